This is an optimization exercise on Yosys and OpenROAD, whose aim is small area, not a production implementation. The RTL was checked by simulation tests, not by an equivalence proof against the original design. Order is by start time. A run may have started before the one above it ended, and the first run may already hold edits. The series may have gaps, and a smaller design here may also do less where the tests do not look. In runs 8 to 11 the design's own scripts or RTL, not TritonCTS, make the clock network. The flow treats the clock pin as an ideal source. Dropping or thinning the clock tree relies on that and would not hold on a real chip. Power figures rest on the tool's default switching activity, not on a simulated workload.

==> flow/design.v <==
`timescale 1ns / 1ps
module ClockDivider_Digit(
    input i_clk,
    input i_reset,
    output o_clk,
    output o_en
    );
    reg r_clk;
    reg [2:0] r_counter;
    assign o_clk = r_clk;
    assign o_en = (r_counter == 5 -1) && !r_clk;
    always @(posedge i_clk or posedge i_reset) begin
        if(i_reset) begin
            r_clk <= 0;
            r_counter <= 0;
        end
        else begin
            if(r_counter == 5 -1) begin
                r_counter <= 0;
                r_clk <= ~r_clk;
            end
            else begin
                r_counter <= r_counter + 1;
            end
        end
    end
endmodule
`timescale 1ns / 1ps
module Counter_FND(
    input i_clk,
    input i_reset,
    input i_en,
    output [1:0] o_counter 
    );
    reg [1:0] r_counter;
    assign o_counter = r_counter;
    always @(posedge i_clk or posedge i_reset) begin
        if(i_reset) begin
            r_counter <= 0;
        end
        else if(i_en) begin
            r_counter <= r_counter + 1;
        end
    end
endmodule
`timescale 1ns / 1ps
module Decoder_2x4(
    input [1:0] i_digitPosition,
    output [3:0] o_Digit
    );
    reg [3:0] r_Digit;
    assign o_Digit = r_Digit;
    always @(*) begin
        case (i_digitPosition)
            2'b00 : r_Digit = 4'b1110;
            2'b01 : r_Digit = 4'b1101;
            2'b10 : r_Digit = 4'b1011;
            2'b11 : r_Digit = 4'b0111;
        endcase
    end
endmodule
`timescale 1ns / 1ps
module ClockDivider_Data(
    input i_clk,
    input i_reset,
    output o_clk,
    output o_en
    );
    reg r_clk;
    reg [5:0] r_counter;
    assign o_clk = r_clk;
    assign o_en = (r_counter == 50 -1) && !r_clk;
    always @(posedge i_clk or posedge i_reset) begin
        if(i_reset) begin
            r_clk <= 0;
            r_counter <= 0;
        end
        else begin
            if(r_counter == 50 -1) begin
                r_counter <= 0;
                r_clk <= ~r_clk;
            end
            else begin
                r_counter <= r_counter + 1;
            end
        end
    end
endmodule
`timescale 1ns / 1ps
module Counter_Data(
    input i_clk,
    input i_reset,
    input i_en,
    output [13:0] o_value
    );
    reg [13:0] r_value;
    assign o_value = r_value;
    always @(posedge i_clk or posedge i_reset) begin
        if(i_reset) begin
            r_value <= 0;
        end
        else if(i_en) begin
            r_value <= r_value + 1;
        end
    end
endmodule
`timescale 1ns / 1ps
module digit_Divider(
    input [13:0] i_value,
    output [3:0] o_1000, o_100, o_10, o_1
    );
    assign o_1 = i_value % 10;
    assign o_10 = i_value / 10 % 10;
    assign o_100 = i_value  / 100 % 10;
    assign o_1000 = i_value / 1000 % 10;
endmodule
`timescale 1ns / 1ps
module MUX_4x1(
    input [3:0] i_1000, i_100, i_10, i_1,
    input [1:0] i_digitPosition,
    output [3:0] o_value
    );
    reg [3:0] r_value;
    assign o_value = r_value;
    always @(*) begin
        r_value = 4'b1111;
        case (i_digitPosition)
            2'b00 : r_value = i_1;
            2'b01 : r_value = i_10;
            2'b10 : r_value = i_100;
            2'b11 : r_value = i_1000;
        endcase
    end
endmodule
`timescale 1ns / 1ps
module BCDToFND_Decoder(
    input [3:0] i_value,
    output [7:0] o_Font
    );
    reg [7:0] r_Font;
    assign o_Font = r_Font;
    always @(*) begin
        r_Font = 8'hff;
        case (i_value)
            4'h0 : r_Font = 8'hc0;
            4'h1 : r_Font = 8'hf9;
            4'h2 : r_Font = 8'ha4;
            4'h3 : r_Font = 8'hb0;
            4'h4 : r_Font = 8'h99;
            4'h5 : r_Font = 8'h92;
            4'h6 : r_Font = 8'h82;
            4'h7 : r_Font = 8'hf8;
            4'h8 : r_Font = 8'h80;
            4'h9 : r_Font = 8'h98;
        endcase
    end
endmodule
`timescale 1ns / 1ps
module UpCounter(
    input i_clk,
    input i_reset,
    output [3:0] o_FND_Digit,
    output [7:0] o_FND_Font
    );
    wire r_digit_clk;
    wire r_digit_en;
    wire [1:0] r_digitPosition;
    wire r_data_clk;
    wire r_data_en;
    wire [13:0] r_data;
    wire [3:0] r_1000, r_100, r_10, r_1;
    wire [3:0] r_value;
    ClockDivider_Digit CountDivDigit(
        .i_clk(i_clk),
        .i_reset(i_reset),
        .o_clk(r_digit_clk),
        .o_en(r_digit_en)
    );
    Counter_FND CountFND(
        .i_clk(i_clk),
        .i_reset(i_reset),
        .i_en(r_digit_en),
        .o_counter(r_digitPosition) 
    );
    Decoder_2x4 DigitSelect(
        .i_digitPosition(r_digitPosition),
        .o_Digit(o_FND_Digit)
    );
    ClockDivider_Data CountDivData(
        .i_clk(i_clk),
        .i_reset(i_reset),
        .o_clk(r_data_clk),
        .o_en(r_data_en)
    );
    Counter_Data CountData(
        .i_clk(i_clk),
        .i_reset(i_reset),
        .i_en(r_data_en),
        .o_value(r_data)
    );
    digit_Divider DigDiv(
        .i_value(r_data),
        .o_1000(r_1000), 
        .o_100(r_100), 
        .o_10(r_10), 
        .o_1(r_1)
    );
    MUX_4x1 SelVal(
        .i_1000(r_1000),
        .i_100(r_100),
        .i_10(r_10),
        .i_1(r_1),
        .i_digitPosition(r_digitPosition),
        .o_value(r_value)
    );
    BCDToFND_Decoder ToFNDFont(
        .i_value(r_value),
        .o_Font(o_FND_Font)
    );
endmodule
==> flow/run.sh <==
#!/bin/bash
# synth_recipe.tcl (not shown) runs the flow's synth.tcl, then flattens the netlist and writes it again
# the make line also repeats each setting of config.mk as NAME=value (left out here)
make -C /OpenROAD-flow-scripts/flow DESIGN_CONFIG=/design/flow/config.mk WORK_HOME=/design/flow/orfs CLKGATE_MAP_FILE= SYNTH_SCRIPT=/design/flow/synth_recipe.tcl finish
==> flow/config.mk <==
export PLATFORM = sky130hd
export DESIGN_NAME = UpCounter
export DESIGN_NICKNAME = UpCounter
export VERILOG_FILES = /design/flow/design.v
export SDC_FILE = /design/flow/constraint.sdc
export NUM_CORES = 4
export LEC_CHECK = 0
export CAP_MARGIN = 20
export CORE_MARGIN = 2
export CORE_UTILIZATION = 40
export SLEW_MARGIN = 20
==> flow/constraint.sdc <==
create_clock -name core_clock -period 120.0 [get_ports {i_clk}]
set_input_delay 24.0000 -clock core_clock [delete_from_list [all_inputs] [get_ports {i_clk}]]
set_output_delay 24.0000 -clock core_clock [all_outputs]
set_load 0.01 [all_outputs]
==> results.txt, run 1 <==
* Hold EP: CountDivDigit.r_counter[0]$_DFF_PP0_
* Slew Viols, Final at 0
* GPL Wtd Cong at 0.941
* DR vias at 27100
* Final Setup Violations at 0
* Share of cells above drive strength 1 at 9.53%
* Grt met2 use at 39.5%
* DR iter-0 viols at 2407
* CP dominant cell by count: ha_1
* Die Y at 254 um
* ANT nets after route at 0
* Rel. slew slack at 24.6%
* Row count at 91
* Data required, critical path at 96.00 ns
* Gr busiest metal: met2
* Mean Syn Cell Area at 6.95 um^2
* Largest net degree at the start of global routing at 42
* Area of the multi-input gates at 23300 um^2
* Post-synthesis instance total at 3611
* Post-CTS sizing at 0
* Worst Setup Slack, final at 17.33 ns
* Netlist cell types at 164
* Synth Cell Area at 25100 um^2
* Number of synthesized register bits at 27
* Depth of the CTS H-tree at 1
* Root Buffer: clkbuf_16
* Num ports at 14
* Antenna violations before repair at 0
* F_max at 9.74 MHz
* Clock sink total at 27
* Reg2Reg Depth at 9
* Clock Skews at 0.00630 ns
* Final wirelength at 80.4 mm
* WL/cell at 18.3 um
* Worst Hold Path Cells at 1
* Post-Place Worst Slack at 18.75 ns
* Delay-heaviest family, CP: simple AND/OR/NAND/NOR gates
* Layout Nets at 3797
* Synth warn at 7
* Tcrit/Tclk final at 85.6%
* Port bufs at 12
* Slew @ Worst Pin at 1.12 ns
* Num CTS Buffers at 3
* CTS tree: yes
* CP max stage cell: a22oi_2
* Worst Min Path Start: CountDivDigit.r_counter[0]$_DFF_PP0_
* Final Hold Vio Count at 0
* Crit path arrival time at 78.67 ns
* Hold Path Class: flop to flop
* First-pass DRT Iterations at 6
* Clk slew on worst S/H paths at 0.08 ns
* Vias per cell at 6.16
* GRT overflow at 0
* Chip width at 254 um
* Layout area overhead at 3.01%
* Number of global-route vias before repair at 24900
* Critical-path maximum fanout at 39
* Post-synth EDFFs at 0
* Grt met1 use at 34.6%
* Post-cts hold buffer count at 0
* Global-route wire length before repair at 131 mm
* Worst reg2reg startpoint: CountDivData.r_counter[1]$_DFF_PP0_
* CP peak stage delay at 0.93 ns
* Ys flop type: dfrtp_1
* GRT Util Overall at 24.2%
* Asr flop ratio synth at 100%
* Residual DRC count at 0
* Setup tns final at 0 ns
* R2r setup slk at 117.42 ns
* FF-to-FF End: CountData.r_value[8]$_DFFE_PP0P_
* Die area at 64800 um^2
* Met3 Use GR at 1.12%
* Clk buf depth at 2
* Inserted Diodes at 0
* Starting Density at 40.6%
* Postcts setup bufs at 0
* Max cap viols at 0
* FF/Latch Area at 676 um^2
* Worst path bufs/invs at 12
* Core Region at 61800 um^2
* RSZ-0062 raised after global routing: no
* Number of fill cells at 6505
* Kind of critical path: flop to output pin
* Post-synthesis sequential area ratio at 2.69%
* Crit path time final at 102.67 ns
* Startpoint types: flop
* Outcome: timing/DRC/antenna clean
* Worst setup EP type: output pin
* DPL Wire Length at 64.8 mm
* Worst-skew pair later-pin latency at 0.28 ns
## sequential cells by signal, indices dropped and copies added, names as in the netlist
| signal | cells |
|---|---|
| CountData.r_value | 14 |
| CountDivData.r_clk | 1 |
| CountDivData.r_counter | 6 |
| CountDivDigit.r_clk | 1 |
| CountDivDigit.r_counter | 3 |
| CountFND.r_counter | 2 |
## cell families after synthesis
logic type / share of synthesized area (%)
simple gates: 32.2
compound gates: 33.2
xor+xnor: 9.30
fa+ha+maj: 11.9
buf+inv: 4.67
mux: 6.04
flops: 2.69
other cells: 0.0299
## cell type report
| type | count | area share [%] |
|---|---|---|
| clock inverter | 1 | 0.0339 |
| sequential | 27 | 2.61 |
| inverter | 125 | 1.82 |
| timing repair buffer | 29 | 0.949 |
| clock buffer | 3 | 0.290 |
| multi-input combinational | 3372 | 90.2 |
| tap | 837 | 4.05 |
## cell usage after synthesis, drive strengths merged (76+ instances only)
master    n  area, um^2
mux2i    82         873
inv     124         465
xor2     80         708
ha      237        2970
a21o     76         591
o21a     76         572
o21ai   269        1410
a21oi   267        1380
nand3   135         713
nor3    150         845
nand2   343        1330
nor2    411        1590
xnor2   184        1630
## worst max-delay path by stage
stage,from,slack (ns),to,cells after the start
6_report,CountFND.r_counter[1]$_DFFE_PP0P_,17.33,o_FND_Font[6],288
4_1_cts,CountFND.r_counter[1]$_DFFE_PP0P_,18.15,o_FND_Font[6],286
3_3_place_gp,CountFND.r_counter[0]$_DFFE_PP0P_,20.33,o_FND_Font[6],288
2_1_floorplan,CountFND.r_counter[0]$_DFFE_PP0P_,32.73,o_FND_Font[6],324
3_5_place_dp,CountFND.r_counter[0]$_DFFE_PP0P_,18.75,o_FND_Font[6],285
5_1_grt,CountFND.r_counter[1]$_DFFE_PP0P_,10.00,o_FND_Font[6],289
## metal layers
metal / up-vias / share of wire [%] / routed length [um]
li1: 13500 / - / -
met1: 12600 / 49 / 39400
met2: 814 / 44 / 35300
met3: 107 / 4.8 / 3900
met4: 0 / 2.3 / 1830
met5: - / 0 / 0
## worst register-to-register path, cell delays in order, from the launching register on
cell	delay, ns
dfrtp_1	0.40
inv_1	0.06
ha_1	0.12
nor2b_1	0.16
nand3_1	0.12
nor3_1	0.58
nand2_1	0.18
nor2_1	0.49
nand3_1	0.19
xnor2_1	0.16
## cell usage in the layout, fill, tap and decap left out, types with 16 or more instances in the layout
master and count:
o21bai_1 22, o2111ai_1 17, xor2_1 79, a211oi_1 36
xnor2_1 182, o31ai_1 42, a21o_1 65, nor4_1 27
nand3_1 129, nand2b_1 54, or3_1 43, mux2i_1 75
nor2b_1 29, a21oi_1 259, dfrtp_1 27, conb_1 19
o211ai_1 45, and2_1 43, buf_4 16, nor3_1 135
nor2_1 403, nand4_1 40, mux2_2 46, o21ai_0 211
nand2_1 333, a31oi_1 50, inv_1 120, and3_1 37
ha_1 235, o21a_1 75, or2_2 36, o21ai_1 46
## metrics by stage
stage | util (%) | hold WS [ns] | cells | area (um^2)
floorplan | - | 0.427 | 3628 | 25200
global placement | 41.7 | 0.442 | 4389 | 25800
detailed placement | 41.7 | 0.454 | 4389 | 25800
CTS | 41.8 | 0.466 | 4393 | 25800
global route | 41.8 | 0.475 | 4394 | 25800
finish | 41.8 | 0.459 | 4394 | 25800
Power of run 1 is not shown: the default activity estimate is doubtful for this run.
==> run 2, diff against run 1 <==
==> flow/design.v (replaced) <==
`timescale 1ns / 1ps
module UpCounter(
    input i_clk,
    input i_reset,
    output [3:0] o_FND_Digit,
    output [7:0] o_FND_Font
    );
    reg [2:0] m;
    reg       g;
    reg [3:0] c1;
    reg [3:0] d0, d1, d2, d3;
    reg       f;
    wire m4   = (m == 3'd4);
    wire cy0  = g & m4;
    wire c19  = (c1 == 4'd9);
    wire cy1  = cy0 & c19;
    wire d09  = (d0 == 4'd9);
    wire d19  = (d1 == 4'd9);
    wire d29  = (d2 == 4'd9);
    wire d39  = (d3 == 4'd9);
    wire wrap = f & (d3 == 4'd6) & (d2 == 4'd3) & (d1 == 4'd8) & (d0 == 4'd3);
    always @(posedge i_clk or posedge i_reset) begin
        if (i_reset) begin
            m  <= 3'd0;
            g  <= 1'b0;
            c1 <= 4'd5;
            d0 <= 4'd0;
            d1 <= 4'd0;
            d2 <= 4'd0;
            d3 <= 4'd0;
            f  <= 1'b0;
        end else begin
            m <= m4 ? 3'd0 : m + 3'd1;
            if (m4)
                g <= ~g;
            if (cy0)
                c1 <= c19 ? 4'd0 : c1 + 4'd1;
            if (cy1) begin
                if (wrap) begin
                    d0 <= 4'd0;
                    d1 <= 4'd0;
                    d2 <= 4'd0;
                    d3 <= 4'd0;
                    f  <= 1'b0;
                end else begin
                    d0 <= d09 ? 4'd0 : d0 + 4'd1;
                    if (d09) begin
                        d1 <= d19 ? 4'd0 : d1 + 4'd1;
                        if (d19) begin
                            d2 <= d29 ? 4'd0 : d2 + 4'd1;
                            if (d29) begin
                                d3 <= d39 ? 4'd0 : d3 + 4'd1;
                                if (d39)
                                    f <= 1'b1;
                            end
                        end
                    end
                end
            end
        end
    end
    wire [1:0] p = c1[1:0] + {1'b0, g} + 2'd3 + {d0[0], 1'b0};
    assign o_FND_Digit = ~(4'b0001 << p);
    reg [3:0] dig;
    always @(*) begin
        case (p)
            2'd0: dig = d0;
            2'd1: dig = d1;
            2'd2: dig = d2;
            default: dig = d3;
        endcase
    end
    reg [7:0] font;
    always @(*) begin
        case (dig)
            4'd0: font = 8'hc0;
            4'd1: font = 8'hf9;
            4'd2: font = 8'ha4;
            4'd3: font = 8'hb0;
            4'd4: font = 8'h99;
            4'd5: font = 8'h92;
            4'd6: font = 8'h82;
            4'd7: font = 8'hf8;
            4'd8: font = 8'h80;
            4'd9: font = 8'h98;
            default: font = 8'hxx;
        endcase
    end
    assign o_FND_Font = font;
endmodule
==> results.txt, run 2 <==
* WL/cell at 15.0 um
* Clock Skews at 0.00406 ns
* Root Buffer: clkbuf_8
* Num CTS Buffers at 3
* Number of global-route vias before repair at 1392
* Post-CTS sizing at 0
* Synth cell count leaders: dfrtp_1, nand2_1, o21ai_0
* Post-cts hold buffer count at 0
* RSZ-0062 raised after global routing: no
* WL met2 at 1.71 mm
* Number of fill cells at 391
* Layout area overhead at 12.0%
* Post-synth EDFFs at 0
* Row count at 23
* Share of cells above drive strength 1 at 10.8%
* Dominant cells by area after synthesis: dfrtp_1, ha_1, o21ai_0, nand2_1, dfstp_2
* Global-route wire length before repair at 6.49 mm
* Crit path time final at 27.24 ns
* Most frequent cell after synthesis: dfrtp_1
* Synth warn at 1
* Die Y at 69.8 um
* Post-synthesis instance total at 183
* Top Layer Used: met4
* Max cap viols at 0
* Clk slew on worst S/H paths at 0.09 ns
* Antenna violations before repair at 0
* Depth of the CTS H-tree at 1
* Setup tns final at 0 ns
* Inserted Diodes at 0
* ANT nets after route at 0
* First-pass DRT Iterations at 4
* Outcome: timing/DRC/antenna clean
* Tcrit/Tclk final at 22.7%
* DR iter-0 viols at 45
* Met1 Routed Length at 1.71 mm
* Yosys top cell area share at 33.2%
* Postcts setup bufs at 0
* Final Setup Violations at 0
* GRT Util Overall at 16.5%
* Kind of critical path: flop to output pin
* Starting Density at 42.4%
* Mean Syn Cell Area at 9.47 um^2
* Final Util at 47.5%
* Number of synthesized register bits at 25
* Met3 WL at 210 um
* Clk buf depth at 2
* Port bufs at 12
* Data required, critical path at 96.00 ns
* Core Region at 4090 um^2
* GRT overflow at 0
* Most common cell after layout, fill and taps aside: dfrtp_1
* Vias per cell at 5.78
* Residual DRC count at 0
* Worst setup EP type: output pin
* Layout Nets at 207
* DR vias at 1415
* Worst-skew pair later-pin latency at 0.27 ns
* Synth Cell Area at 1730 um^2
* Asr flop ratio synth at 100%
* Ys flop type: dfrtp_1
* Chip width at 69.8 um
* DPL Wire Length at 2.82 mm
* Final wirelength at 3.68 mm
* Startpoint types: flop
* CTS tree: yes
* Num ports at 14
* Rel. slew slack at 65.0%
* Commonest non-fill, non-tap cells in the layout: dfrtp_1, nand2_1, o21ai_0, inv_1, clkdlybuf4s50_1
* Critical-path maximum fanout at 5
* GPL Wtd Cong at 0.927
* Clock sink total at 25
* Slew @ Worst Pin at 0.522 ns
* F_max at 36.7 MHz
* Hold Path Class: flop to flop
* Netlist cell types at 54
* Final Hold Vio Count at 0
* Area leader, netlist: dfrtp_1
* Crit path arrival time at 3.24 ns
* Slew Viols, Final at 0
* Post-synthesis sequential area ratio at 36.2%
* Largest net degree at the start of global routing at 26
* Die area at 4870 um^2
run 2: changes by cell type after synthesis, moves of 125 or more:
cell | previous run | this run
a21oi_1 | 259 | 7
ha_1 | 237 | 9
nand2_1 | 333 | 21
nand3_1 | 129 | 4
nor2_1 | 403 | 7
nor3_1 | 135 | 6
o21ai_0 | 212 | 16
xnor2_1 | 182 | 3
run 2: path summary, 6_finish.rpt:
check / startpoint / to / slack [ns] / depth (start not counted)
setup / recovery: c1[0]$_DFFE_PP1N_ / o_FND_Font[5] / 92.76 / 10
hold / removal: m[0]$_DFF_PP0_ / m[0]$_DFF_PP0_ / 0.48 / 1
setup reg to reg: m[0]$_DFF_PP0_ / d1[2]$_DFFE_PP0P_ / 117.54 / 7
hold reg to reg: m[0]$_DFF_PP0_ / m[0]$_DFF_PP0_ / 0.48 / 1
max in group asynchronous: i_reset / c1[0]$_DFFE_PP1N_ / 95.52 / 3
min in group asynchronous: i_reset / d0[2]$_DFFE_PP0P_ / 23.97 / 2
run 2: kinds of logic after synthesis:
group                    count (synthesis)  share of synthesized area (%)
buffers and inverters                   19                           5.34
multiplexers                             5                           5.34
AND/OR/NAND/NOR                         70                           24.2
XOR/XNOR                                 8                           4.91
flip-flops                              25                           36.2
adder cells (fa/ha/maj)                  9                           6.50
other                                    1                          0.216
AO/OA/AOI/OAI                           46                           17.3
run 2: final cells by class:
type	instances	area [um^2]	share of cell area [%]
inverters	13	48.8	2.51
repair buffers	14	143	7.35
clock inverters	1	5.00	0.258
flip-flops and latches	25	628	32.4
well taps	50	62.6	3.22
multi-input cells	139	1010	52.2
clock buffers	3	41.3	2.13
run 2: metal layers:
metal  up-vias  track usage (%)
met2        32             28.1
met1       690             21.5
li1        689                -
met3         4             2.18
met5         -                0
met4         0             5.77
run 2: critical path, stage by stage (launching register included):
cell             delay [ns]
dfstp_2                0.56
inv_1                  0.05
ha_1                   0.20
xor2_1                 0.32
a21oi_1                0.12
o21ai_0                0.31
nand2_1                0.19
ha_1                   0.25
or2_2                  0.29
a21oi_1                0.14
clkdlybuf4s50_1        0.54
run 2: per-stage QoR:
stage               worst slack [ns]  area, um^2  hold slack (ns)  instances
floorplan                      93.62        1730            0.427        183
global placement               93.15        1880            0.438        240
detailed placement             93.04        1880            0.480        240
CTS                            92.73        1930            0.490        244
global route                   92.50        1940            0.514        245
finish                         92.76        1940            0.483        245
Power of run 2 is not shown: the default activity estimate is doubtful for this run.
==> run 3, diff against run 2 <==
==> flow/design.v (replaced) <==
`timescale 1ns / 1ps
module UpCounter(
    input i_clk,
    input i_reset,
    output [3:0] o_FND_Digit,
    output [7:0] o_FND_Font
    );
    reg [2:0] m;
    reg       g;
    reg [3:0] c1;
    reg [3:0] d0, d1, d2, d3;
    reg       f;
    function [3:0] bcd_next(input [3:0] b, input e);
        bcd_next = {b[3] ^ (e & b[0] & (b[3] | (b[1] & b[2]))),
                    b[2] ^ (e & b[0] & b[1]),
                    b[1] ^ (e & b[0] & ~b[3]),
                    b[0] ^ e};
    endfunction
    wire cy0 = g & m[2];
    wire cy1 = cy0 & c1[0] & c1[3];
    wire e1  = cy1 & d0[0] & d0[3];
    wire e2  = e1 & d1[0] & d1[3];
    wire e3  = e2 & d2[0] & d2[3];
    wire clr = cy1 & f & d3[2] & d3[1] & d2[1] & d2[0] & d1[3] & d0[1] & d0[0];
    wire [3:0] n0 = bcd_next(d0, cy1);
    wire [3:0] n1 = bcd_next(d1, e1);
    wire [3:0] n2 = bcd_next(d2, e2);
    wire [3:0] n3 = bcd_next(d3, e3);
    always @(posedge i_clk or posedge i_reset) begin
        if (i_reset) begin
            m  <= 3'd0;
            g  <= 1'b0;
            c1 <= 4'd5;
            d0 <= 4'd0;
            d1 <= 4'd0;
            d2 <= 4'd0;
            d3 <= 4'd0;
            f  <= 1'b0;
        end else begin
            m  <= {m[1] & m[0], m[1] ^ m[0], ~(m[0] | m[2])};
            g  <= g ^ m[2];
            c1 <= bcd_next(c1, cy0);
            d0 <= {n0[3], n0[2] & ~clr, n0[1:0]};
            d1 <= {n1[3] & ~clr, n1[2:0]};
            d2 <= {n2[3:2], n2[1:0] & ~{2{clr}}};
            d3 <= {n3[3], n3[2:1] & ~{2{clr}}, n3[0]};
            f  <= ~clr & (f | (e3 & d3[0] & d3[3]));
        end
    end
    wire [1:0] p = {~(c1[1] ^ d0[0] ^ (c1[0] | g)), ~(c1[0] ^ g)};
    assign o_FND_Digit = ~(4'b0001 << p);
    reg [3:0] dig;
    always @(*) begin
        case (p)
            2'd0: dig = d0;
            2'd1: dig = d1;
            2'd2: dig = d2;
            default: dig = d3;
        endcase
    end
    reg [7:0] font;
    always @(*) begin
        case (dig)
            4'd0: font = 8'hc0;
            4'd1: font = 8'hf9;
            4'd2: font = 8'ha4;
            4'd3: font = 8'hb0;
            4'd4: font = 8'h99;
            4'd5: font = 8'h92;
            4'd6: font = 8'h82;
            4'd7: font = 8'hf8;
            4'd8: font = 8'h80;
            4'd9: font = 8'h98;
            default: font = 8'hxx;
        endcase
    end
    assign o_FND_Font = font;
endmodule
--- a/flow/config.mk
+++ b/flow/config.mk
@@ -8,4 +8,7 @@
 export CAP_MARGIN = 20
 export CORE_MARGIN = 2
-export CORE_UTILIZATION = 40
+export CORE_UTILIZATION = 70
+export CTS_BUF_LIST = sky130_fd_sc_hd__clkbuf_16
+export CTS_CLUSTER_DIAMETER = 100
+export CTS_CLUSTER_SIZE = 30
 export SLEW_MARGIN = 20
==> results.txt, run 3 <==
* Top Layer Used: met4
* Die area at 2590 um^2
* Yosys top cell area share at 37.4%
* Crit path time final at 27.54 ns
* Die Y at 50.9 um
* Synth cell count leaders: dfrtp_1, ha_1, nand2_1
* Global-route wire length before repair at 5.01 mm
* Startpoint types: flop
* Worst Min Path Start: m[0]$_DFF_PP0_
* Crit path arrival time at 3.54 ns
* Post-synthesis sequential area ratio at 40.8%
* Setup tns final at 0 ns
* F_max at 36.3 MHz
* Clock Skews at 0.00369 ns
* Chip width at 50.9 um
* Clock sink total at 25
* Post-CTS sizing at 0
* GPL Wtd Cong at 0.890
* CTS tree: yes
* Outcome: timing/DRC/antenna clean
* Rel. slew slack at 46.7%
* Slew @ Worst Pin at 0.794 ns
* Most frequent cell after synthesis: dfrtp_1
* Depth of the CTS H-tree at 1
* GRT Util Overall at 26.6%
* Worst-skew pair later-pin latency at 0.25 ns
* Layout area overhead at 15.0%
* DR vias at 1169
* Worst path bufs/invs at 3
* Worst reg2reg startpoint: m[2]$_DFF_PP0_
* Cell Chain, Critical Path: inv_1, ha_1, xor2_2, mux2_2, a211o_1, nand2_1, inv_1, ha_1, a21boi_0, o31a_1, clkdlybuf4s50_1
* Residual DRC count at 0
* CP peak stage delay at 0.53 ns
* Final wirelength at 3.22 mm
* Met3 WL at 156 um
* Mean Syn Cell Area at 10.3 um^2
* Final Hold Vio Count at 0
* Dominant cells by area after synthesis: dfrtp_1, ha_1, xnor2_1, mux2i_1, dfstp_2
* Post-cts hold buffer count at 0
* Ys flop type: dfrtp_1
* Critical-path maximum fanout at 10
* Asr flop ratio synth at 100%
* Antenna violations before repair at 0
* Share of cells above drive strength 1 at 11.6%
* WL met2 at 1.65 mm
* Slew Viols, Final at 0
* Synth warn at 1
* ANT nets after route at 0
* Number of synthesized register bits at 25
* First-pass DRT Iterations at 4
* RSZ-0062 raised after global routing: no
* Area leader, netlist: dfrtp_1
* Hold Path Class: flop to flop
* Worst Setup SP: c1[0]$_DFF_PP1_
* Worst setup EP type: output pin
* Largest net degree at the start of global routing at 26
* Starting Density at 76.2%
* Number of global-route vias before repair at 1128
* Num ports at 14
* Kind of critical path: flop to output pin
* FF/Latch Area at 628 um^2
* Num CTS Buffers at 3
* Synth Cell Area at 1540 um^2
* DR iter-0 viols at 25
* Met1 Routed Length at 1.34 mm
* Number of fill cells at 108
* Postcts setup bufs at 0
* WL/cell at 16.8 um
* GRT overflow at 0
* Port bufs at 12
* Root Buffer: clkbuf_16
* Delay-heaviest family, CP: compound AO/OA/AOI/OAI gates
* Core Region at 2020 um^2
* Netlist cell types at 39
* CP max stage cell: dfstp_2
* Data required, critical path at 96.00 ns
* Layout Nets at 181
* Inserted Diodes at 0
* Max cap viols at 0
* Clk buf depth at 2
* Vias per cell at 6.12
* DPL Wire Length at 2.21 mm
* Post-synthesis instance total at 150
* Clk slew on worst S/H paths at 0.06 ns
* Post-Place Worst Slack at 92.77 ns
* Row count at 16
* Most common cell after layout, fill and taps aside: dfrtp_1
* Worst Setup Slack, final at 92.46 ns
* Commonest non-fill, non-tap cells in the layout: dfrtp_1, nand2_1, ha_1, clkdlybuf4s50_1, nor2_1
* Area of the multi-input gates at 850 um^2
* Final Setup Violations at 0
* Post-synth EDFFs at 0
* Tcrit/Tclk final at 23.0%
[run 3: cell types whose count changed after synthesis, sizes merged, moves of 4 or more]
cell   previous run  this run
inv              13         9
o31ai             5         0
ha                9        14
xnor2             3         9
and2              1         5
o21ai            19         5
mux2i             1         7
nand2            21        14
[run 3: final timing paths]
path | to | slack [ns] | cells after the start
min | m[0]$_DFF_PP0_ | 0.44 | 1
max reg2reg | d3[3]$_DFF_PP0_ | 117.03 | 12
min in group asynchronous | c1[3]$_DFF_PP0_ | 24.03 | 2
min reg2reg | m[0]$_DFF_PP0_ | 0.44 | 1
max in group asynchronous | c1[0]$_DFF_PP1_ | 95.47 | 3
max | o_FND_Font[3] | 92.46 | 11
[run 3: layer usage]
layer | GRT usage [%] | vias up
met5 | 0 | -
met4 | 9.01 | 0
met3 | 4.39 | 8
met2 | 48.1 | 49
met1 | 32.0 | 581
li1 | - | 531
[run 3: logic make-up after synthesis]
| logic type | count (synthesis) | share of synthesized area, % |
|---|---|---|
| xor gates and xnor gates | 12 | 8.29 |
| AOI/OAI and AO/OA | 20 | 8.86 |
| and+or+nand+nor | 55 | 18.2 |
| muxes | 11 | 8.20 |
| buffers and inverters | 12 | 4.06 |
| other | 1 | 0.243 |
| adders and majority gates | 14 | 11.4 |
| DFF | 25 | 40.8 |
[run 3: worst register-to-register path: stages, from the launching register on]
cell and delay, ns:
dfrtp_1 0.39, ha_1 0.20, ha_1 0.21, and2_1 0.20
ha_1 0.23, and2_1 0.18, ha_1 0.24, and2_1 0.18
ha_1 0.22, and2_1 0.17, ha_1 0.22, nor2b_1 0.17
a31o_2 0.25
[run 3: area by class of cell]
class	count	share of cell area, %
multi-input combinational	113	48.0
sequential	25	35.5
timing repair buffer	13	8.33
clock buffer	3	4.24
inverter	9	1.91
tap	27	1.91
clock inverter	1	0.212
[run 3: through the flow]
| stage | hold WS [ns] | utilization (%) | cell area, um^2 | instances |
|---|---|---|---|---|
| after floorplan | 0.403 | - | 1540 | 150 |
| after global placement | 0.419 | 82.4 | 1670 | 186 |
| after detailed placement | 0.433 | 82.4 | 1670 | 186 |
| after CTS | 0.442 | 86.3 | 1740 | 190 |
| after global routing | 0.470 | 87.6 | 1770 | 191 |
| final | 0.439 | 87.6 | 1770 | 191 |
Power of run 3 is not shown: the default activity estimate is doubtful for this run.
==> run 4, diff against run 3 <==
--- a/flow/config.mk
+++ b/flow/config.mk
@@ -8,6 +8,6 @@
 export CAP_MARGIN = 20
 export CORE_MARGIN = 2
-export CORE_UTILIZATION = 70
-export CTS_BUF_LIST = sky130_fd_sc_hd__clkbuf_16
+export CORE_UTILIZATION = 40
+export CTS_BUF_LIST = sky130_fd_sc_hd__clkbuf_8
 export CTS_CLUSTER_DIAMETER = 100
 export CTS_CLUSTER_SIZE = 30
==> results.txt, run 4 <==
* Post-synth EDFFs at 0
* WL met2 at 1.27 mm
* Rel. slew slack at 38.2%
* Final design area excluding fillers at 1740 um^2
* Top Layer Used: met4
* Post-CTS sizing at 0
* Dominant cells by area after synthesis: dfrtp_1, ha_1, xnor2_1, mux2i_1, dfstp_2
* Crit path arrival time at 3.49 ns
* Residual DRC count at 0
* CP peak stage delay at 0.53 ns
* Final Hold Vio Count at 0
* Post-synthesis instance total at 150
* Worst-skew pair later-pin latency at 0.27 ns
* Outcome: timing/DRC/antenna clean
* Slew Viols, Final at 0
* Data required, critical path at 96.00 ns
* Met1 Routed Length at 1.24 mm
* Asr flop ratio synth at 100%
* Starting Density at 41.8%
* Post-cts hold buffer count at 0
* CP dominant cell by count: ha_1
* CTS tree: yes
* FF/Latch Area at 628 um^2
* Cell Chain, Critical Path: inv_1, ha_1, xor2_2, mux2_2, a211o_1, nand2_1, ha_1, nor3_1, o31a_1, clkdlybuf4s50_1
* Share of cells above drive strength 1 at 11.0%
* Kind of critical path: flop to output pin
* Placed cells at 207
* WL/cell at 12.6 um
* Mean Syn Cell Area at 10.3 um^2
* Synth warn at 1
* Fin cells at 211
* Chip width at 66.1 um
* CP max stage cell: dfstp_2
* Startpoint types: flop
* Layout area overhead at 12.8%
* Netlist cell types at 39
* Inserted Diodes at 0
* Clock sink total at 25
* Area of the multi-input gates at 850 um^2
* DR iter-0 viols at 24
* GRT Util Overall at 13.6%
* GRT overflow at 0
* Placed cell areas at 1690 um^2
* Hold Path Class: flop to flop
* ANT nets after route at 0
* Ys flop type: dfrtp_1
* Crit path time final at 27.49 ns
* Worst setup EP type: output pin
* Number of synthesized register bits at 25
* DR vias at 1065
* Most frequent cell after synthesis: dfrtp_1
* First-pass DRT Iterations at 4
* Most common cell after layout, fill and taps aside: dfrtp_1
* Core Region at 3690 um^2
* Synth Cell Area at 1540 um^2
* Post-synthesis sequential area ratio at 40.8%
* Postcts setup bufs at 0
* Clk slew on worst S/H paths at 0.08 ns
* Critical-path maximum fanout at 10
* Max cap viols at 0
* Clock Skews at 0.00554 ns
* Largest net degree at the start of global routing at 26
* Vias per cell at 5.05
* Layout Nets at 180
* Setup tns final at 0 ns
* Number of global-route vias before repair at 1036
* RSZ-0062 raised after global routing: no
* Global-route wire length before repair at 4.54 mm
* Port bufs at 12
* Row count at 22
* Num CTS Buffers at 3
* Area leader, netlist: dfrtp_1
* Commonest non-fill, non-tap cells in the layout: dfrtp_1, nand2_1, ha_1, clkdlybuf4s50_1, nor2_1
* Final Setup Violations at 0
* Yosys top cell area share at 37.4%
* Root Buffer: clkbuf_8
* Num ports at 14
* Slew @ Worst Pin at 0.926 ns
* F_max at 36.4 MHz
* DPL Wire Length at 2.10 mm
* Tcrit/Tclk final at 22.9%
* Clk buf depth at 2
* Final wirelength at 2.65 mm
* Met3 WL at 88 um
* Number of fill cells at 364
* Depth of the CTS H-tree at 1
* Die Y at 66.1 um
* Die area at 4360 um^2
* Synth cell count leaders: dfrtp_1, ha_1, nand2_1
* Antenna violations before repair at 0
* GPL Wtd Cong at 0.781
## run 4: cell counts after synthesis
No cell type changed its count.
## run 4: stage by stage
step                      util [%]  setup WS, ns  hold WS (ns)
after floorplan                  -         93.44         0.403
after global placement        45.9         92.87         0.423
after detailed placement      45.9         92.80         0.424
after CTS                     47.1         92.50         0.436
after global routing          47.1         92.31         0.459
final                         47.1         92.51         0.432
## run 4: cell type report
class,instances,area share [%]
flip-flops and latches,25,36.2
repair buffers,12,6.92
clock buffers,3,2.38
inverters,9,1.95
multi-input cells,113,48.9
clock inverters,1,0.216
well taps,48,3.46
## run 4: worst paths after layout
path                            startpoint               to  slack (ns)  cells after the start
max in group asynchronous          i_reset  c1[1]$_DFF_PP0_       95.20                      2
max reg2reg                 m[2]$_DFF_PP0_  d3[1]$_DFF_PP0_      117.08                     13
min                         m[0]$_DFF_PP0_   m[0]$_DFF_PP0_        0.43                      1
max                        c1[0]$_DFF_PP1_    o_FND_Font[3]       92.51                     10
min in group asynchronous          i_reset  d2[3]$_DFF_PP0_       24.23                      2
min reg2reg                 m[0]$_DFF_PP0_   m[0]$_DFF_PP0_        0.43                      1
## run 4: critical path: cells and delay by family, from the launching register on
family	cells	cell delay, ns
buffers and inverters	2	0.57
AOI/OAI and AO/OA	2	0.47
adders and majority gates	2	0.49
DFF	1	0.53
and+or+nand+nor	2	0.38
muxes	1	0.39
xor gates and xnor gates	1	0.40
## run 4: per-layer routing
metal / vias to the layer above / global-route usage [%]
li1: 529 / -
met1: 511 / 16.9
met2: 20 / 23.5
met3: 5 / 2.04
met4: 0 / 5.36
met5: - / 0
## run 4: logic make-up (layout without fill, tap and decap cells)
family	Yosys count	count (layout)	synth area share, %
AND/OR/NAND/NOR	55	55	18.2
flip-flops	25	25	40.8
AO/OA/AOI/OAI	20	20	8.86
adder cells (fa/ha/maj)	14	14	11.4
XOR/XNOR	12	12	8.29
buffers and inverters	12	25	4.06
multiplexers	11	11	8.20
other	1	1	0.243
Power of run 4 is not shown: the default activity estimate is doubtful for this run.
==> run 5, diff against run 4 <==
==> flow/flow/run.sh (new file) <==
#!/bin/bash
set -euo pipefail
W=$PWD
F=$W/flow

# synthesis script: synth_recipe.tcl with the abc command redirected to $MY_ABC_SCRIPT
{
  head -n 1 synth_recipe.tcl
  cat <<'TCL'
proc abc {args} {
  set i [lsearch $args -script]
  if {$i >= 0} {
    set args [lreplace $args [expr {$i + 1}] [expr {$i + 1}] $::env(MY_ABC_SCRIPT)]
  }
  yosys abc {*}$args
}
TCL
  tail -n +2 synth_recipe.tcl
} > my_synth.tcl

sed -e "s#SYNTH_SCRIPT=[^ ]*synth_recipe.tcl#SYNTH_SCRIPT=$W/my_synth.tcl#" standard.sh > my_standard.sh
grep -q "SYNTH_SCRIPT=$W/my_synth.tcl" my_standard.sh

# try each ABC script, synthesis only
best=""; best_area=""
for s in "$F"/abc*.script; do
  n=$(basename "$s" .script)
  sed -e "s#WORK_HOME=[^ ]*#WORK_HOME=$W/trial_$n#" my_standard.sh > "trial_$n.sh"
  ( MY_ABC_SCRIPT=$s bash "trial_$n.sh" synth > "trial_$n.log" 2>&1 || true ) &
done
wait
for s in "$F"/abc*.script; do
  n=$(basename "$s" .script)
  a=$(awk '/Chip area/{print $NF}' "$W"/trial_$n/reports/*/UpCounter/base/synth_stat.txt 2>/dev/null | tail -n 1)
  echo "$n: ${a:-failed}" | tee -a abc_trials.log
  if [[ -n "$a" ]] && { [[ -z "$best" ]] || awk -v a="$a" -v b="$best_area" 'BEGIN{exit !(a < b)}'; }; then
    best=$s; best_area=$a
  fi
done
[[ -n "$best" ]]
echo "chosen: $best ($best_area)" | tee -a abc_trials.log

export MY_ABC_SCRIPT=$best
export BUFFER_PORTS_ARGS="-buffer_cell sky130_fd_sc_hd__buf_1"
bash my_standard.sh > flow_make.log 2>&1
test -f out/final.def
==> flow/flow/abc1.script (new file) <==
strash
dch
amap
==> flow/flow/abc2.script (new file) <==
strash
&get -n
&dch -f
&nf -R 1000 -a
&put
==> flow/flow/abc3.script (new file) <==
strash
balance
rewrite
refactor
balance
rewrite
rewrite -z
balance
refactor -z
rewrite -z
balance
balance
rewrite
refactor
balance
rewrite
rewrite -z
balance
refactor -z
rewrite -z
balance
dch -f
amap
==> flow/flow/abc4.script (new file) <==
strash
balance
rewrite
refactor
balance
rewrite
rewrite -z
balance
refactor -z
rewrite -z
balance
&get -n
&dch -f
&nf -R 1000 -a
&put
==> flow/standard.sh (new file) <==
#!/bin/bash
# synth_recipe.tcl (not shown) runs the flow's synth.tcl, then flattens the netlist and writes it again
# the make line also repeats each setting of config.mk as NAME=value (left out here)
make -C /OpenROAD-flow-scripts/flow DESIGN_CONFIG=/design/flow/config.mk WORK_HOME=/design/flow/orfs CLKGATE_MAP_FILE= SYNTH_SCRIPT=/design/flow/synth_recipe.tcl "${@:-finish}"
removed: flow/run.sh
==> results.txt, run 5 <==
* Commonest non-fill, non-tap cells in the layout: dfrtp_1, nor2_1, ha_1, nand2_1, buf_1
* RSZ-0062 raised after global routing: no
* DPL Wire Length at 1.80 mm
* Synth warn at 1
* Starting Density at 42.4%
* Final Hold Vio Count at 0
* Num ports at 14
* Clk buf depth at 2
* F_max at 36.5 MHz
* DR vias at 956
* Die area at 3730 um^2
* Root Buffer: clkbuf_8
* Post-synthesis compound-gate area fraction at 8.73%
* Number of global-route vias before repair at 916
* Area leader, netlist: dfrtp_1
* Levels on crit path at 13
* Setup tns final at 0 ns
* Post-Synth XOR/XNOR Area at 6.72%
* Critical-path maximum fanout at 8
* CTS tree: yes
* Share of cells above drive strength 1 at 4.11%
* Chip width at 61.1 um
* Inserted Diodes at 0
* Synthesized-area fraction occupied by adder cells at 13.4%
* Num CTS Buffers at 3
* Final wirelength at 2.35 mm
* First-pass DRT Iterations at 4
* Worst setup EP type: output pin
* Worst-skew pair later-pin latency at 0.27 ns
* Hold slack final at 0.434 ns
* Number of synthesized register bits at 25
* Hold Path Class: flop to flop
* Mean Syn Cell Area at 9.95 um^2
* Global-route wire length before repair at 3.98 mm
* CP peak stage delay at 0.54 ns
* Slew @ Worst Pin at 0.895 ns
* Die Y at 61.1 um
* Antenna violations before repair at 0
* ANT nets after route at 0
* GRT Util Overall at 14.4%
* Crit path time final at 27.38 ns
* Core Region at 3080 um^2
* Tcrit/Tclk final at 22.8%
* Post-synthesis instance total at 131
* Largest net degree at the start of global routing at 26
* Ys flop type: dfrtp_1
* Reg2Reg Depth at 14
* GPL Wtd Cong at 0.867
* Number of fill cells at 314
* Final Setup Violations at 0
* Max cap viols at 0
* Synth Cell Area at 1300 um^2
* Layout area overhead at 10.7%
* Residual DRC count at 0
* Depth of the CTS H-tree at 1
* Final design area excluding fillers at 1440 um^2
* Postcts setup bufs at 0
* Row count at 20
* DR iter-0 viols at 61
* Post-CTS sizing at 0
* Netlist cell types at 23
* Post-synth EDFFs at 0
* Vias per cell at 5.03
* Yosys top cell area share at 44.1%
* Rel. slew slack at 40.0%
* Clock Skews at 0.00536 ns
* Delay-heaviest family, CP: compound AO/OA/AOI/OAI gates
* Crit path arrival time at 3.38 ns
* CP dominant cell by count: a21oi_1
* Worst path bufs/invs at 3
* Dominant cells by area after synthesis: dfrtp_1, ha_1, xnor2_1, dfstp_2, nor2_1
* Clock sink total at 25
* Slew Viols, Final at 0
* Asr flop ratio synth at 100%
* Outcome: timing/DRC/antenna clean
* Most frequent cell after synthesis: dfrtp_1
* Synth cell count leaders: dfrtp_1, ha_1, nor2_1
* Startpoint types: flop
* Clk slew on worst S/H paths at 0.09 ns
* Cell Chain, Critical Path: clkinv_1, ha_1, xnor2_1, xnor2_1, nor2_1, a22oi_1, nand2_1, a21oi_1, clkinv_1, ha_1, a21oi_1, a21oi_1, buf_1
* CP max stage cell: dfstp_2
* Data required, critical path at 96.00 ns
* Worst Hold Path Cells at 1
* Kind of critical path: flop to output pin
* Placed cell areas at 1400 um^2
* WL/cell at 12.3 um
* Multiplexer share of the synthesized area at 0.768%
* Port bufs at 12
* Layout Nets at 163
* Most common cell after layout, fill and taps aside: dfrtp_1
* Post-synthesis sequential area ratio at 48.2%
* Largest family of logic cells by synthesized area: simple AND/OR/NAND/NOR gates
* Simple-gate share of the synthesized area at 18.4%
* GRT overflow at 0
* Post-cts hold buffer count at 0
-- run 5: final timing paths --
kind,from,slack (ns),endpoint
min reg2reg,m[2]$_DFF_PP0_,0.43,m[0]$_DFF_PP0_
min,m[2]$_DFF_PP0_,0.43,m[0]$_DFF_PP0_
max in group asynchronous,i_reset,95.81,d1[0]$_DFF_PP0_
max,c1[0]$_DFF_PP1_,92.62,o_FND_Font[3]
max reg2reg,m[2]$_DFF_PP0_,116.99,d3[1]$_DFF_PP0_
min in group asynchronous,i_reset,23.77,m[1]$_DFF_PP0_
-- run 5: layout make-up --
class | count | area (um^2) | area share (%)
multi-input combinational | 95 | 631 | 43.7
timing repair buffer | 12 | 45.0 | 3.12
inverter | 10 | 37.5 | 2.60
clock buffer | 3 | 41.3 | 2.86
sequential | 25 | 628 | 43.5
tap | 44 | 55.1 | 3.82
clock inverter | 1 | 5.00 | 0.347
-- run 5: stage by stage --
stage / cells / utilization (%) / worst slack [ns]
2_1_floorplan: 131 / - / 93.23
3_3_place_gp: 186 / 45.4 / 93.03
4_1_cts: 190 / 46.9 / 92.63
6_report: 190 / 46.9 / 92.62
3_5_place_dp: 186 / 45.4 / 92.95
5_1_grt: 190 / 46.9 / 92.33
-- run 5: cell families after synthesis --
| kind of cell | Yosys count |
|---|---|
| xor+xnor | 10 |
| simple gates | 50 |
| other cells | 1 |
| flops | 25 |
| buf+inv | 11 |
| compound gates | 19 |
| fa+ha+maj | 14 |
| mux | 1 |
-- run 5: metal layers --
metal	GRT usage [%]	wire length [um]	vias up
met5	0	0	-
met4	4.66	13	0
met3	2.52	112	2
met2	21.7	1110	18
met1	21.0	1110	469
li1	-	-	467
Power of run 5 is not shown: the default activity estimate is doubtful for this run.
==> run 6, diff against run 5 <==
--- a/flow/flow/run.sh
+++ b/flow/flow/run.sh
@@ -19,5 +19,5 @@
 } > my_synth.tcl
 
-sed -e "s#SYNTH_SCRIPT=[^ ]*synth_recipe.tcl#SYNTH_SCRIPT=$W/my_synth.tcl#" standard.sh > my_standard.sh
+sed -e "s#SYNTH_SCRIPT=[^ ]*synth_recipe.tcl#SYNTH_SCRIPT=$W/my_synth.tcl ADDER_MAP_FILE=#" standard.sh > my_standard.sh
 grep -q "SYNTH_SCRIPT=$W/my_synth.tcl" my_standard.sh
 
@@ -43,4 +43,6 @@
 export MY_ABC_SCRIPT=$best
 export BUFFER_PORTS_ARGS="-buffer_cell sky130_fd_sc_hd__buf_1"
+export CTS_ARGS="-sink_clustering_enable -repair_clock_nets -dont_use_dummy_load -buf_list sky130_fd_sc_hd__clkbuf_8"
+#export POST_CTS_TCL=$F/post_cts.tcl
 bash my_standard.sh > flow_make.log 2>&1
 test -f out/final.def
==> flow/flow/post_cts.tcl (new file) <==
set block [ord::get_db_block]
set rootnet [[$block findNet i_clk] getITerms]
set roots {}
foreach it $rootnet {
  if {[$it isInputSignal]} { lappend roots [$it getInst] }
}
if {[llength $roots] != 1} { error "clock port drives [llength $roots] cells" }
set rootinst [lindex $roots 0]
set clknet [[$rootinst findITerm X] getNet]
foreach it [$clknet getITerms] {
  set inst [$it getInst]
  if {$inst == $rootinst || ![$it isInputSignal]} continue
  if {![string match "*clkbuf*" [[$inst getMaster] getName]]} continue
  set lnet [[$inst findITerm X] getNet]
  foreach lt [$lnet getITerms] {
    if {[$lt getInst] == $inst} continue
    $lt disconnect
    $lt connect $clknet
  }
  $it disconnect
  [$inst findITerm X] disconnect
  puts "post_cts: removed [$inst getName]"
  odb::dbInst_destroy $inst
  odb::dbNet_destroy $lnet
}
set xs 0; set ys 0; set n 0
foreach it [$clknet getITerms] {
  set inst [$it getInst]
  if {$inst == $rootinst} continue
  set loc [$inst getLocation]
  set xs [expr {$xs + [lindex $loc 0]}]; set ys [expr {$ys + [lindex $loc 1]}]; incr n
}
$rootinst setLocation [expr {$xs / $n}] [expr {$ys / $n}]
set limit [expr {[info exists ::env(POST_CTS_SLEW_PS)] ? $::env(POST_CTS_SLEW_PS) : 100}]
foreach cell {sky130_fd_sc_hd__clkbuf_4 sky130_fd_sc_hd__clkbuf_8 sky130_fd_sc_hd__clkbuf_16} {
  $rootinst swapMaster [[ord::get_db] findMaster $cell]
  detailed_placement
  estimate_parasitics -placement
  set worst 0
  foreach it [$clknet getITerms] {
    if {[$it getInst] == $rootinst} continue
    set pin [get_pins [[$it getInst] getName]/[[$it getMTerm] getName]]
    foreach a {slew_max_rise slew_max_fall} {
      set s [expr {1000.0 * [get_property $pin $a]}]
      if {$s > $worst} { set worst $s }
    }
  }
  puts "post_cts: [$rootinst getName] as $cell drives $n sinks, worst clock-pin slew $worst"
  if {$worst <= $limit} break
}
check_placement -verbose
--- a/flow/config.mk
+++ b/flow/config.mk
@@ -8,7 +8,4 @@
 export CAP_MARGIN = 20
 export CORE_MARGIN = 2
-export CORE_UTILIZATION = 40
-export CTS_BUF_LIST = sky130_fd_sc_hd__clkbuf_8
-export CTS_CLUSTER_DIAMETER = 100
-export CTS_CLUSTER_SIZE = 30
+export CORE_UTILIZATION = 60
 export SLEW_MARGIN = 20
==> results.txt, run 6 <==
* GRT Util Overall at 21.4%
* Share of cells above drive strength 1 at 3.45%
* Tcrit/Tclk final at 22.2%
* GRT overflow at 0
* Row count at 16
* Die Y at 48.8 um
* Top Layer Used: met4
* Largest family of logic cells by synthesized area: simple AND/OR/NAND/NOR gates
* F_max at 37.5 MHz
* Synthesized-area fraction occupied by adder cells at 0%
* Post-synthesis compound-gate area fraction at 15.7%
* Clock sink total at 25
* Met3 WL at 146 um
* DPL Wire Length at 1.69 mm
* Final Hold Vio Count at 0
* Data required, critical path at 96.00 ns
* DR vias at 977
* Yosys top cell area share at 47.9%
* Multiplexer share of the synthesized area at 0%
* Rel. slew slack at 43.8%
* Fin cells at 172
* Number of synthesized register bits at 25
* Outcome: timing/DRC/antenna clean
* WL met2 at 964 um
* First-pass DRT Iterations at 5
* Slew Viols, Final at 0
* Clk slew on worst S/H paths at 0.07 ns
* Residual DRC count at 0
* ANT nets after route at 0
* Die area at 2380 um^2
* Synth warn at 1
* Synth Cell Area at 1200 um^2
* Inserted Diodes at 0
* Antenna violations before repair at 0
* DR iter-0 viols at 49
* Max cap viols at 0
* Worst setup EP type: output pin
* Mean Syn Cell Area at 9.18 um^2
* Post-synthesis sequential area ratio at 52.2%
* Kind of critical path: flop to output pin
* Final wirelength at 2.26 mm
* WL/cell at 13.1 um
* CTS tree: yes
* Starting Density at 62.6%
* Crit path time final at 26.70 ns
* Hold Path Class: flop to flop
* Post-synthesis instance total at 131
* Ys flop type: dfrtp_1
* Crit path arrival time at 2.70 ns
* Asr flop ratio synth at 100%
* Placed cells at 169
* Vias per cell at 5.68
* Layout area overhead at 9.37%
* Critical-path maximum fanout at 7
* Setup tns final at 0 ns
* Post-Synth XOR/XNOR Area at 7.28%
* Met1 Routed Length at 1.11 mm
* Synth cell count leaders: dfrtp_1, nor2_1, a21oi_1
* Port bufs at 12
* GPL Wtd Cong at 0.831
* Layout Nets at 149
* Area leader, netlist: dfrtp_1
* Chip width at 48.8 um
* Most frequent cell after synthesis: dfrtp_1
* Number of global-route vias before repair at 897
* Largest net degree at the start of global routing at 26
* Clock Skews at 0.00779 ns
* Post-synth EDFFs at 0
* Most common cell after layout, fill and taps aside: dfrtp_1
* Num ports at 14
* Worst-skew pair later-pin latency at 0.27 ns
* Global-route wire length before repair at 3.89 mm
* Commonest non-fill, non-tap cells in the layout: dfrtp_1, nor2_1, a21oi_1, buf_1, nand2_1
* Startpoint types: flop
* Dominant cells by area after synthesis: dfrtp_1, a21oi_1, nor2_1, xnor2_1, dfstp_2
* Core Region at 1920 um^2
* Netlist cell types at 27
* RSZ-0062 raised after global routing: no
* Final Setup Violations at 0
* Slew @ Worst Pin at 0.838 ns
* Simple-gate share of the synthesized area at 21.3%
==> run 6: per-stage QoR <==
step | hold WS (ns) | cell area [um^2] | util (%) | setup WS, ns
after global placement | 0.425 | 1270 | 66.3 | 93.80
after floorplan | 0.412 | 1200 | - | 93.98
after detailed placement | 0.443 | 1270 | 66.3 | 93.63
final | 0.452 | 1320 | 68.4 | 93.30
after global routing | 0.495 | 1320 | 68.4 | 93.05
==> run 6: layer usage <==
metal,up-vias,track usage [%]
met5,-,0
met4,0,9.52
met3,6,4.32
li1,485,-
met2,33,31.3
met1,453,30.9
==> run 6: layout make-up <==
type	count	area, um^2
sequential	25	628
fill	164	607
multi-input combinational	97	537
timing repair buffer	12	45.0
clock buffer	3	41.3
tap	27	33.8
inverter	8	30.0
==> run 6: worst paths after layout <==
kind	startpoint	endpoint	slack, ns	cells after the start
worst max-delay path	c1[1]$_DFF_PP0_	o_FND_Font[3]	93.30	10
worst min-delay path	m[0]$_DFF_PP0_	m[0]$_DFF_PP0_	0.45	1
worst max register to register	c1[0]$_DFF_PP1_	d3[3]$_DFF_PP0_	117.43	8
worst min register to register	m[0]$_DFF_PP0_	m[0]$_DFF_PP0_	0.45	1
max in group asynchronous	i_reset	c1[3]$_DFF_PP0_	95.84	2
min in group asynchronous	i_reset	d2[3]$_DFF_PP0_	23.76	2
==> run 6: logic make-up (layout without fill, tap and decap cells) <==
kind of cell / count (synthesis) / in the layout
XOR/XNOR: 10 / 10
buffers and inverters: 9 / 23
AO/OA/AOI/OAI: 31 / 31
AND/OR/NAND/NOR: 55 / 55
other: 1 / 1
flip-flops: 25 / 25
==> run 6: critical path: stages (launching register included) <==
cell	delay (ns)
dfrtp_1	0.42
xnor2_1	0.25
xnor2_1	0.19
nor2_1	0.14
a22o_1	0.20
a221oi_1	0.62
nor2b_1	0.26
nor2_1	0.06
nand2_1	0.09
o22ai_1	0.07
buf_1	0.14
Power of run 6 is not shown: the default activity estimate is doubtful for this run.
==> run 7, diff against run 6 <==
--- a/flow/flow/run.sh
+++ b/flow/flow/run.sh
@@ -43,6 +43,6 @@
 export MY_ABC_SCRIPT=$best
 export BUFFER_PORTS_ARGS="-buffer_cell sky130_fd_sc_hd__buf_1"
-export CTS_ARGS="-sink_clustering_enable -repair_clock_nets -dont_use_dummy_load -buf_list sky130_fd_sc_hd__clkbuf_8"
-#export POST_CTS_TCL=$F/post_cts.tcl
+export CTS_ARGS="-sink_clustering_enable -repair_clock_nets -dont_use_dummy_load -apply_ndr none -buf_list sky130_fd_sc_hd__clkbuf_8"
+export POST_CTS_TCL=$F/post_cts.tcl
 bash my_standard.sh > flow_make.log 2>&1
 test -f out/final.def
==> flow/flow/post_cts.tcl (replaced) <==
set block [ord::get_db_block]
set db [ord::get_db]
set portnet [$block findNet i_clk]
set limit [expr {[info exists ::env(POST_CTS_SLEW_PS)] ? $::env(POST_CTS_SLEW_PS) : 118}]

proc collect_sinks {net} {
  set s {}
  foreach it [$net getITerms] {
    if {![$it isInputSignal]} continue
    set inst [$it getInst]
    if {[string match "*clkbuf*" [[$inst getMaster] getName]]} {
      set s [concat $s [collect_sinks [[$inst findITerm X] getNet]]]
    } else {
      lappend s $it
    }
  }
  return $s
}

proc remove_clock_buffers {net} {
  foreach it [$net getITerms] {
    if {![$it isInputSignal]} continue
    set inst [$it getInst]
    if {![string match "*clkbuf*" [[$inst getMaster] getName]]} continue
    set on [[$inst findITerm X] getNet]
    remove_clock_buffers $on
    foreach jt [$on getITerms] { $jt disconnect }
    $it disconnect
    puts "post_cts: removed [$inst getName]"
    odb::dbInst_destroy $inst
    odb::dbNet_destroy $on
  }
}

set sinks [collect_sinks $portnet]
set pts {}
foreach it $sinks {
  set box [[$it getInst] getBBox]
  lappend pts [list [expr {([$box xMin] + [$box xMax]) / 2}] [expr {([$box yMin] + [$box yMax]) / 2}]]
}
remove_clock_buffers $portnet
foreach it $sinks { $it disconnect }

proc kmeans {pts N} {
  set sorted [lsort -integer -index 1 $pts]
  set cents {}
  for {set k 0} {$k < $N} {incr k} {
    lappend cents [lindex $sorted [expr {int(($k + 0.5) * [llength $sorted] / $N)}]]
  }
  for {set iter 0} {$iter < 30} {incr iter} {
    set assign {}
    foreach p $pts {
      set best 0; set bd 1e30
      for {set k 0} {$k < $N} {incr k} {
        set c [lindex $cents $k]
        set d [expr {abs([lindex $p 0] - [lindex $c 0]) + abs([lindex $p 1] - [lindex $c 1])}]
        if {$d < $bd} { set bd $d; set best $k }
      }
      lappend assign $best
    }
    set nc {}
    for {set k 0} {$k < $N} {incr k} {
      set sx 0; set sy 0; set n 0
      foreach p $pts a $assign {
        if {$a == $k} { incr sx [lindex $p 0]; incr sy [lindex $p 1]; incr n }
      }
      if {$n} { lappend nc [list [expr {$sx / $n}] [expr {$sy / $n}]] } else { lappend nc [lindex $cents $k] }
    }
    set cents $nc
  }
  return [list $assign $cents]
}

set made {}
proc build {N cell} {
  global block db portnet sinks pts made
  foreach m $made {
    lassign $m inst net
    foreach it [$net getITerms] { $it disconnect }
    [$inst findITerm A] disconnect
    odb::dbInst_destroy $inst
    odb::dbNet_destroy $net
  }
  set made {}
  lassign [kmeans $pts $N] assign cents
  set master [$db findMaster $cell]
  for {set k 0} {$k < $N} {incr k} {
    set inst [odb::dbInst_create $block $master clkbuf_${k}_i_clk]
    set net [odb::dbNet_create $block clknet_${k}_i_clk]
    $net setSigType CLOCK
    [$inst findITerm A] connect $portnet
    [$inst findITerm X] connect $net
    foreach it $sinks a $assign { if {$a == $k} { $it connect $net } }
    set c [lindex $cents $k]
    $inst setLocation [expr {[lindex $c 0] - [$master getWidth] / 2}] [expr {[lindex $c 1] - [$master getHeight] / 2}]
    $inst setPlacementStatus PLACED
    lappend made [list $inst $net]
  }
  detailed_placement
  estimate_parasitics -placement
  set worst 0
  foreach it $sinks {
    set pin [get_pins [[$it getInst] getName]/[[$it getMTerm] getName]]
    foreach a {slew_max_rise slew_max_fall} {
      set s [expr {1000.0 * [get_property $pin $a]}]
      if {$s > $worst} { set worst $s }
    }
  }
  return $worst
}

foreach cfg {
  {4 sky130_fd_sc_hd__clkbuf_1}
  {3 sky130_fd_sc_hd__clkbuf_2}
  {4 sky130_fd_sc_hd__clkbuf_2}
  {3 sky130_fd_sc_hd__clkbuf_4}
  {1 sky130_fd_sc_hd__clkbuf_16}
  {2 sky130_fd_sc_hd__clkbuf_16}
} {
  lassign $cfg N cell
  set worst [build $N $cell]
  puts "post_cts: $N x $cell for [llength $sinks] clock pins, worst estimated clock-pin slew $worst ps"
  if {$worst <= $limit} break
}
check_placement -verbose
==> results.txt, run 7 <==
* Yosys top cell area share at 47.9%
* Starting Density at 62.6%
* Number of synthesized register bits at 25
* Die Y at 48.8 um
* Placed cells at 169
* Synth Cell Area at 1200 um^2
* Outcome: did not finish
* Asr flop ratio synth at 100%
* Post-synth EDFFs at 0
* GPL Wtd Cong at 0.831
* First error: Error: cts.tcl, 90 can't read "made": no such variable
* Num ports at 14
* Post-synthesis instance total at 131
* Ys flop type: dfrtp_1
* Synth cell count leaders: dfrtp_1, nor2_1, a21oi_1
* Row count at 16
* Clock sink total at 25
* Post-synthesis sequential area ratio at 52.2%
* Halt Stage: 4_1_cts
* Area leader, netlist: dfrtp_1
* Netlist cell types at 27
* Chip width at 48.8 um
* Port bufs at 12
* DPL Wire Length at 1.69 mm
* Synth warn at 1
* Dominant cells by area after synthesis: dfrtp_1, a21oi_1, nor2_1, xnor2_1, dfstp_2
* Most frequent cell after synthesis: dfrtp_1
* Mean Syn Cell Area at 9.18 um^2
run 7: cell counts after synthesis:
No cell type changed its count.
run 7: cells by family after synthesis:
group | synth area share, %
XOR/XNOR | 7.28
flip-flops | 52.2
AO/OA/AOI/OAI | 15.7
AND/OR/NAND/NOR | 21.3
buffers and inverters | 3.12
other | 0.312
run 7: power by group through the flow:
stage                     logic [uW]  clock network [uW]  registers [uW]
after floorplan                0.163                   0            8.59
after global placement         0.187                   0            8.59
after detailed placement       0.196                   0            8.59
run 7: how the worst max path moves through the flow:
| stage | start | to | slack [ns] |
|---|---|---|---|
| 3_5_place_dp | c1[1]$_DFF_PP0_ | o_FND_Font[3] | 93.63 |
| 3_3_place_gp | c1[1]$_DFF_PP0_ | o_FND_Font[3] | 93.80 |
| 2_1_floorplan | c1[1]$_DFF_PP0_ | o_FND_Font[3] | 93.98 |
run 7: metrics by stage:
stage	utilization (%)	hold WS, ns	setup slack [ns]	instance area [um^2]
after floorplan	-	0.412	93.98	1200
after global placement	66.3	0.425	93.80	1270
after detailed placement	66.3	0.443	93.63	1270
==> run 8, diff against run 7 <==
--- a/flow/design.v
+++ b/flow/design.v
@@ -8,5 +8,6 @@
     reg [2:0] m;
     reg       g;
-    reg [3:0] c1;
+    reg [3:0] c1x;               
+    wire [3:0] c1 = c1x ^ 4'b0101;
     reg [3:0] d0, d1, d2, d3;
     reg       f;
@@ -31,5 +32,5 @@
             m  <= 3'd0;
             g  <= 1'b0;
-            c1 <= 4'd5;
+            c1x <= 4'd0;
             d0 <= 4'd0;
             d1 <= 4'd0;
@@ -40,5 +41,5 @@
             m  <= {m[1] & m[0], m[1] ^ m[0], ~(m[0] | m[2])};
             g  <= g ^ m[2];
-            c1 <= bcd_next(c1, cy0);
+            c1x <= bcd_next(c1, cy0) ^ 4'b0101;
             d0 <= {n0[3], n0[2] & ~clr, n0[1:0]};
             d1 <= {n1[3] & ~clr, n1[2:0]};
@@ -59,20 +60,11 @@
         endcase
     end
-    reg [7:0] font;
-    always @(*) begin
-        case (dig)
-            4'd0: font = 8'hc0;
-            4'd1: font = 8'hf9;
-            4'd2: font = 8'ha4;
-            4'd3: font = 8'hb0;
-            4'd4: font = 8'h99;
-            4'd5: font = 8'h92;
-            4'd6: font = 8'h82;
-            4'd7: font = 8'hf8;
-            4'd8: font = 8'h80;
-            4'd9: font = 8'h98;
-            default: font = 8'hxx;
-        endcase
-    end
-    assign o_FND_Font = font;
+    assign o_FND_Font[0] = (dig[2] & ~dig[1] & ~dig[0]) | (~dig[3] & ~dig[2] & ~dig[1] & dig[0]);
+    assign o_FND_Font[1] = (dig[2] & ~dig[1] & dig[0]) | (dig[2] & dig[1] & ~dig[0]);
+    assign o_FND_Font[2] = (~dig[2] & dig[1] & ~dig[0]);
+    assign o_FND_Font[3] = (dig[2] & ~dig[1] & ~dig[0]) | (~dig[2] & ~dig[1] & dig[0]) | (dig[2] & dig[1] & dig[0]);
+    assign o_FND_Font[4] = (dig[0]) | (dig[2] & ~dig[1]);
+    assign o_FND_Font[5] = (~dig[2] & dig[1]) | (dig[1] & dig[0]) | (~dig[3] & ~dig[2] & dig[0]);
+    assign o_FND_Font[6] = (dig[2] & dig[1] & dig[0]) | (~dig[3] & ~dig[2] & ~dig[1]);
+    assign o_FND_Font[7] = 1'b1;
 endmodule
--- a/flow/flow/post_cts.tcl
+++ b/flow/flow/post_cts.tcl
@@ -1,5 +1,5 @@
-set block [ord::get_db_block]
-set db [ord::get_db]
-set portnet [$block findNet i_clk]
+set ::block [ord::get_db_block]
+set ::db [ord::get_db]
+set ::portnet [$::block findNet i_clk]
 set limit [expr {[info exists ::env(POST_CTS_SLEW_PS)] ? $::env(POST_CTS_SLEW_PS) : 118}]
 
@@ -33,12 +33,12 @@
 }
 
-set sinks [collect_sinks $portnet]
-set pts {}
-foreach it $sinks {
+set ::sinks [collect_sinks $::portnet]
+set ::pts {}
+foreach it $::sinks {
   set box [[$it getInst] getBBox]
-  lappend pts [list [expr {([$box xMin] + [$box xMax]) / 2}] [expr {([$box yMin] + [$box yMax]) / 2}]]
+  lappend ::pts [list [expr {([$box xMin] + [$box xMax]) / 2}] [expr {([$box yMin] + [$box yMax]) / 2}]]
 }
-remove_clock_buffers $portnet
-foreach it $sinks { $it disconnect }
+remove_clock_buffers $::portnet
+foreach it $::sinks { $it disconnect }
 
 proc kmeans {pts N} {
@@ -72,8 +72,7 @@
 }
 
-set made {}
+set ::made {}
 proc build {N cell} {
-  global block db portnet sinks pts made
-  foreach m $made {
+  foreach m $::made {
     lassign $m inst net
     foreach it [$net getITerms] { $it disconnect }
@@ -82,23 +81,23 @@
     odb::dbNet_destroy $net
   }
-  set made {}
-  lassign [kmeans $pts $N] assign cents
-  set master [$db findMaster $cell]
+  set ::made {}
+  lassign [kmeans $::pts $N] assign cents
+  set master [$::db findMaster $cell]
   for {set k 0} {$k < $N} {incr k} {
-    set inst [odb::dbInst_create $block $master clkbuf_${k}_i_clk]
-    set net [odb::dbNet_create $block clknet_${k}_i_clk]
+    set inst [odb::dbInst_create $::block $master clkbuf_${k}_i_clk]
+    set net [odb::dbNet_create $::block clknet_${k}_i_clk]
     $net setSigType CLOCK
-    [$inst findITerm A] connect $portnet
+    [$inst findITerm A] connect $::portnet
     [$inst findITerm X] connect $net
-    foreach it $sinks a $assign { if {$a == $k} { $it connect $net } }
+    foreach it $::sinks a $assign { if {$a == $k} { $it connect $net } }
     set c [lindex $cents $k]
     $inst setLocation [expr {[lindex $c 0] - [$master getWidth] / 2}] [expr {[lindex $c 1] - [$master getHeight] / 2}]
     $inst setPlacementStatus PLACED
-    lappend made [list $inst $net]
+    lappend ::made [list $inst $net]
   }
   detailed_placement
   estimate_parasitics -placement
   set worst 0
-  foreach it $sinks {
+  foreach it $::sinks {
     set pin [get_pins [[$it getInst] getName]/[[$it getMTerm] getName]]
     foreach a {slew_max_rise slew_max_fall} {
@@ -120,5 +119,5 @@
   lassign $cfg N cell
   set worst [build $N $cell]
-  puts "post_cts: $N x $cell for [llength $sinks] clock pins, worst estimated clock-pin slew $worst ps"
+  puts "post_cts: $N x $cell for [llength $::sinks] clock pins, worst estimated clock-pin slew $worst ps"
   if {$worst <= $limit} break
 }
--- a/flow/config.mk
+++ b/flow/config.mk
@@ -8,4 +8,5 @@
 export CAP_MARGIN = 20
 export CORE_MARGIN = 2
-export CORE_UTILIZATION = 60
+export CORE_UTILIZATION = 36
+export PLACE_DENSITY = 0.8
 export SLEW_MARGIN = 20
==> results.txt, run 8 <==
* Outcome: timing/DRC/antenna clean
* Share of cells above drive strength 1 at 0.704%
* Slew Viols, Final at 0
* Final Util at 42.5%
* Commonest non-fill, non-tap cells in the layout: dfrtp_1, a21oi_1, nor2_1, buf_1, nand2_1
* Port bufs at 12
* CP dominant cell by count: clkinv_1
* Ys flop type: dfrtp_1
* Final Hold Vio Count at 0
* Core Region at 3100 um^2
* CP max stage cell: dfrtp_1
* Synth cell count leaders: dfrtp_1, a21oi_1, nor2_1
* R2r setup slk at 117.45 ns
* Reg2Reg Depth at 9
* F_max at 38.1 MHz
* Netlist cell types at 23
* Worst-skew pair later-pin latency at 0.16 ns
* Post-synthesis instance total at 130
* Hold Path Class: flop to flop
* Crit path arrival time at 2.28 ns
* Layout area overhead at 9.78%
* Antenna violations before repair at 0
* Worst setup EP type: output pin
* Synthesized-area fraction occupied by adder cells at 0%
* Chip width at 61.8 um
* GPL Wtd Cong at 0.849
* Worst reg2reg startpoint: g$_DFF_PP0_
* Final Setup Violations at 0
* DPL Wire Length at 1.69 mm
* Fin cells at 186
* Max cap viols at 0
* Largest family of logic cells by synthesized area: simple AND/OR/NAND/NOR gates
* GRT overflow at 0
* Synth Cell Area at 1200 um^2
* Kind of critical path: flop to output pin
* FF-to-FF End: d3[3]$_DFF_PP0_
* RSZ-0062 raised after global routing: no
* DR vias at 960
* Most common cell after layout, fill and taps aside: dfrtp_1
* Number of synthesized register bits at 25
* ANT nets after route at 0
* Tcrit/Tclk final at 21.9%
* Multiplexer share of the synthesized area at 0%
* Final wirelength at 2.35 mm
* Clock sink total at 25
* Crit path time final at 26.28 ns
* Placed cells at 185
* Layout Nets at 146
* WL/cell at 12.6 um
* Worst Setup Slack, final at 93.72 ns
* Number of global-route vias before repair at 874
* Synth warn at 1
* Inserted Diodes at 0
* Area leader, netlist: dfrtp_1
* Startpoint types: flop
* Mean Syn Cell Area at 9.25 um^2
* Rel. slew slack at 38.7%
* CP endpoint: o_FND_Font[3]
* Yosys top cell area share at 52.0%
* First-pass DRT Iterations at 4
* Die area at 3820 um^2
* Dominant cells by area after synthesis: dfrtp_1, a21oi_1, xnor2_1, and3_1, nor2_1
* Post-Place Worst Slack at 93.93 ns
* Post-Synth XOR/XNOR Area at 8.01%
* Simple-gate share of the synthesized area at 21.7%
* Delay-heaviest family, CP: compound AO/OA/AOI/OAI gates
* Worst Setup SP: d0[0]$_DFF_PP0_
* GRT Util Overall at 12.9%
* Worst path bufs/invs at 3
* Setup tns final at 0 ns
* Vias per cell at 5.16
* Slew @ Worst Pin at 0.913 ns
* Critical-path maximum fanout at 5
* Num ports at 14
* Starting Density at 38.7%
* Asr flop ratio synth at 100%
* Cell Chain, Critical Path: xor2_1, xnor2_1, nor2b_1, a221o_1, clkinv_1, a21oi_1, clkinv_1, and3_1, buf_1
* Levels on crit path at 9
* Clock Skews at 0.00249 ns
* Data required, critical path at 96.00 ns
* Die Y at 61.8 um
* CP peak stage delay at 0.44 ns
* Largest net degree at the start of global routing at 26
* Post-synthesis compound-gate area fraction at 14.5%
* Global-route wire length before repair at 3.88 mm
* Clk slew on worst S/H paths at 0.09 ns
* Row count at 20
* Residual DRC count at 0
* DR iter-0 viols at 29
* Most frequent cell after synthesis: dfrtp_1
* Post-synthesis sequential area ratio at 52.0%
* Post-synth EDFFs at 0
-- run 8: cell count changes after synthesis, moves of 2 or more --
cell	change
dfrtp_1	+2
nand2b_1	+2
and3_1	+3
a22oi_1	-2
o21ai_0	+2
dfstp_2	-2
a311oi_1	-2
a31oi_1	-2
xor2_1	+2
nor2_1	-4
-- run 8: how the worst min path moves through the flow --
stage                    from              to  slack (ns)  cells past startpoint
3_3_place_gp   m[0]$_DFF_PP0_  m[0]$_DFF_PP0_        0.43                      1
2_1_floorplan  m[0]$_DFF_PP0_  m[0]$_DFF_PP0_        0.41                      1
3_5_place_dp   m[0]$_DFF_PP0_  m[0]$_DFF_PP0_        0.43                      1
5_1_grt        m[0]$_DFF_PP0_  m[0]$_DFF_PP0_        0.47                      1
6_report       m[0]$_DFF_PP0_  m[0]$_DFF_PP0_        0.44                      1
-- run 8: worst register-to-register path, stage by stage (launching register included) --
cell     delay, ns
dfrtp_1       0.43
nand2_1       0.12
nor2_1        0.20
and3_1        0.33
and3_1        0.33
and3_1        0.36
and3_1        0.34
and3_1        0.21
nor2_1        0.04
a21oi_1       0.12
-- run 8: cells by family after synthesis --
| family | Yosys count |
|---|---|
| xor+xnor | 11 |
| buf+inv | 10 |
| compound gates | 29 |
| simple gates | 54 |
| flops | 25 |
| other cells | 1 |
-- run 8: per-layer routing --
layer / part of all wire (%) / GRT usage [%] / wire length, um / vias up
li1: - / - / - / 471
met1: 46 / 16.9 / 1070 / 466
met2: 48 / 23.8 / 1140 / 19
met3: 4.5 / 1.04 / 105 / 4
met4: 1.5 / 1.82 / 36 / 0
met5: 0 / 0 / 0 / -
-- run 8: final cells by class --
class	count	area, um^2
inverters	9	33.8
fillers	325	1780
flip-flops and latches	25	626
repair buffers	12	45.0
multi-input cells	95	536
plain buffers	1	25.0
well taps	44	55.1
-- run 8: stage by stage --
step                hold slack [ns]  cell area (um^2)
global placement              0.431              1290
floorplan                     0.412              1200
detailed placement            0.432              1290
finish                        0.439              1320
global route                  0.470              1320
Power of run 8 is not shown: the default activity estimate is doubtful for this run.
==> run 9, diff against run 8 <==
--- a/flow/config.mk
+++ b/flow/config.mk
@@ -9,4 +9,3 @@
 export CORE_MARGIN = 2
 export CORE_UTILIZATION = 36
-export PLACE_DENSITY = 0.8
 export SLEW_MARGIN = 20
==> results.txt, run 9 <==
* Outcome: timing/DRC/antenna clean
* Max cap viols at 0
* Data required, critical path at 96.00 ns
* Worst setup EP type: output pin
* Row count at 20
* Post-Synth XOR/XNOR Area at 8.01%
* Global-route wire length before repair at 3.80 mm
* Synthesized-area fraction occupied by adder cells at 0%
* Commonest non-fill, non-tap cells in the layout: dfrtp_1, a21oi_1, nor2_1, buf_1, nand2_1
* Final Util at 42.5%
* Crit path time final at 26.26 ns
* Post-synthesis sequential area ratio at 52.0%
* Layout Nets at 148
* Chip width at 61.8 um
* Netlist cell types at 23
* Die area at 3820 um^2
* Post-synth EDFFs at 0
* Critical-path maximum fanout at 5
* F_max at 38.1 MHz
* Tcrit/Tclk final at 21.9%
* Share of cells above drive strength 1 at 2.08%
* DR vias at 923
* Worst reg2reg startpoint: g$_DFF_PP0_
* RSZ-0062 raised after global routing: no
* Layout area overhead at 9.57%
* Port bufs at 12
* Placed cells at 185
* Setup tns final at 0 ns
* WL/cell at 11.9 um
* Residual DRC count at 0
* ANT nets after route at 0
* Inserted Diodes at 0
* GPL Wtd Cong at 0.744
* Multiplexer share of the synthesized area at 0%
* Startpoint types: flop
* Simple-gate share of the synthesized area at 21.7%
* Die Y at 61.8 um
* Core Region at 3100 um^2
* Number of fill cells at 321
* Hold Path Class: flop to flop
* Synth warn at 1
* Most common cell after layout, fill and taps aside: dfrtp_1
* Kind of critical path: flop to output pin
* Area leader, netlist: dfrtp_1
* Yosys top cell area share at 52.0%
* Clock Skews at 0.0102 ns
* Post-synthesis instance total at 130
* Worst Min Path Start: m[0]$_DFF_PP0_
* Starting Density at 38.7%
* Rel. slew slack at 41.8%
* DR iter-0 viols at 35
* GRT overflow at 0
* Fin cells at 188
* Clock sink total at 25
* First-pass DRT Iterations at 4
* Slew @ Worst Pin at 0.866 ns
* Synth cell count leaders: dfrtp_1, a21oi_1, nor2_1
* Mean Syn Cell Area at 9.25 um^2
* Dominant cells by area after synthesis: dfrtp_1, a21oi_1, xnor2_1, and3_1, nor2_1
* Number of synthesized register bits at 25
* Post-synthesis compound-gate area fraction at 14.5%
* Final Hold Vio Count at 0
* DPL Wire Length at 1.73 mm
* Area of the multi-input gates at 536 um^2
* Clk slew on worst S/H paths at 0.08 ns
* Num ports at 14
* Number of global-route vias before repair at 810
* Largest family of logic cells by synthesized area: simple AND/OR/NAND/NOR gates
* Asr flop ratio synth at 100%
* Most frequent cell after synthesis: dfrtp_1
* Final wirelength at 2.23 mm
* Crit path arrival time at 2.26 ns
* FF/Latch Area at 626 um^2
* Worst Setup SP: d0[0]$_DFF_PP0_
* Antenna violations before repair at 0
* Final Setup Violations at 0
* GRT Util Overall at 12.9%
* Ys flop type: dfrtp_1
* Synth Cell Area at 1200 um^2
* Largest net degree at the start of global routing at 26
* Slew Viols, Final at 0
* Vias per cell at 4.91
* Worst-skew pair later-pin latency at 0.15 ns
[run 9: cell types whose count changed in the layout (fill, tap and decap cells not counted), sizes merged]
cell / change
clkbuf: +2
[run 9: metal layers]
layer	wire, um	vias up	part of all wire [%]	GRT usage (%)
met2	1030	18	46	21.7
met4	50	0	2.2	2.43
met5	0	-	0	0
li1	-	474	-	-
met1	1050	425	47	18.2
met3	106	6	4.8	1.24
[run 9: kinds of logic (layout without fill, tap and decap cells)]
| family | count (synthesis) | after routing |
|---|---|---|
| buffers and inverters | 10 | 24 |
| and+or+nand+nor | 54 | 54 |
| other | 1 | 1 |
| DFF | 25 | 25 |
| xor gates and xnor gates | 11 | 11 |
| AOI/OAI and AO/OA | 29 | 29 |
[run 9: worst paths after layout]
kind | endpoint | slack (ns) | cells past startpoint
worst max-delay path | o_FND_Font[3] | 93.74 | 9
worst min-delay path | m[0]$_DFF_PP0_ | 0.45 | 1
worst max register to register | d3[3]$_DFF_PP0_ | 117.56 | 9
worst min register to register | m[0]$_DFF_PP0_ | 0.45 | 1
max in group asynchronous | d1[1]$_DFF_PP0_ | 95.70 | 2
min in group asynchronous | f$_DFF_PP0_ | 23.88 | 2
[run 9: critical path, cell delays in order, from the launching register on]
cell and delay [ns]:
dfrtp_1 0.43, xor2_1 0.25, xnor2_1 0.11, nor2b_1 0.31, a221o_1 0.30, clkinv_1 0.13, a21oi_1 0.21, clkinv_1 0.10
and3_1 0.16, buf_1 0.12
[run 9: stage by stage]
step	area, um^2	hold WS (ns)	worst slack, ns
after global routing	1320	0.476	93.47
after global placement	1290	0.429	94.01
final	1320	0.452	93.74
after floorplan	1200	0.412	94.11
after detailed placement	1290	0.433	93.91
[run 9: area by class of cell]
cell class / count / area share, %
sequential: 25 / 47.5
multi-input combinational: 95 / 40.6
tap: 44 / 4.18
timing repair buffer: 12 / 3.42
inverter: 9 / 2.56
buffer: 3 / 1.71
Power of run 9 is not shown: the default activity estimate is doubtful for this run.
==> run 10, diff against run 9 <==
==> flow/flow/abc5.script (new file) <==
strash
&get -n
&dch -f
&nf -a -F 10 -A 10 -E 100 -R 1000
&put
==> flow/flow/abc6.script (new file) <==
strash
&get -n
&dch -f
&nf -a -F 20 -A 20 -E 1000 -R 1000 -p
&put
==> flow/flow/abc7.script (new file) <==
strash
&get -n
&deepsyn -T 40
&dch -f
&nf -a -F 10 -A 10 -E 100 -R 1000
&put
==> results.txt, run 10 <==
* Outcome: timing/DRC/antenna clean
* Starting Density at 38.4%
* Inserted Diodes at 0
* Post-Place Worst Slack at 93.51 ns
* DR vias at 931
* Chip width at 61.3 um
* Data required, critical path at 96.00 ns
* Yosys top cell area share at 52.9%
* Slew @ Worst Pin at 0.870 ns
* Number of global-route vias before repair at 866
* Final Setup Violations at 0
* Most frequent cell after synthesis: dfrtp_1
* Slew Viols, Final at 0
* Synth Cell Area at 1180 um^2
* GPL Wtd Cong at 0.797
* Port bufs at 12
* Post-synthesis sequential area ratio at 52.9%
* Gr busiest metal: met2
* Antenna violations before repair at 0
* R2r setup slk at 117.32 ns
* Clk slew on worst S/H paths at 0.09 ns
* Final wirelength at 2.30 mm
* Worst-skew pair later-pin latency at 0.16 ns
* Core Region at 3080 um^2
* Max cap viols at 0
* GRT Util Overall at 13.6%
* Number of synthesized register bits at 25
* Synth warn at 1
* Row count at 20
* ANT nets after route at 0
* Synth cell count leaders: dfrtp_1, nor2_1, a21oi_1
* Number of fill cells at 324
* GRT overflow at 0
* RSZ-0062 raised after global routing: no
* Layout area overhead at 9.95%
* CP max stage cell: o21ai_0
* Ys flop type: dfrtp_1
* CP peak stage delay at 0.51 ns
* Final Hold Vio Count at 0
* Cell Chain, Critical Path: xor2_1, o21ai_0, nor2_1, a222oi_1, nand2_1, xor2_1, nor2_1, clkinv_1, and3_1, o21a_1, buf_1
* Netlist cell types at 27
* Commonest non-fill, non-tap cells in the layout: dfrtp_1, nor2_1, a21oi_1, nand2_1, buf_1
* Post-synthesis instance total at 124
* DPL Wire Length at 1.75 mm
* DR iter-0 viols at 48
* Residual DRC count at 0
* Largest net degree at the start of global routing at 26
* Worst Setup Slack, final at 93.26 ns
* Kind of critical path: flop to output pin
* Hold Path Class: flop to flop
* Global-route wire length before repair at 3.94 mm
* Rel. slew slack at 41.6%
* Most common cell after layout, fill and taps aside: dfrtp_1
* Clock sink total at 25
* Num ports at 14
* Post-synth EDFFs at 0
* Grt met2 use at 23.6%
* Layout Nets at 140
* Area leader, netlist: dfrtp_1
* Crit path time final at 26.74 ns
* Die Y at 61.3 um
* Asr flop ratio synth at 100%
* Startpoint types: flop
* WL/cell at 12.8 um
* Mean Syn Cell Area at 9.54 um^2
* Dominant cells by area after synthesis: dfrtp_1, a21oi_1, xnor2_1, nor2_1, nand2_1
* Grt met1 use at 20.1%
* Critical-path maximum fanout at 5
* F_max at 37.4 MHz
* First-pass DRT Iterations at 5
* Vias per cell at 5.17
* Crit path arrival time at 2.74 ns
* Tcrit/Tclk final at 22.3%
* Worst setup EP type: output pin
* Share of cells above drive strength 1 at 0.735%
* Setup tns final at 0 ns
* Clock Skews at 0.00189 ns
* Met3 Use GR at 0.630%
* Die area at 3760 um^2
[run 10: per-stage QoR]
stage,instances,cell area [um^2],hold slack (ns),util [%]
finish,180,1300,0.450,42.2
global route,180,1300,0.486,42.2
detailed placement,179,1270,0.440,41.4
global placement,179,1270,0.426,41.4
floorplan,124,1180,0.412,-
[run 10: kinds of logic (layout without fill, tap and decap cells)]
family                 Yosys count  count (layout)  synth area share, %
AO/OA/AOI/OAI                   30              30                 16.6
XOR/XNOR                        11              11                 8.15
other                            1               1                0.317
buffers and inverters           10              22                 3.49
AND/OR/NAND/NOR                 47              47                 18.5
flip-flops                      25              25                 52.9
[run 10: worst max-delay path: cells and delay by family (launching register included)]
| family | cells | cell delay, ns |
|---|---|---|
| flops | 1 | 0.43 |
| simple gates | 4 | 0.66 |
| compound gates | 3 | 0.91 |
| buf+inv | 2 | 0.22 |
| xor+xnor | 2 | 0.38 |
[run 10: per-layer routing]
metal | share of wire, % | vias up | wire length, um
li1 | - | 460 | -
met1 | 48 | 455 | 1100
met2 | 49 | 16 | 1130
met3 | 3.2 | 0 | 74
met4 | 0 | 0 | 0
met5 | 0 | - | 0
[run 10: cell type report]
type	instances	area (um^2)	area share, %
Sequential cell	25	626	48.1
Inverter	9	33.8	2.60
Timing Repair Buffer	12	45.0	3.46
Tap cell	44	55.1	4.23
Multi-Input combinational cell	89	515	39.7
Buffer	1	25.0	1.92
[run 10: worst paths after layout]
kind	from	end	depth (start not counted)
max	c1x[1]$_DFF_PP0_	o_FND_Font[0]	11
min	m[0]$_DFF_PP0_	m[0]$_DFF_PP0_	1
max reg2reg	g$_DFF_PP0_	d3[1]$_DFF_PP0_	8
min reg2reg	m[0]$_DFF_PP0_	m[0]$_DFF_PP0_	1
max in group asynchronous	i_reset	d3[0]$_DFF_PP0_	2
min in group asynchronous	i_reset	m[2]$_DFF_PP0_	2
Power of run 10 is not shown: the default activity estimate is doubtful for this run.
==> run 11, diff against run 10 <==
--- a/flow/flow/post_cts.tcl
+++ b/flow/flow/post_cts.tcl
@@ -2,5 +2,5 @@
 set ::db [ord::get_db]
 set ::portnet [$::block findNet i_clk]
-set limit [expr {[info exists ::env(POST_CTS_SLEW_PS)] ? $::env(POST_CTS_SLEW_PS) : 118}]
+set limit [expr {[info exists ::env(POST_CTS_SLEW_PS)] ? $::env(POST_CTS_SLEW_PS) : 124}]
 
 proc collect_sinks {net} {
@@ -43,19 +43,28 @@
 
 proc kmeans {pts N} {
+  # k-means with balanced clusters: each holds at most ceil(n/N) sinks
+  set npts [llength $pts]
+  set cap [expr {($npts + $N - 1) / $N}]
   set sorted [lsort -integer -index 1 $pts]
   set cents {}
   for {set k 0} {$k < $N} {incr k} {
-    lappend cents [lindex $sorted [expr {int(($k + 0.5) * [llength $sorted] / $N)}]]
+    lappend cents [lindex $sorted [expr {int(($k + 0.5) * $npts / $N)}]]
   }
   for {set iter 0} {$iter < 30} {incr iter} {
-    set assign {}
-    foreach p $pts {
-      set best 0; set bd 1e30
+    set pairs {}
+    for {set i 0} {$i < $npts} {incr i} {
+      set p [lindex $pts $i]
       for {set k 0} {$k < $N} {incr k} {
         set c [lindex $cents $k]
-        set d [expr {abs([lindex $p 0] - [lindex $c 0]) + abs([lindex $p 1] - [lindex $c 1])}]
-        if {$d < $bd} { set bd $d; set best $k }
+        lappend pairs [list [expr {abs([lindex $p 0] - [lindex $c 0]) + abs([lindex $p 1] - [lindex $c 1])}] $i $k]
       }
-      lappend assign $best
+    }
+    set assign [lrepeat $npts -1]
+    set count [lrepeat $N 0]
+    foreach pr [lsort -integer -index 0 $pairs] {
+      lassign $pr d i k
+      if {[lindex $assign $i] >= 0 || [lindex $count $k] >= $cap} continue
+      lset assign $i $k
+      lset count $k [expr {[lindex $count $k] + 1}]
     }
     set nc {}
==> results.txt, run 11 <==
* Starting Density at 38.4%
* ANT nets after route at 0
* Post-Place Worst Slack at 93.51 ns
* Delay-heaviest family, CP: compound AO/OA/AOI/OAI gates
* Worst path bufs/invs at 2
* Levels on crit path at 11
* Netlist cell types at 27
* DR vias at 950
* Final Setup Violations at 0
* Layout Nets at 142
* Simple-gate share of the synthesized area at 18.5%
* Antenna violations before repair at 0
* Core Region at 3080 um^2
* CP max stage cell: o21ai_0
* Global-route wire length before repair at 4.06 mm
* Worst reg2reg startpoint: g$_DFF_PP0_
* Critical-path maximum fanout at 5
* Worst Setup SP: c1x[1]$_DFF_PP0_
* Worst-skew pair later-pin latency at 0.16 ns
* Largest net degree at the start of global routing at 26
* CP endpoint: o_FND_Font[0]
* FF-to-FF End: d3[1]$_DFF_PP0_
* DPL Wire Length at 1.75 mm
* Hold slack final at 0.445 ns
* Synth cell count leaders: dfrtp_1, nor2_1, a21oi_1
* Layout area overhead at 9.74%
* Yosys top cell area share at 52.9%
* Synth warn at 1
* Dominant cells by area after synthesis: dfrtp_1, a21oi_1, xnor2_1, nor2_1, nand2_1
* Rel. slew slack at 40.8%
* Chip width at 61.3 um
* Die area at 3760 um^2
* Row count at 20
* Clock sink total at 25
* Kind of critical path: flop to output pin
* Inserted Diodes at 0
* Number of synthesized register bits at 25
* Largest family of logic cells by synthesized area: simple AND/OR/NAND/NOR gates
* Hold Path Class: flop to flop
* Num ports at 14
* DR iter-0 viols at 54
* Startpoint types: flop
* Post-synthesis compound-gate area fraction at 16.6%
* Port bufs at 12
* Outcome: timing/DRC/antenna clean
* Residual DRC count at 0
* Asr flop ratio synth at 100%
* Reg2Reg Depth at 8
* Tcrit/Tclk final at 22.3%
* Vias per cell at 5.22
* Worst setup EP type: output pin
* Crit path arrival time at 2.71 ns
* Synthesized-area fraction occupied by adder cells at 0%
* GPL Wtd Cong at 0.797
* Share of cells above drive strength 1 at 2.17%
* Post-synthesis sequential area ratio at 52.9%
* Slew Viols, Final at 0
* First-pass DRT Iterations at 6
* Die Y at 61.3 um
* Worst Hold Path Cells at 1
* Final Hold Vio Count at 0
* Commonest non-fill, non-tap cells in the layout: dfrtp_1, nor2_1, a21oi_1, nand2_1, buf_1
* Clock Skews at 0.0149 ns
* Crit path time final at 26.71 ns
* RSZ-0062 raised after global routing: no
* Area leader, netlist: dfrtp_1
* Synth Cell Area at 1180 um^2
* Cell Chain, Critical Path: xor2_1, o21ai_0, nor2_1, a222oi_1, nand2_1, xor2_1, nor2_1, clkinv_1, and3_1, o21a_1, buf_1
* Post-Synth XOR/XNOR Area at 8.15%
* Mean Syn Cell Area at 9.54 um^2
* Number of global-route vias before repair at 886
* Setup tns final at 0 ns
* Most common cell after layout, fill and taps aside: dfrtp_1
* GRT Util Overall at 14.0%
* Most frequent cell after synthesis: dfrtp_1
* Ys flop type: dfrtp_1
* F_max at 37.4 MHz
* Post-synth EDFFs at 0
* Clk slew on worst S/H paths at 0.10 ns
* GRT overflow at 0
* Worst Setup Slack, final at 93.29 ns
* Post-synthesis instance total at 124
* WL/cell at 13.1 um
* Max cap viols at 0
* Final wirelength at 2.39 mm
* CP peak stage delay at 0.47 ns
* Multiplexer share of the synthesized area at 0%
* R2r setup slk at 117.26 ns
* Data required, critical path at 96.00 ns
* Slew @ Worst Pin at 0.882 ns
-- run 11: cell types whose count changed in the layout (fill, tap and decap cells not counted) --
cell and delta:
clkbuf_16 -1, clkbuf_4 +3
-- run 11: cells by family after synthesis --
logic type,count (synthesis)
buf+inv,10
other cells,1
simple gates,47
xor+xnor,11
flops,25
compound gates,30
-- run 11: through the flow --
step	area [um^2]	instances	utilization (%)
6_report	1300	182	42.2
5_1_grt	1300	182	42.2
3_5_place_dp	1270	179	41.4
3_3_place_gp	1270	179	41.4
2_1_floorplan	1180	124	-
-- run 11: how the worst min path moves through the flow --
stage / start / endpoint
detailed placement: m[0]$_DFF_PP0_ / m[0]$_DFF_PP0_
global route: m[0]$_DFF_PP0_ / m[0]$_DFF_PP0_
global placement: m[0]$_DFF_PP0_ / m[0]$_DFF_PP0_
floorplan: m[0]$_DFF_PP0_ / m[0]$_DFF_PP0_
finish: m[0]$_DFF_PP0_ / m[0]$_DFF_PP0_
-- run 11: cell type report --
| class | instances | area, um^2 |
|---|---|---|
| tap | 44 | 55.1 |
| inverter | 9 | 33.8 |
| timing repair buffer | 12 | 45.0 |
| fill | 325 | 1780 |
| buffer | 3 | 22.5 |
| multi-input combinational | 89 | 515 |
| sequential | 25 | 626 |
-- run 11: layer usage --
| metal | global-route usage (%) | vias up | share of wire (%) |
|---|---|---|---|
| met2 | 22.6 | 17 | 47 |
| met3 | 1.68 | 2 | 4.3 |
| li1 | - | 462 | - |
| met4 | 1.24 | 0 | 0.88 |
| met5 | 0 | - | 0 |
| met1 | 21.2 | 469 | 48 |
Power of run 11 is not shown: the default activity estimate is doubtful for this run.

-- port drivers added, routing unchanged --
No port has a modelled driver above. Below, the same layouts with a new extraction and two added sets of constraints.
Step 1, drivers: a clkbuf_16 drives i_clk and a buf_2 each remaining input, both assumed.
Step 2 moves the port delays by t, midway between the first and last clock arrival at a register: inputs arrive t later, outputs are due t later. That takes back most of the time a late clock gives input paths.
a / b / c = ideal ports / drivers / drivers and shift; a / b = the first two.
run	shift t [ns]	slack for setup (ns)	hold WS [ns]	worst setup path after step 2
run 1	0.337	17.330 / 17.274 / 17.610	0.459 / 0.459 / 0.459	register to output
run 2	0.298	92.761 / 92.735 / 93.033	0.483 / 0.483 / 0.483	register to output
run 3	0.280	92.457 / 92.430 / 92.710	0.439 / 0.439 / 0.439	register to output
run 4	0.286	92.509 / 92.488 / 92.774	0.432 / 0.432 / 0.432	register to output
run 5	0.287	92.617 / 92.594 / 92.881	0.434 / 0.434 / 0.434	register to output
run 6	0.284	93.301 / 93.280 / 93.564	0.452 / 0.452 / 0.452	register to output
run 8	0.186	93.719 / 93.689 / 93.875	0.439 / 0.439 / 0.439	register to output
run 9	0.186	93.742 / 93.705 / 93.891	0.452 / 0.452 / 0.452	register to output
run 10	0.180	93.255 / 93.231 / 93.411	0.450 / 0.450 / 0.450	register to output
run 11	0.191	93.287 / 93.250 / 93.441	0.445 / 0.445 / 0.445	register to output
After both steps setup and hold are still met in every run listed.
